Source: an optimization exercise on an open RTL-to-GDS flow (aim: small area). Production flows keep margins and buffers that such runs may drop. The RTL was checked by simulation tests, not by an equivalence proof against the original design. The runs stand in the order in which they began. Some may have run side by side, so a run need not build on the results above it, and the first need not be the original design. The series may have gaps, and a smaller design here may also do less where the tests do not look. Power figures rest on the tool's default switching activity, not on a simulated workload.

## flow/design.v

```verilog
`timescale 1ns / 1ps
module fibonacci_lfsr_64(CLK, nRST, r);
parameter SEED = 64'hFEEDBABEDEADBEEF;
input CLK, nRST;
output reg [63:0] r;
reg [63:0] shift_reg, next_shift_reg;
reg [63:0] next_r;
wire shift_in;
assign shift_in = shift_reg[63] ^ shift_reg[62] ^ shift_reg[60] ^ shift_reg[59];
always @(posedge CLK) begin
    if (!nRST) begin
        shift_reg <= SEED;
        r <= 64'd0;
    end
    else begin
        shift_reg <= next_shift_reg;
        r <= next_r;
    end
end
always @(*) begin
    next_shift_reg <= {shift_reg[62:0], shift_in};
    next_r <= {r[62:0], shift_reg[63]};
end
endmodule
`timescale 1ns / 1ps
module stoch_decorr(CLK, nRST, a, y);
parameter COUNTER_SIZE = 8;
parameter NEW_COUNTER_SIZE = (COUNTER_SIZE != 8) ? 8 : COUNTER_SIZE;
parameter STEP_VAL = 16;
input CLK, nRST;
input a;
output y;
wire [NEW_COUNTER_SIZE-1:0] c;
reg [1:0] buffer, next_buffer;
reg [NEW_COUNTER_SIZE-1:0] counter, next_counter;
wire [63:0] r;
wire shift_in;
wire [NEW_COUNTER_SIZE-1:0] dec;
fibonacci_lfsr_64 lfsr(
    .CLK(CLK),
    .nRST(nRST),
    .r(r)
    );
assign c = (a == 1'b1) ? counter + STEP_VAL : counter;
assign shift_in = (r[NEW_COUNTER_SIZE-1:0] <= counter) ? 1'b1 : 1'b0;
assign y = buffer[1];
assign dec = (y == 1'b1) ? c - STEP_VAL : c;
always @(posedge CLK) begin
    if (!nRST) begin
        counter <= {NEW_COUNTER_SIZE{1'b0}};
        buffer <= 2'd0;
    end
    else begin
        counter <= next_counter;
        buffer <= next_buffer;
    end
end
always @(*) begin
    if ((c < STEP_VAL) & y) next_counter <= {NEW_COUNTER_SIZE{1'b0}};
    else next_counter <= dec;
end
always @(*) begin
    next_buffer <= {buffer[0], shift_in};
end
endmodule
`timescale 1ns / 1ps
module stoch_decorr_mat(CLK, nRST, A, Y);
parameter COUNTER_SIZE = 8;
parameter STEP_VAL = 16;
parameter NUM_ROWS = 2;
parameter NUM_COLS = 2;
input CLK, nRST;
input [(NUM_ROWS*NUM_COLS)-1:0] A;
output [(NUM_ROWS*NUM_COLS)-1:0] Y;
genvar i, j;
generate
    for (i = 0; i < NUM_ROWS; i = i + 1) begin : row
        for (j = 0; j < NUM_COLS; j = j + 1) begin: col
            stoch_decorr #(.COUNTER_SIZE(COUNTER_SIZE), .STEP_VAL(STEP_VAL)) decorr(
                .CLK(CLK),
                .nRST(nRST),
                .a(A[(i*NUM_COLS)+j]),
                .y(Y[(i*NUM_COLS)+j])
                );
        end
    end 
endgenerate
endmodule
`timescale 1ns / 1ps
module stoch_dot_prod(CLK, nRST, u, v, y);
parameter VEC_LEN = 2;
parameter COUNTER_SIZE = 8;
input CLK, nRST;
input [VEC_LEN-1:0] u, v;
output y;
wire [VEC_LEN-1:0] c;
reg signed [COUNTER_SIZE-1:0] sum [0:VEC_LEN-2];
wire signed [COUNTER_SIZE-1:0] new_counter;
reg signed [COUNTER_SIZE-1:0] counter, next_counter;
assign c = u & v;
integer i;
always @(*) begin
    for (i = 0; i < VEC_LEN - 1; i = i + 1) begin
        if (i == 0) sum[i] <= c[i] + c[i + 1];
        else sum[i] <= sum[i - 1] + c[i + 1];
    end
end
assign new_counter = counter + sum[VEC_LEN - 2];
assign y = (new_counter >= $signed({{(COUNTER_SIZE - 1){1'b0}}, 1'b1})) ? 1'b1 : 1'b0;
always @(posedge CLK) begin
    if (!nRST) counter <= {COUNTER_SIZE{1'b0}};
    else counter <= next_counter;
end
always @(*) begin
    next_counter <= new_counter - y;
end
endmodule
`timescale 1ns / 1ps
module stoch_matrix_mult(CLK, nRST, A, B, Y);
parameter NUM_ROWS = 2;
parameter NUM_MID = 2;
parameter NUM_COLS = 2;
input CLK, nRST;
input [(NUM_ROWS*NUM_MID)-1:0] A;
input [(NUM_MID*NUM_COLS)-1:0] B;
output [(NUM_ROWS*NUM_COLS)-1:0] Y;
reg [(NUM_MID*NUM_COLS)-1:0] B_transpose;
always @(*) begin : transpose
    integer m, n;
    for (m = 0; m < NUM_MID; m = m + 1) begin
        for (n = 0; n < NUM_COLS; n = n + 1) begin
            B_transpose[(n*NUM_MID) + m] <= B[(m*NUM_COLS) + n];
        end
    end
end
genvar i, j;
generate
    for (i = 0; i < NUM_ROWS; i = i + 1) begin : row
        for (j = 0; j < NUM_COLS; j = j + 1) begin : col
            stoch_dot_prod #(.VEC_LEN(NUM_MID)) dot_prod(
                .CLK(CLK),
                .nRST(nRST),
                .u(A[(i*NUM_MID) +: NUM_MID]),
                .v(B_transpose[(j*NUM_MID) +: NUM_MID]),
                .y(Y[(i*NUM_COLS)+j])
                );
        end
    end 
endgenerate
endmodule
`timescale 1ns / 1ps
module stoch_square_root(CLK, nRST, a, y);
parameter COUNTER_SIZE = 10;
input CLK, nRST;
input a;
output y;
reg signed [COUNTER_SIZE-1:0] counter, next_counter;
reg b_and;
wire next_b_and;
wire y_decorr;
wire [2:0] a_x4, b_and_x4;
wire signed [COUNTER_SIZE-1:0] new_counter;
wire [63:0] r;
fibonacci_lfsr_64 lfsr(
    .CLK(CLK),
    .nRST(nRST),
    .r(r)
    );
stoch_decorr decorr(
	.CLK(CLK),
	.nRST(nRST),
	.a(y),
	.y(y_decorr)
	);
assign a_x4 = a << 2;
assign b_and_x4 = b_and << 2;
assign new_counter = counter + a_x4 - b_and_x4;
assign y = (next_counter > $signed({{(COUNTER_SIZE-8){1'b0}}, r[8:0]})) ? 1'b1 : 1'b0;
assign next_b_and = y & y_decorr;
always @(posedge CLK) begin
    if (!nRST) begin
        counter <= {COUNTER_SIZE{1'b0}};
        b_and <= 1'b0;
    end
    else begin
        counter <= next_counter;
        b_and <= next_b_and;
    end
end
always @(*) begin
    if (new_counter < $signed({{(COUNTER_SIZE-8){1'b1}}, -8'sd100})) next_counter <= {{(COUNTER_SIZE-8){1'b1}}, -8'sd100};
    else next_counter <= new_counter;
end
endmodule
`timescale 1ns / 1ps
module stoch_l2_norm(CLK, nRST, up, un, y);
parameter COUNTER_SIZE = 8;
parameter SQ_RT_COUNTER_SIZE = (COUNTER_SIZE + 1 < 10) ? 10 : COUNTER_SIZE + 1;
parameter STEP_VAL = 16;
parameter VEC_LEN = 2;
input CLK, nRST;
input [VEC_LEN-1:0] up, un;
output y;
wire [VEC_LEN-1:0] u, u_decorr;
wire y_sq;
assign u = up | un;
stoch_decorr_mat #(.COUNTER_SIZE(COUNTER_SIZE), .STEP_VAL(STEP_VAL), .NUM_ROWS(VEC_LEN), .NUM_COLS(1)) decorr(
	.CLK(CLK),
	.nRST(nRST),
	.A(u),
	.Y(u_decorr)
	);
stoch_dot_prod #(.VEC_LEN(VEC_LEN)) dot_prod (
	.CLK(CLK),
	.nRST(nRST),
	.u(u),
	.v(u_decorr),
	.y(y_sq)
	);
stoch_square_root #(.COUNTER_SIZE(SQ_RT_COUNTER_SIZE)) sq_root(
	.CLK(CLK),
	.nRST(nRST),
	.a(y_sq),
	.y(y)
	);
endmodule
`timescale 1ns / 1ps
module stoch_div(CLK, nRST, a, b, y);
parameter COUNTER_SIZE = 10;
parameter NEW_COUNTER_SIZE = (COUNTER_SIZE < 10) ? 10 : COUNTER_SIZE;
input CLK, nRST;
input a, b;
output y;
reg signed [NEW_COUNTER_SIZE-1:0] counter, next_counter;
reg b_and;
wire next_b_and;
wire [1:0] a_x2, b_and_x2;
wire signed [NEW_COUNTER_SIZE-1:0] new_counter;
wire [63:0] r;
fibonacci_lfsr_64 lfsr(
    .CLK(CLK),
    .nRST(nRST),
    .r(r)
    );
assign a_x2 = a << 1;
assign b_and_x2 = b_and << 1;
assign new_counter = counter + a_x2 - b_and_x2;
assign y = (next_counter > $signed({{(NEW_COUNTER_SIZE-5){1'b0}}, r[5:0]})) ? 1'b1 : 1'b0;
assign next_b_and = y & b;
always @(posedge CLK) begin
    if (!nRST) begin
        counter <= {NEW_COUNTER_SIZE{1'b0}};
        b_and <= 1'b0;
    end
    else begin
        counter <= next_counter;
        b_and <= next_b_and;
    end
end
always @(*) begin
    if (new_counter < -8'sd100) next_counter <= -8'sd100;
    else next_counter <= new_counter;
end
endmodule
`timescale 1ns / 1ps
module stoch_div_mat(CLK, nRST, A, B, Y);
parameter COUNTER_SIZE = 10;
parameter DIV_COUNTER_SIZE = (COUNTER_SIZE + 1 < 10) ? 10 : COUNTER_SIZE + 1;
parameter NUM_ROWS = 2;
parameter NUM_COLS = 2;
input CLK, nRST;
input [(NUM_ROWS*NUM_COLS)-1:0] A, B;
output [(NUM_ROWS*NUM_COLS)-1:0] Y;
genvar i, j;
generate
    for (i = 0; i < NUM_ROWS; i = i + 1) begin : row
        for (j = 0; j < NUM_COLS; j = j + 1) begin: col
            stoch_div #(.COUNTER_SIZE(DIV_COUNTER_SIZE)) div(
                .CLK(CLK),
                .nRST(nRST),
                .a(A[(i*NUM_COLS)+j]),
                .b(B[(i*NUM_COLS)+j]),
                .y(Y[(i*NUM_COLS)+j])
                );
        end
    end 
endgenerate
endmodule
`timescale 1ns / 1ps
module stoch_power_iter(CLK, nRST, A, v, w, sigma, u);
parameter NUM_ROWS = 8;
parameter NUM_COLS = 8;
input CLK, nRST;
input [(NUM_ROWS*NUM_COLS)-1:0] A;
input [NUM_COLS-1:0] v;
output [NUM_ROWS-1:0] w;
output sigma;
output [NUM_ROWS-1:0] u;
stoch_matrix_mult #(.NUM_ROWS(NUM_ROWS), .NUM_MID(NUM_COLS), .NUM_COLS(1)) mv(
    .CLK(CLK),
    .nRST(nRST),
    .A(A),
    .B(v),
    .Y(w)
    );
stoch_l2_norm #(.VEC_LEN(NUM_ROWS)) norm(
    .CLK(CLK),
    .nRST(nRST),
    .up(w),
    .un({NUM_ROWS{1'b0}}),
    .y(sigma)
    );
stoch_div_mat #(.NUM_ROWS(NUM_ROWS), .NUM_COLS(1)) div(
    .CLK(CLK),
    .nRST(nRST),
    .A(w),
    .B({NUM_ROWS{sigma}}),
    .Y(u)
    );
endmodule
```

## flow/run.sh

```bash
#!/bin/bash
# synth_recipe.tcl (not shown) runs the flow's synth.tcl, then flattens the netlist and writes it again
# the make line also repeats each setting of config.mk as NAME=value (left out here)
make -C /OpenROAD-flow-scripts/flow DESIGN_CONFIG=/design/flow/config.mk WORK_HOME=/design/flow/orfs CLKGATE_MAP_FILE= SYNTH_SCRIPT=/design/flow/synth_recipe.tcl finish
```

## flow/config.mk

```make
export PLATFORM = sky130hd
export DESIGN_NAME = stoch_power_iter
export DESIGN_NICKNAME = stoch_power_iter
export VERILOG_FILES = /design/flow/design.v
export SDC_FILE = /design/flow/constraint.sdc
export NUM_CORES = 4
export LEC_CHECK = 0
export CAP_MARGIN = 20
export CORE_MARGIN = 2
export CORE_UTILIZATION = 40
export SLEW_MARGIN = 20
```

## flow/constraint.sdc

```tcl
create_clock -name core_clock -period 25.0 [get_ports {CLK}]
set_input_delay 5.0000 -clock core_clock [delete_from_list [all_inputs] [get_ports {CLK}]]
set_output_delay 5.0000 -clock core_clock [all_outputs]
set_load 0.01 [all_outputs]
```

==> results_dict.tcl, run 1 <==
set metrics [dict create \
    synth_flop_cell "dfxtp_1" \
    max_clock_freq_mhz 44.0 \
    fp.dieH_um 371 \
    endpoint_kind "primary output" \
    grt_max_degree 274 \
    clk_latency_ps 760 \
    rr_startpoint "mv.row[1].col[0].dot_prod.counter[0]" \
    h-tree-depth 4 \
    yosysWarnings 8 \
    antenna_found_initial 0 \
    nets 5579 \
    avgViaCountPerCell 4.41 \
    antenna_left 0 \
    cts_resized 0 \
    dpl.hpwl_mm 49.9 \
    cts-root-buf "clkbuf_16" \
    num_rows 134 \
    cp_max_fo 11 \
    hold_depth 1 \
    yosys-top-cells-area "dfxtp_1 56%, nand2b_1 10%, ha_1 6.1%" \
    synth_area_um2 53700 \
    post-cts-setup-buffers 0 \
    synth.ff_latch_count 1514 \
    max_stage_delay_ps 660 \
    cpMostUsedCell "fa_1" \
    yosys.cell_types.count 81 \
    synth.avg_cell_area_um2 10.5 \
    period_minus_slack_ps 22710 \
    drc 0 \
    slew_violations 0 \
    yosysSeqAreaShare 0.564 \
    numCtsBuffers 155 \
    startpoint "v[0]" \
    maxCapViolCount 0 \
    cts_tree "built" \
    reg2reg_depth 48 \
    synth_cells 5122 \
    start_kind "input pin" \
    grt_setup_unrepaired "no" \
    yosys.area.top_type "dfxtp_1" \
    timing.setup.tns_ps 0 \
    status "complete, no violations" \
    async_reset_ff_frac 0 \
    die_x_um 371 \
    cts_buffer_depth 3 \
    gr-total-overflow 0 \
    track_usage 0.124 \
    io_pins 91 \
    crit_type "in2out" \
    grt_pass1_vias 30500 \
    worst_pin_slew_ps 1180 \
    core_area_um2 133000 \
    vias 31200 \
    port_buffers 90 \
    setup_viol 0 \
    area_growth_pct 14.0 \
    crit_slowest_cell "clkdlybuf4s50_1" \
    cp.arrival_ps 17710 \
    post_drt_wl_per_cell_um 11.7 \
    start_util 0.403 \
    clock-sinks 1514 \
    cts_hold_buf 0 \
    die-area_um2 137000 \
    hp-class "reg2reg" \
    hold_viol 0 \
    cts.clk_slew.worst_paths_ps 60 \
    synth_edf_count 0 \
    drive_above_1_share 0.0595 \
    drtIter0Drc 1422 \
    grt_pass1_wl_mm 144 \
    whs_ps 387 \
    clock_skew_ps 20.9 \
    max_slew_margin 0.213 \
    routed_wl_mm 82.8 \
    synth_top_cell_area_share 0.564 \
    n_antenna_cell 0 \
    synth_nets 5522 \
    gp_congestion 0.810 \
    drtPass1Iterations 6 \
    fin_crit_sh 0.908 \
    cp.required_ps 20000 \
]
layout make-up:
class	count	area, um2
inverter	329	1240
clock buffer	227	4510
clock inverter	47	598
sequential	1514	30300
tap	1768	2210
fill	12500	72200
timing repair buffer	102	1050
multi-input combinational	3077	21400
metrics by stage:
step / cell area [um2] / setup WS (ps) / std cells / util
after floorplan: 53700 / 4140 / 5122 / -
final: 61300 / 2290 / 7064 / 0.459
after detailed placement: 56200 / 2290 / 6790 / 0.421
after CTS: 61300 / 2200 / 7064 / 0.459
after global routing: 61300 / 1350 / 7064 / 0.459
after global placement: 56200 / 2470 / 6790 / 0.421
worst paths after layout:
| kind | to | slack, ps |
|---|---|---|
| min reg2reg | register | 390 |
| max | sigma | 2290 |
| max reg2reg | norm.sq_root.decorr.counter[7] | 12360 |
| min | register | 390 |
placed cells by master (no fill, tap or decap), drive strengths merged, types with 11 or more instances in the layout:
cell,instances
a211oi,28
a21o,37
a21oi,143
a31oi,11
and2,430
and3,22
buf,13
clkbuf,227
clkdlybuf4s50,89
clkinv,29
dfxtp,1514
fa,62
ha,264
inv,337
mux2i,19
nand2,151
nand2b,887
nand3,76
nand4,13
nor2,316
nor2b,38
nor3,45
o21a,20
o21ai,75
o31ai,11
or2,42
or3,18
xnor2,129
xor2,111
worst max-delay path, delay by kind of cell:
family | cells | cell delay, ps
AND/OR/NAND/NOR | 10 | 1960
XOR/XNOR | 1 | 350
buffers and inverters | 6 | 1520
AO/OA/AOI/OAI | 16 | 3510
adder cells (fa/ha/maj) | 13 | 5350
synthesized netlist by cell type (all sizes together) (9+ instances only):
library cell,count
nor2b,38
o211ai,10
ha,264
clkbuf,178
and3,22
dfxtp,1514
xnor2,129
o21a,20
nor4b,10
nand4,13
o31ai,11
a21o,37
a31oi,11
o21ai,75
a211oi,28
and2,430
nor2,316
nor3,45
xor2,111
nand2b,887
inv,328
fa,62
or3,18
nand2,151
buf,24
nand3,76
a21oi,143
or2,42
and4b,9
mux2i,19
kinds of logic after synthesis:
family / count (synthesis) / share of synthesized area
fa+ha+maj: 326 / 0.0846
buf+inv: 531 / 0.0383
mux: 21 / 0.00403
flops: 1514 / 0.564
xor+xnor: 241 / 0.0397
simple gates: 2094 / 0.222
compound gates: 395 / 0.0472
per-layer routing:
layer | vias to the layer above | track usage | wire length (um)
met4 | 0 | 0.0466 | 1920
met1 | 14300 | 0.171 | 42700
met5 | - | 0 | 0
met3 | 130 | 0.0311 | 3870
li1 | 16300 | - | -
met2 | 365 | 0.185 | 34300
Power of run 1 is not shown: the default activity estimate is doubtful for this run.
==> run 2: changes to the inputs <==
==> flow/design.v (replaced) <==
`timescale 1ns / 1ps
module fibonacci_lfsr_64(CLK, nRST, r);
parameter SEED = 64'hFEEDBABEDEADBEEF;
input CLK, nRST;
output [8:0] r;
reg [72:0] e;
wire shift_in = e[63] ^ e[62] ^ e[60] ^ e[59];
always @(posedge CLK) begin
    if (!nRST) e <= {9'd0, SEED};
    else e <= {e[71:0], shift_in};
end
assign r = e[72:64];
endmodule
`timescale 1ns / 1ps
module stoch_decorr(CLK, nRST, a, rq, y);
input CLK, nRST;
input a;
input [4:0] rq;      
output y;
reg [3:0] k;
reg [1:0] buffer;
wire [3:0] c = k + {3'd0, a};
wire shift_in = (rq <= {k, 1'b0});
assign y = buffer[1];
always @(posedge CLK) begin
    if (!nRST) begin
        k <= 4'd0;
        buffer <= 2'd0;
    end
    else begin
        k <= (y & (c == 4'd0)) ? 4'd0 : c - {3'd0, y};
        buffer <= {buffer[0], shift_in};
    end
end
endmodule
`timescale 1ns / 1ps
module stoch_decorr_mat(CLK, nRST, A, rq, Y);
parameter N = 2;
input CLK, nRST;
input [N-1:0] A;
input [4:0] rq;
output [N-1:0] Y;
genvar i;
generate
    for (i = 0; i < N; i = i + 1) begin : el
        stoch_decorr decorr(
            .CLK(CLK),
            .nRST(nRST),
            .a(A[i]),
            .rq(rq),
            .y(Y[i])
            );
    end
endgenerate
endmodule
`timescale 1ns / 1ps
module stoch_dot_prod(CLK, nRST, u, v, y);
parameter VEC_LEN = 2;
parameter COUNTER_SIZE = 8;
input CLK, nRST;
input [VEC_LEN-1:0] u, v;
output y;
wire [VEC_LEN-1:0] c = u & v;
reg [COUNTER_SIZE-1:0] counter;
reg [COUNTER_SIZE-1:0] sum;
integer i;
always @(*) begin
    sum = {COUNTER_SIZE{1'b0}};
    for (i = 0; i < VEC_LEN; i = i + 1)
        sum = sum + c[i];
end
wire [COUNTER_SIZE-1:0] new_counter = counter + sum;
assign y = ~new_counter[COUNTER_SIZE-1] & (|new_counter[COUNTER_SIZE-2:0]);
always @(posedge CLK) begin
    if (!nRST) counter <= {COUNTER_SIZE{1'b0}};
    else counter <= new_counter - {{(COUNTER_SIZE-1){1'b0}}, y};
end
endmodule
`timescale 1ns / 1ps
module stoch_matrix_mult(CLK, nRST, A, B, Y);
parameter NUM_ROWS = 2;
parameter NUM_MID = 2;
input CLK, nRST;
input [(NUM_ROWS*NUM_MID)-1:0] A;
input [NUM_MID-1:0] B;
output [NUM_ROWS-1:0] Y;
genvar i;
generate
    for (i = 0; i < NUM_ROWS; i = i + 1) begin : row
        stoch_dot_prod #(.VEC_LEN(NUM_MID)) dot_prod(
            .CLK(CLK),
            .nRST(nRST),
            .u(A[(i*NUM_MID) +: NUM_MID]),
            .v(B),
            .y(Y[i])
            );
    end
endgenerate
endmodule
`timescale 1ns / 1ps
module stoch_square_root(CLK, nRST, a, r, rq, y);
input CLK, nRST;
input a;
input [8:0] r;
input [4:0] rq;
output y;
reg [7:0] m;
reg b_and;
wire y_decorr;
stoch_decorr decorr(
    .CLK(CLK),
    .nRST(nRST),
    .a(y),
    .rq(rq),
    .y(y_decorr)
    );
wire [7:0] new_m = m + {7'd0, a} - {7'd0, b_and};
wire [7:0] next_m = ($signed(new_m) < -8'sd25) ? -8'sd25 : new_m;
assign y = $signed(next_m) > $signed({2'b00, r[8:2]});
always @(posedge CLK) begin
    if (!nRST) begin
        m <= 8'd0;
        b_and <= 1'b0;
    end
    else begin
        m <= next_m;
        b_and <= y & y_decorr;
    end
end
endmodule
`timescale 1ns / 1ps
module stoch_l2_norm(CLK, nRST, u, r, rq, y);
parameter VEC_LEN = 2;
input CLK, nRST;
input [VEC_LEN-1:0] u;
input [8:0] r;
input [4:0] rq;
output y;
wire [VEC_LEN-1:0] u_decorr;
wire y_sq;
stoch_decorr_mat #(.N(VEC_LEN)) decorr(
    .CLK(CLK),
    .nRST(nRST),
    .A(u),
    .rq(rq),
    .Y(u_decorr)
    );
stoch_dot_prod #(.VEC_LEN(VEC_LEN)) dot_prod(
    .CLK(CLK),
    .nRST(nRST),
    .u(u),
    .v(u_decorr),
    .y(y_sq)
    );
stoch_square_root sq_root(
    .CLK(CLK),
    .nRST(nRST),
    .a(y_sq),
    .r(r),
    .rq(rq),
    .y(y)
    );
endmodule
`timescale 1ns / 1ps
module stoch_div(CLK, nRST, a, b, r, y);
input CLK, nRST;
input a, b;
input [4:0] r;       
output y;
reg [9:0] n;
reg b_and;
wire [9:0] new_n = n + {9'd0, a} - {9'd0, b_and};
wire [9:0] next_n = ($signed(new_n) < -10'sd50) ? -10'sd50 : new_n;
assign y = $signed(next_n) > $signed({1'b0, r});
always @(posedge CLK) begin
    if (!nRST) begin
        n <= 10'd0;
        b_and <= 1'b0;
    end
    else begin
        n <= next_n;
        b_and <= y & b;
    end
end
endmodule
`timescale 1ns / 1ps
module stoch_div_mat(CLK, nRST, A, B, r, Y);
parameter N = 2;
input CLK, nRST;
input [N-1:0] A, B;
input [4:0] r;
output [N-1:0] Y;
genvar i;
generate
    for (i = 0; i < N; i = i + 1) begin : el
        stoch_div div(
            .CLK(CLK),
            .nRST(nRST),
            .a(A[i]),
            .b(B[i]),
            .r(r),
            .y(Y[i])
            );
    end
endgenerate
endmodule
`timescale 1ns / 1ps
module stoch_power_iter(CLK, nRST, A, v, w, sigma, u);
parameter NUM_ROWS = 8;
parameter NUM_COLS = 8;
input CLK, nRST;
input [(NUM_ROWS*NUM_COLS)-1:0] A;
input [NUM_COLS-1:0] v;
output [NUM_ROWS-1:0] w;
output sigma;
output [NUM_ROWS-1:0] u;
wire [8:0] r;
wire [4:0] rq = {r[7:4], |r[3:0]};
fibonacci_lfsr_64 lfsr(
    .CLK(CLK),
    .nRST(nRST),
    .r(r)
    );
stoch_matrix_mult #(.NUM_ROWS(NUM_ROWS), .NUM_MID(NUM_COLS)) mv(
    .CLK(CLK),
    .nRST(nRST),
    .A(A),
    .B(v),
    .Y(w)
    );
stoch_l2_norm #(.VEC_LEN(NUM_ROWS)) norm(
    .CLK(CLK),
    .nRST(nRST),
    .u(w),
    .r(r),
    .rq(rq),
    .y(sigma)
    );
stoch_div_mat #(.N(NUM_ROWS)) div(
    .CLK(CLK),
    .nRST(nRST),
    .A(w),
    .B({NUM_ROWS{sigma}}),
    .r(r[5:1]),
    .Y(u)
    );
endmodule
==> results_dict.tcl, run 2 <==
set metrics [dict create \
    antenna_found_initial 1 \
    maxCapViolCount 0 \
    num_rows 82 \
    r2r_slack_ps 12940 \
    grt_max_degree 92 \
    die_x_um 229 \
    yosysSeqAreaShare 0.294 \
    yosys-top-cells-area "dfxtp_1 29%, ha_1 18%, fa_1 5.4%" \
    dpl.hpwl_mm 32.0 \
    clk_latency_ps 550 \
    cp_max_fo 10 \
    largest_reg_flops 80 \
    drive_above_1_share 0.0515 \
    synth.avg_cell_area_um2 8.68 \
    max_slew_margin 0.371 \
    post_drt_wl_per_cell_um 13.9 \
    area_growth_pct 13.5 \
    cpMostUsedCell "fa_1" \
    multiInputGateArea_um2 13000 \
    grt_pass1_wl_mm 73.8 \
    post-cts-setup-buffers 0 \
    core_area_um2 50000 \
    setup_viol 0 \
    routed_wl_mm 43.0 \
    cts-root-buf "clkbuf_16" \
    cts_resized 0 \
    grt_setup_unrepaired "no" \
    yosys.area.top_type "dfxtp_1" \
    synth_area_um2 20200 \
    port_buffers 90 \
    top_register "div.el.div.n" \
    timing.setup.tns_ps 0 \
    period_minus_slack_ps 22430 \
    io_pins 91 \
    hold_viol 0 \
    slew_violations 0 \
    track_usage 0.167 \
    worst_pin_slew_ps 944 \
    crit_type "in2out" \
    cts_buffer_depth 3 \
    regArea_um2 5930 \
    drtIter0Drc 778 \
    yosys-top-cells-count "296 x dfxtp_1, 288 x ha_1, 254 x nor2_1, 240 x inv_1, 125 x nand2_1" \
    gp_congestion 0.849 \
    n_antenna_cell 0 \
    synth_cells 2323 \
    synth_edf_count 0 \
    hp-class "reg2reg" \
    crit_slowest_cell "clkdlybuf4s50_1" \
    final_common_cell "dfxtp_1" \
    h-tree-depth 2 \
    synth.ff_latch_count 296 \
    avgViaCountPerCell 5.00 \
    yosys.cell_types.count 75 \
    nets 2818 \
    max_clock_freq_mhz 44.6 \
    nFillCells 4840 \
    async_reset_ff_frac 0 \
    synth_flop_cell "dfxtp_1" \
    fp.dieH_um 229 \
    dp_slack_ps 2530 \
    fin_crit_sh 0.897 \
    numCtsBuffers 37 \
    status "complete, no violations" \
    synth_nets 2739 \
    synth_top_cell_area_share 0.294 \
    vias 15500 \
    grt_pass1_vias 15600 \
    layout_common_cells "296 x dfxtp_1, 288 x ha_1, 254 x nor2_1, 240 x inv_1, 125 x nand2_1" \
    cts.clk_slew.worst_paths_ps 60 \
    max_stage_delay_ps 690 \
    antenna_left 0 \
    start_kind "input pin" \
    drc 0 \
    setup_ws_ps 2570 \
    cp.required_ps 20000 \
    clock_skew_ps 12.4 \
    cts_hold_buf 0 \
    gr-total-overflow 0 \
    cts_tree "built" \
    cp.arrival_ps 17430 \
    die-area_um2 52200 \
    clock-sinks 296 \
    start_util 0.404 \
    drtPass1Iterations 7 \
    yosysWarnings 5 \
    endpoint_kind "primary output" \
    synth_most_common_cell "dfxtp_1" \
]
==> run 2: cells by family (layout without fill, tap and decap cells) <==
group | Yosys count | after routing | synth area share
AOI/OAI and AO/OA | 383 | 383 | 0.126
xor gates and xnor gates | 184 | 184 | 0.0799
adders and majority gates | 342 | 342 | 0.232
buffers and inverters | 302 | 408 | 0.0596
DFF | 296 | 296 | 0.294
muxes | 21 | 21 | 0.0106
and+or+nand+nor | 795 | 795 | 0.198
==> run 2: path summary, 6_finish.rpt <==
check                                              startpoint                        to  depth (start not counted)
worst max-delay path                                     v[0]                     sigma                         46
worst min register to register                     lfsr.e[14]                lfsr.e[15]                          1
worst max register to register  mv.row[3].dot_prod.counter[0]  norm.sq_root.decorr.k[2]                         50
worst min-delay path                               lfsr.e[14]                lfsr.e[15]                          1
==> run 2: cell type report <==
| type | instances | area share |
|---|---|---|
| tap | 672 | 0.0367 |
| timing repair buffer | 101 | 0.0428 |
| multi-input combinational | 1725 | 0.570 |
| clock buffer | 52 | 0.0464 |
| inverter | 241 | 0.0396 |
| sequential | 296 | 0.259 |
| clock inverter | 14 | 0.00601 |
==> run 2: through the flow <==
stage	hold WS, ps	utilization	std cells	instance area (um2)
6_report	401	0.458	3101	22900
5_1_grt	412	0.458	3101	22900
4_1_cts	403	0.458	3101	22900
3_5_place_dp	391	0.434	3035	21700
3_3_place_gp	390	0.434	3035	21700
2_1_floorplan	386	-	2323	20200
==> run 2: worst max-delay path: cells and delay by family <==
family                   cells  cell delay, ps
adder cells (fa/ha/maj)     15            6190
AND/OR/NAND/NOR             10            1850
AO/OA/AOI/OAI               13            2640
buffers and inverters        8            1790
==> run 2: metal layers <==
| layer | wire length (um) | global-route usage |
|---|---|---|
| met5 | 0 | 0 |
| met1 | 20600 | 0.217 |
| met4 | 1050 | 0.0490 |
| met3 | 1810 | 0.0341 |
| met2 | 19500 | 0.281 |
Power of run 2 is left out: the tool's default activity adds up to more than one toggle a clock period on the data nets, which glitch-free logic cannot reach.
==> run 3: changes to the inputs <==
--- a/flow/design.v
+++ b/flow/design.v
@@ -2,13 +2,15 @@
 module fibonacci_lfsr_64(CLK, nRST, r);
 parameter SEED = 64'hFEEDBABEDEADBEEF;
+localparam [72:0] POL = 73'h0AAAAAAAAAAAAAAAAAA;
+localparam [72:0] INIT = {9'd0, SEED} ^ POL;
 input CLK, nRST;
 output [8:0] r;
-reg [72:0] e;
-wire shift_in = e[63] ^ e[62] ^ e[60] ^ e[59];
-always @(posedge CLK) begin
-    if (!nRST) e <= {9'd0, SEED};
-    else e <= {e[71:0], shift_in};
-end
-assign r = e[72:64];
+reg [72:0] s;
+wire shift_in = s[63] ^ s[62] ^ s[60] ^ s[59];
+always @(posedge CLK) begin
+    if (!nRST) s <= INIT;
+    else s <= {~s[71:0], shift_in};
+end
+assign r = s[72:64] ^ POL[72:64];
 endmodule
 `timescale 1ns / 1ps
@@ -16,19 +18,37 @@
 input CLK, nRST;
 input a;
-input [4:0] rq;      
+input [4:0] rq;
 output y;
 reg [3:0] k;
-reg [1:0] buffer;
-wire [3:0] c = k + {3'd0, a};
-wire shift_in = (rq <= {k, 1'b0});
-assign y = buffer[1];
+reg buf0_n, buf1;
+reg [3:0] nk;
+assign y = buf1;
+wire [5:0] g;
+assign g[1] = rq[0];
+genvar i;
+generate
+    for (i = 1; i < 5; i = i + 1) begin : cmp
+        assign g[i+1] = (rq[i] & ~k[i-1]) | (rq[i] & g[i]) | (~k[i-1] & g[i]);
+    end
+endgenerate
+wire shift_in = ~g[5];
+always @(*) begin
+    case ({a, y})
+        2'b10: nk = k ^ {k[2] & k[1] & k[0], k[1] & k[0], k[0], 1'b1};
+        2'b01: nk = (k == 4'd0) ? 4'd0 : k ^ {~k[2] & ~k[1] & ~k[0], ~k[1] & ~k[0], ~k[0], 1'b1};
+        2'b11: nk = (k == 4'd15) ? 4'd0 : k;
+        default: nk = k;
+    endcase
+end
 always @(posedge CLK) begin
     if (!nRST) begin
         k <= 4'd0;
-        buffer <= 2'd0;
+        buf0_n <= 1'b1;
+        buf1 <= 1'b0;
     end
     else begin
-        k <= (y & (c == 4'd0)) ? 4'd0 : c - {3'd0, y};
-        buffer <= {buffer[0], shift_in};
+        k <= nk;
+        buf0_n <= ~shift_in;
+        buf1 <= ~buf0_n;
     end
 end
@@ -55,24 +75,48 @@
 endmodule
 `timescale 1ns / 1ps
+module stoch_fa(a, b, c, s, co);
+input a, b, c;
+output s, co;
+assign s = a ^ b ^ c;
+assign co = (a & b) | (a & c) | (b & c);
+endmodule
 module stoch_dot_prod(CLK, nRST, u, v, y);
-parameter VEC_LEN = 2;
-parameter COUNTER_SIZE = 8;
-input CLK, nRST;
-input [VEC_LEN-1:0] u, v;
-output y;
-wire [VEC_LEN-1:0] c = u & v;
-reg [COUNTER_SIZE-1:0] counter;
-reg [COUNTER_SIZE-1:0] sum;
-integer i;
-always @(*) begin
-    sum = {COUNTER_SIZE{1'b0}};
-    for (i = 0; i < VEC_LEN; i = i + 1)
-        sum = sum + c[i];
-end
-wire [COUNTER_SIZE-1:0] new_counter = counter + sum;
-assign y = ~new_counter[COUNTER_SIZE-1] & (|new_counter[COUNTER_SIZE-2:0]);
-always @(posedge CLK) begin
-    if (!nRST) counter <= {COUNTER_SIZE{1'b0}};
-    else counter <= new_counter - {{(COUNTER_SIZE-1){1'b0}}, y};
+input CLK, nRST;
+input [7:0] u, v;
+output y;
+wire [7:0] c = u & v;
+reg [7:0] q;
+wire [7:0] nw;
+wire s1, s2, s3, s5, k1, k2, k3, k4, k5, k6, k7;
+wire [7:3] cy;
+stoch_fa fa1(c[0], c[1], c[2], s1, k1);
+stoch_fa fa2(c[3], c[4], c[5], s2, k2);
+stoch_fa fa3(c[6], c[7], q[0], s3, k3);
+stoch_fa fa4(s1, s2, s3, nw[0], k4);
+stoch_fa fa5(k1, k2, k3, s5, k5);
+stoch_fa fa6(s5, k4, q[1], nw[1], k6);
+stoch_fa fa7(k5, k6, q[2], nw[2], k7);
+assign cy[3] = k7;
+genvar i;
+generate
+    for (i = 3; i < 8; i = i + 1) begin : inc
+        assign nw[i] = q[i] ^ cy[i];
+        if (i < 7) assign cy[i+1] = q[i] & cy[i];
+    end
+endgenerate
+assign y = ~nw[7] & (|nw[6:0]);
+wire [7:0] bw;
+wire [7:0] nxt;
+assign bw[0] = y;
+generate
+    for (i = 0; i < 7; i = i + 1) begin : dec
+        assign nxt[i] = nw[i] ^ bw[i];
+        assign bw[i+1] = bw[i] & ~nw[i];
+    end
+endgenerate
+assign nxt[7] = nw[7];
+always @(posedge CLK) begin
+    if (!nRST) q <= 8'd0;
+    else q <= nxt;
 end
 endmodule
@@ -88,5 +132,5 @@
 generate
     for (i = 0; i < NUM_ROWS; i = i + 1) begin : row
-        stoch_dot_prod #(.VEC_LEN(NUM_MID)) dot_prod(
+        stoch_dot_prod dot_prod(
             .CLK(CLK),
             .nRST(nRST),
@@ -115,7 +159,28 @@
     .y(y_decorr)
     );
-wire [7:0] new_m = m + {7'd0, a} - {7'd0, b_and};
-wire [7:0] next_m = ($signed(new_m) < -8'sd25) ? -8'sd25 : new_m;
-assign y = $signed(next_m) > $signed({2'b00, r[8:2]});
+wire inc = a & ~b_and;
+wire dec = ~a & b_and;
+wire is_max = ~m[7] & (&m[6:0]);           
+wire is_min = m[7] & ~m[4] & ~m[3];        
+wire [8:0] all1, all0;
+assign all1[0] = 1'b1;
+assign all0[0] = 1'b1;
+genvar i;
+generate
+    for (i = 0; i < 8; i = i + 1) begin : chain
+        assign all1[i+1] = all1[i] & m[i];
+        assign all0[i+1] = all0[i] & ~m[i];
+    end
+endgenerate
+wire [7:0] t = ({8{inc}} & all1[7:0]) | ({8{dec & ~is_min}} & all0[7:0]);
+wire [7:0] next_m = (inc & is_max) ? 8'hE7 : (m ^ t);
+wire [7:0] g;
+assign g[0] = 1'b0;
+generate
+    for (i = 0; i < 7; i = i + 1) begin : cmp
+        assign g[i+1] = (next_m[i] & ~r[i+2]) | (next_m[i] & g[i]) | (~r[i+2] & g[i]);
+    end
+endgenerate
+assign y = ~next_m[7] & g[7];
 always @(posedge CLK) begin
     if (!nRST) begin
@@ -146,5 +211,5 @@
     .Y(u_decorr)
     );
-stoch_dot_prod #(.VEC_LEN(VEC_LEN)) dot_prod(
+stoch_dot_prod dot_prod(
     .CLK(CLK),
     .nRST(nRST),
@@ -170,7 +235,28 @@
 reg [9:0] n;
 reg b_and;
-wire [9:0] new_n = n + {9'd0, a} - {9'd0, b_and};
-wire [9:0] next_n = ($signed(new_n) < -10'sd50) ? -10'sd50 : new_n;
-assign y = $signed(next_n) > $signed({1'b0, r});
+wire inc = a & ~b_and;
+wire dec = ~a & b_and;
+wire is_max = ~n[9] & (&n[8:0]);                   
+wire is_min = n[9] & ~n[5] & ~n[4] & ~n[0];        
+wire [10:0] all1, all0;
+assign all1[0] = 1'b1;
+assign all0[0] = 1'b1;
+genvar i;
+generate
+    for (i = 0; i < 10; i = i + 1) begin : chain
+        assign all1[i+1] = all1[i] & n[i];
+        assign all0[i+1] = all0[i] & ~n[i];
+    end
+endgenerate
+wire [9:0] t = ({10{inc}} & all1[9:0]) | ({10{dec & ~is_min}} & all0[9:0]);
+wire [9:0] next_n = (inc & is_max) ? 10'h3CE : (n ^ t);
+wire [5:0] g;
+assign g[0] = 1'b0;
+generate
+    for (i = 0; i < 5; i = i + 1) begin : cmp
+        assign g[i+1] = (next_n[i] & ~r[i]) | (next_n[i] & g[i]) | (~r[i] & g[i]);
+    end
+endgenerate
+assign y = ~next_n[9] & ((|next_n[8:5]) | g[5]);
 always @(posedge CLK) begin
     if (!nRST) begin
==> results_dict.tcl, run 3 <==
set metrics [dict create \
    grt_pass1_wl_mm 73.8 \
    drc 0 \
    cts_resized 0 \
    yosysSeqAreaShare 0.328 \
    p_leak_nw 8.36 \
    avgViaCountPerCell 5.39 \
    rr_startpoint "mv.row[7].dot_prod.q[0]" \
    cts_buffer_depth 3 \
    cp.arrival_ps 15550 \
    hold_viol 0 \
    antenna_left 0 \
    clockPowerShare 0.211 \
    dpl.hpwl_mm 31.4 \
    yosys-top-cells-count "296 x dfxtp_1, 279 x nor2_1, 174 x inv_1, 130 x ha_1, 126 x nand2_1" \
    wl_met2_mm 20.4 \
    antenna_found_initial 0 \
    largest_reg_flops 80 \
    highest_layer "met4" \
    crit_type "in2out" \
    async_reset_ff_frac 0 \
    yosys.area.top_type "dfxtp_1" \
    grt_max_degree 129 \
    endpoint_kind "primary output" \
    n_antenna_cell 0 \
    yosys-top-cells-area "dfxtp_1 33%, ha_1 9.0%, fa_1 6.7%" \
    cp.required_ps 20000 \
    p_switching_mw 1.04 \
    r2r_slack_ps 14580 \
    start_util 0.407 \
    drive_above_1_share 0.0556 \
    nets 2396 \
    synth.ff_latch_count 296 \
    timing.setup.tns_ps 0 \
    numCtsBuffers 35 \
    synth_cells 2112 \
    clk_latency_ps 530 \
    track_usage 0.191 \
    power.internal_mw 1.48 \
    routed_wl_mm 44.5 \
    p_comb_frac 0.517 \
    grt_setup_unrepaired "no" \
    post-cts-setup-buffers 0 \
    fp.dieH_um 216 \
    area_growth_pct 13.1 \
    start_kind "input pin" \
    cts_tree "built" \
    r2r-end "norm.sq_root.decorr.k[2]" \
    wl_met1_mm 21.2 \
    cp_max_fo 12 \
    final_common_cell "dfxtp_1" \
    vdd_ir_drop_max_uv 68.2 \
    num_rows 77 \
    synth_flop_cell "dfxtp_1" \
    die-area_um2 46900 \
    cts_hold_buf 0 \
    yosys.cell_types.count 99 \
    synth_most_common_cell "dfxtp_1" \
    met3RoutedLength_mm 1.83 \
    crit_slowest_cell "clkdlybuf4s50_1" \
    holdPathEnd "lfsr.s[6]" \
    total_power_mw 2.53 \
    h-tree-depth 2 \
    seqPwrFrac 0.272 \
    yosysWarnings 5 \
    max_clock_freq_mhz 48.7 \
    hold_depth 1 \
    synth_edf_count 0 \
    gr-total-overflow 0 \
    clock_skew_ps 21.4 \
    cts-root-buf "clkbuf_16" \
    cts.clk_slew.worst_paths_ps 60 \
    hp-class "reg2reg" \
    die_x_um 216 \
    reg2reg_depth 40 \
    period_minus_slack_ps 20550 \
    cpMostUsedCell "ha_1" \
    hold_start "lfsr.s[5]" \
    top_register "div.el.div.n" \
    setup_viol 0 \
    maxCapViolCount 0 \
    grt_pass1_vias 14500 \
    vias 14800 \
    drtIter0Drc 1050 \
    slew_violations 0 \
    sw_frac_of_total 0.413 \
    max_slew_margin 0.331 \
    gp_congestion 0.877 \
    worst_pin_slew_ps 1000 \
    whs_ps 363 \
    io_pins 91 \
    post_drt_wl_per_cell_um 16.2 \
    clock-sinks 296 \
    fin_crit_sh 0.822 \
    port_buffers 90 \
    drtPass1Iterations 7 \
    synth.avg_cell_area_um2 8.55 \
    synth_top_cell_area_share 0.328 \
    max_stage_delay_ps 690 \
    layout_common_cells "296 x dfxtp_1, 279 x nor2_1, 173 x inv_1, 130 x ha_1, 126 x nand2_1" \
    synth_area_um2 18100 \
    status "complete, no violations" \
    synth_nets 2376 \
    core_area_um2 44400 \
    power_density_nw_per_um2 124 \
]
## run 3: cell types whose count changed in the layout (fill, tap and decap cells not counted), moves of 20 or more
cell      before  now
ha_1         288  130
nand2b_1      82   21
o21a_1        32   11
maj3_1         0   22
xnor2_1      106   56
o21ai_0       65   85
or2_2         40    4
nor2_1       254  279
xor2_1        78   26
inv_1        240  173
a21o_1        42   13
a21oi_1      110   85
## run 3: layout make-up
cell class	instances	area, um2
clock buffer	50	1010
clock inverter	12	185
fill	4299	24000
inverter	179	677
multi-input combinational	1523	10900
sequential	296	5930
tap	592	741
timing repair buffer	97	948
## run 3: worst max path at each step
stage | startpoint | endpoint | slack (ps) | cells after the start
detailed placement | v[3] | sigma | 4480 | 39
floorplan | v[3] | sigma | 6550 | 39
finish | v[3] | sigma | 4450 | 38
CTS | v[3] | sigma | 4430 | 38
global route | v[3] | sigma | 3830 | 39
global placement | v[3] | sigma | 4710 | 39
## run 3: layer usage
layer / track usage / vias up
met1: 0.259 / 7057
li1: - / 7407
met5: 0 / -
met2: 0.317 / 298
met3: 0.0247 / 59
met4: 0.0587 / 0
## run 3: worst max-delay path: cells and delay by family
| kind | cells | cell delay, ps |
|---|---|---|
| fa+ha+maj | 16 | 4710 |
| buf+inv | 10 | 2200 |
| compound gates | 7 | 1900 |
| simple gates | 4 | 1470 |
| xor+xnor | 1 | 260 |
## run 3: cells by family (layout without fill, tap and decap cells)
| family | count (synthesis) | count (layout) | synth area share |
|---|---|---|---|
| flip-flops | 296 | 296 | 0.328 |
| adder cells (fa/ha/maj) | 213 | 213 | 0.169 |
| buffers and inverters | 293 | 338 | 0.0660 |
| AO/OA/AOI/OAI | 438 | 438 | 0.172 |
| multiplexers | 20 | 20 | 0.0114 |
| AND/OR/NAND/NOR | 770 | 770 | 0.214 |
| XOR/XNOR | 82 | 82 | 0.0398 |
## run 3: power groups by stage
stage | Sequential (mW) | Combinational [mW] | Clock, mW
2_1_floorplan | 0.656 | 1.00 | 0
3_3_place_gp | 0.692 | 1.29 | 0
3_5_place_dp | 0.695 | 1.31 | 0
4_1_cts | 0.686 | 1.32 | 0.548
5_1_grt | 0.704 | 1.48 | 0.568
6_report | 0.688 | 1.31 | 0.532
## run 3: metrics by stage
| step | area [um2] | util | cells | setup WS, ps |
|---|---|---|---|---|
| 2_1_floorplan | 18100 | - | 2112 | 6550 |
| 3_3_place_gp | 19200 | 0.433 | 2687 | 4710 |
| 3_5_place_dp | 19200 | 0.433 | 2687 | 4480 |
| 4_1_cts | 20400 | 0.460 | 2749 | 4430 |
| 5_1_grt | 20400 | 0.460 | 2749 | 3830 |
| 6_report | 20400 | 0.460 | 2749 | 4450 |
==> run 4: changes to the inputs <==
==> flow/flow/run.sh (new file) <==
#!/bin/bash
# Own layout flow: the standard synthesis, then the combinational logic
# (everything but the flip-flops, which keep their names and cells) is mapped
# again by ABC for area; then the standard layout with smaller port
# buffers and a lighter clock tree.
set -euo pipefail
W=$(pwd)
R=$W/orfs/results/$FLOW_PLATFORM/stoch_power_iter/base

bash standard.sh synth > $W/log_synth.txt 2>&1

cp $R/1_2_yosys.v $W/std_synth.v
STD_NETLIST=$W/std_synth.v OUT_NETLIST=$W/remap.v ABC_SCRIPT=$W/flow/remap.abc \
    LIB=$FLOW_HOME/platforms/$FLOW_PLATFORM/lib/sky130_fd_sc_hd__tt_025C_1v80.lib \
    yosys -c $W/flow/remap.tcl > $W/log_remap.txt 2>&1
cp $W/remap.v $R/1_2_yosys.v
rm -f $R/1_synth.odb $R/1_synth.sdc

bash standard.sh \
    "BUFFER_PORTS_ARGS=-buffer_cell sky130_fd_sc_hd__buf_1" \
    finish > $W/log_layout.txt 2>&1
==> flow/flow/remap.abc (new file) <==
&get -n
&st
&syn2
&dch -f
&nf -R 1000
&put
==> flow/flow/remap.tcl (new file) <==
# Re-map the combinational cells of the standard synthesis with ABC.
# Flip-flops stay as they are (same instances, names and cell types).
yosys read_liberty -ignore_miss_func $::env(LIB)
yosys read_verilog $::env(STD_NETLIST)
yosys hierarchy -top $::env(FLOW_TOP)
yosys setattr -mod -set keep_hierarchy 1 sky130_fd_sc_hd__dfxtp_1 sky130_fd_sc_hd__fa_1
yosys flatten
yosys opt_clean
yosys stat
yosys abc -liberty $::env(LIB) -dont_use *probe* -dont_use *lpflow* -script $::env(ABC_SCRIPT)
yosys opt_clean -purge
yosys hilomap -singleton -hicell sky130_fd_sc_hd__conb_1 HI -locell sky130_fd_sc_hd__conb_1 LO
yosys stat -liberty $::env(LIB)
yosys select $::env(FLOW_TOP)
yosys write_verilog -noattr -nohex -nodec -selected $::env(OUT_NETLIST)
==> flow/standard.sh (new file) <==
#!/bin/bash
# synth_recipe.tcl (not shown) runs the flow's synth.tcl, then flattens the netlist and writes it again
# the make line also repeats each setting of config.mk as NAME=value (left out here)
make -C /OpenROAD-flow-scripts/flow DESIGN_CONFIG=/design/flow/config.mk WORK_HOME=/design/flow/orfs CLKGATE_MAP_FILE= SYNTH_SCRIPT=/design/flow/synth_recipe.tcl "${@:-finish}"
removed: flow/run.sh
==> results_dict.tcl, run 4 <==
set metrics [dict create \
    max_clock_freq_mhz 51.5 \
    hp-class "reg2reg" \
    p_leak_nw 6.83 \
    cts_hold_buf 0 \
    area_growth_pct 15.4 \
    routed_wl_mm 38.4 \
    endpoint_kind "primary output" \
    cts_buffer_depth 3 \
    grt_busiest_layer "met2" \
    cts_resized 0 \
    avgViaCountPerCell 5.33 \
    power_density_nw_per_um2 126 \
    period_minus_slack_ps 19430 \
    drc 0 \
    track_usage 0.188 \
    grt_setup_unrepaired "no" \
    yosysWarnings 5 \
    drive_above_1_share 0.0369 \
    numCtsBuffers 36 \
    start_kind "input pin" \
    cp.arrival_ps 14430 \
    nets 2220 \
    cts-root-buf "clkbuf_16" \
    antenna_left 0 \
    max_slew_margin 0.381 \
    die_x_um 202 \
    cp.required_ps 20000 \
    clk_latency_ps 530 \
    use_met1 0.255 \
    slew_violations 0 \
    io_pins 91 \
    maxCapViolCount 0 \
    synth_area_um2 15700 \
    final_common_cell "nor2_1" \
    gr-usage-met2 0.310 \
    clock_skew_ps 21.4 \
    dpl.hpwl_mm 26.5 \
    whs_ps 365 \
    antenna_found_initial 0 \
    synth_cells 1944 \
    h-tree-depth 2 \
    top_register "div.el.div.n" \
    grt_max_degree 88 \
    max_stage_delay_ps 650 \
    num_rows 72 \
    grt_pass1_vias 13300 \
    timing.setup.tns_ps 0 \
    layout_common_cells "317 x nor2_1, 296 x dfxtp_1, 212 x nand2_1, 132 x a21oi_1, 127 x o21ai_0" \
    dp_slack_ps 5330 \
    worst_pin_slew_ps 929 \
    vias 14000 \
    grt_pass1_wl_mm 64.5 \
    cts.clk_slew.worst_paths_ps 60 \
    gp_congestion 0.894 \
    hold_viol 0 \
    synth_nets 2078 \
    cp_max_fo 11 \
    fp.dieH_um 202 \
    vdd_ir_drop_max_uv 54.1 \
    start_util 0.406 \
    drtPass1Iterations 5 \
    largest_reg_flops 80 \
    synth.avg_cell_area_um2 8.09 \
    crit_slowest_cell "o221ai_1" \
    status "complete, no violations" \
    port_buffers 90 \
    crit_type "in2out" \
    die-area_um2 40900 \
    gr-total-overflow 0 \
    n_antenna_cell 0 \
    fin_crit_sh 0.777 \
    clock-sinks 296 \
    setup_viol 0 \
    setup_ws_ps 5570 \
    core_area_um2 38700 \
    cpMostUsedCell "fa_1" \
    drtIter0Drc 831 \
    cts_tree "built" \
    gr-usage-met3 0.0287 \
    post-cts-setup-buffers 0 \
    post_drt_wl_per_cell_um 14.6 \
]
[run 4: through the flow]
| stage | power [mW] | util | cell area (um2) | cells |
|---|---|---|---|---|
| floorplan | 1.46 | - | 15700 | 1944 |
| global placement | 1.70 | 0.434 | 16800 | 2566 |
| detailed placement | 1.72 | 0.434 | 16800 | 2566 |
| CTS | 2.31 | 0.468 | 18100 | 2631 |
| global route | 2.49 | 0.468 | 18100 | 2631 |
| finish | 2.29 | 0.468 | 18100 | 2631 |
[run 4: where the power goes]
group / internal [mW] / switching, mW / total [mW]
Clock: 0.362 / 0.210 / 0.573
Combinational: 0.418 / 0.599 / 1.02
Sequential: 0.584 / 0.119 / 0.703
Total: 1.36 / 0.929 / 2.29
[run 4: layer usage]
| layer | vias to the layer above | wire, um |
|---|---|---|
| met2 | 263 | 17700 |
| met5 | - | 0 |
| met3 | 56 | 1710 |
| li1 | 7087 | - |
| met1 | 6627 | 18200 |
| met4 | 0 | 788 |
[run 4: critical path, delay by kind of cell]
kind / cells / cell delay (ps)
AO/OA/AOI/OAI: 8 / 1940
XOR/XNOR: 1 / 160
adder cells (fa/ha/maj): 7 / 3010
buffers and inverters: 9 / 1310
AND/OR/NAND/NOR: 11 / 2990
[run 4: worst paths after layout]
| check | start | end | slack (ps) | cells past startpoint |
|---|---|---|---|---|
| worst min register to register | lfsr.s[61] | lfsr.s[62] | 360 | 1 |
| worst max register to register | mv.row[6].dot_prod.q[0] | norm.sq_root.decorr.k[1] | 15170 | 34 |
| worst min-delay path | lfsr.s[61] | lfsr.s[62] | 360 | 1 |
| worst max-delay path | v[3] | sigma | 5570 | 36 |
[run 4: layout make-up]
class / count / area [um2]
Fill cell: 3842 / 20600
Sequential cell: 296 / 5930
Tap cell: 518 / 648
Clock inverter: 17 / 287
Multi-Input combinational cell: 1536 / 9380
Timing Repair Buffer: 104 / 447
Inverter: 112 / 423
Clock buffer: 48 / 1030
==> run 5: changes to the inputs <==
--- a/flow/flow/run.sh
+++ b/flow/flow/run.sh
@@ -19,3 +19,4 @@
 bash standard.sh \
     "BUFFER_PORTS_ARGS=-buffer_cell sky130_fd_sc_hd__buf_1" \
+    "CTS_ARGS=-sink_clustering_enable -repair_clock_nets -dont_use_dummy_load -buf_list sky130_fd_sc_hd__clkbuf_2" \
     finish > $W/log_layout.txt 2>&1
--- a/flow/config.mk
+++ b/flow/config.mk
@@ -8,4 +8,5 @@
 export CAP_MARGIN = 20
 export CORE_MARGIN = 2
-export CORE_UTILIZATION = 40
+export CORE_UTILIZATION = 65
+export PLACE_DENSITY = 0.75
 export SLEW_MARGIN = 20
==> results_dict.tcl, run 5 <==
set metrics [dict create \
    status "complete, no violations" \
    max_slew_margin 0.306 \
    die-area_um2 25400 \
    worst_pin_slew_ps 1030 \
    dp_slack_ps 5690 \
    dpl.hpwl_mm 25.0 \
    io_pins 91 \
    fp.dieH_um 160 \
    cts_resized 0 \
    antenna_left 0 \
    post-cts-setup-buffers 0 \
    die_x_um 160 \
    cts_tree "built" \
    hold_viol 0 \
    area_growth_pct 7.69 \
    drtPass1Iterations 6 \
    cts-root-buf "clkbuf_2" \
    power_density_nw_per_um2 116 \
    cp.required_ps 20000 \
    multiInputGateArea_um2 9380 \
    fin_util 0.717 \
    period_minus_slack_ps 19510 \
    clk_latency_ps 850 \
    num_rows 56 \
    drtIter0Drc 1176 \
    vdd_ir_drop_max_uv 70.2 \
    nets 2256 \
    cp_max_fo 11 \
    top_register "div.el.div.n" \
    synth_nets 2078 \
    setup_ws_ps 5490 \
    cp.arrival_ps 14510 \
    p_leak_nw 6.49 \
    h-tree-depth 3 \
    endpoint_kind "primary output" \
    synth.avg_cell_area_um2 8.09 \
    clock-sinks 296 \
    layout_common_cells "317 x nor2_1, 296 x dfxtp_1, 212 x nand2_1, 132 x a21oi_1, 128 x o21ai_0" \
    fin_crit_sh 0.780 \
    grt_pass1_vias 13900 \
    largest_reg_flops 80 \
    setup_viol 0 \
    critPathBufInv 7 \
    crit_type "in2out" \
    grt_max_degree 97 \
    cts.clk_slew.worst_paths_ps 100 \
    final_common_cell "nor2_1" \
    dp.cells 2363 \
    cpMostUsedCell "fa_1" \
    yosysWarnings 5 \
    cts_buffer_depth 3 \
    track_usage 0.283 \
    start_kind "input pin" \
    r2r_slack_ps 14780 \
    final_cells 2440 \
    vias 14400 \
    gr-total-overflow 0 \
    slew_violations 0 \
    post_drt_wl_per_cell_um 14.7 \
    max_stage_delay_ps 820 \
    start_util 0.666 \
    max_clock_freq_mhz 51.3 \
    core_area_um2 23600 \
    grt_setup_unrepaired "no" \
    cp_top_family "adder cells" \
    port_buffers 90 \
    antenna_found_initial 1 \
    clock_skew_ps 171 \
    routed_wl_mm 36.0 \
    timing.setup.tns_ps 0 \
    synth_area_um2 15700 \
    synth_cells 1944 \
    cts_hold_buf 0 \
    crit_slowest_cell "o21ai_0" \
    gp_congestion 0.881 \
    drc 0 \
    avgViaCountPerCell 5.88 \
    maxCapViolCount 0 \
    drive_above_1_share 0.0420 \
    grt_pass1_wl_mm 61.7 \
    nFillCells 2047 \
    numCtsBuffers 76 \
    regArea_um2 5930 \
    hp-class "reg2reg" \
]
==> run 5: routing by layer <==
metal / GRT usage / up-vias / part of all wire
li1: - / 7147 / -
met1: 0.360 / 6733 / 0.46
met2: 0.482 / 395 / 0.47
met3: 0.0539 / 84 / 0.050
met4: 0.0988 / 0 / 0.023
met5: 0 / - / 0
==> run 5: through the flow <==
stage                     hold slack [ps]  total power [mW]  area, um2
after detailed placement              355              1.71      16500
final                                 317              1.96      16900
after CTS                             308              1.96      16900
after global routing                  315              2.14      16900
after global placement                354              1.67      16500
after floorplan                       350              1.46      15700
==> run 5: final cells by class <==
type	instances	share of cell area
multi-input cells	1536	0.554
flip-flops and latches	296	0.350
inverters	112	0.0250
repair buffers	100	0.0246
well taps	319	0.0236
clock buffers	76	0.0225
diodes	1	0.000148
==> run 5: path summary, 6_finish.rpt <==
check	from	end	depth (start not counted)
worst max register to register	mv.row[0].dot_prod.q[0]	norm.sq_root.decorr.k[2]	37
worst max-delay path	v[0]	sigma	35
worst min-delay path	lfsr.s[11]	lfsr.s[12]	1
worst min register to register	lfsr.s[11]	lfsr.s[12]	1
==> run 5: where the power goes <==
group / switching (mW) / internal, mW / leakage [nW] / total (mW)
clock network: 0.168 / 0.0789 / 0.316 / 0.247
logic: 0.591 / 0.419 / 3.74 / 1.01
registers: 0.119 / 0.583 / 2.43 / 0.703
total: 0.878 / 1.08 / 6.49 / 1.96
==> run 6: changes to the inputs <==
--- a/flow/config.mk
+++ b/flow/config.mk
@@ -8,5 +8,4 @@
 export CAP_MARGIN = 20
 export CORE_MARGIN = 2
-export CORE_UTILIZATION = 65
-export PLACE_DENSITY = 0.75
+export CORE_UTILIZATION = 40
 export SLEW_MARGIN = 20
==> results_dict.tcl, run 6 <==
set metrics [dict create \
    layout_common_cells "317 x nor2_1, 296 x dfxtp_1, 212 x nand2_1, 132 x a21oi_1, 127 x o21ai_0" \
    post_drt_wl_per_cell_um 14.5 \
    gr-total-overflow 0 \
    max_slew_margin 0.386 \
    largest_reg_flops 80 \
    yosysWarnings 5 \
    grt_pass1_wl_mm 64.8 \
    r2r_slack_ps 15160 \
    worst_pin_slew_ps 920 \
    drtPass1Iterations 5 \
    avgViaCountPerCell 5.35 \
    cts_hold_buf 0 \
    rr_startpoint "mv.row[7].dot_prod.q[0]" \
    p_switching_mw 0.898 \
    period_minus_slack_ps 19410 \
    seqPwrFrac 0.354 \
    die_x_um 202 \
    antenna_found_initial 2 \
    grt_setup_unrepaired "no" \
    p_comb_frac 0.512 \
    cp_max_fo 11 \
    final_cells 2651 \
    port_buffers 90 \
    fin_crit_sh 0.777 \
    hold_depth 1 \
    die-area_um2 40900 \
    cp.arrival_ps 14410 \
    clock_skew_ps 93.1 \
    max_stage_delay_ps 660 \
    drtIter0Drc 807 \
    p_leak_nw 6.54 \
    power.internal_mw 1.09 \
    routed_wl_mm 38.5 \
    power_density_nw_per_um2 115 \
    nets 2267 \
    sw_frac_of_total 0.453 \
    clockPowerShare 0.134 \
    setup_viol 0 \
    hold_viol 0 \
    synth_area_um2 15700 \
    vdd_ir_drop_max_uv 38.0 \
    h-tree-depth 3 \
    cts_tree "built" \
    final_common_cell "nor2_1" \
    cts_resized 0 \
    endpoint_kind "primary output" \
    num_rows 72 \
    io_pins 91 \
    timing.setup.tns_ps 0 \
    track_usage 0.190 \
    synth_cells 1944 \
    area_growth_pct 9.70 \
    slew_violations 0 \
    top_register "div.el.div.n" \
    holdPathEnd "norm.decorr.el[5].decorr.buf1" \
    reg2reg_depth 35 \
    grt_max_degree 88 \
    cpMostUsedCell "fa_1" \
    cts.clk_slew.worst_paths_ps 90 \
    antenna_left 0 \
    status "complete, no violations" \
    max_clock_freq_mhz 51.5 \
    dpl.hpwl_mm 26.5 \
    start_util 0.406 \
    fin_util 0.445 \
    synth_nets 2078 \
    clk_latency_ps 930 \
    fp.dieH_um 202 \
    clock-sinks 296 \
    hp-class "reg2reg" \
    drc 0 \
    cts-root-buf "clkbuf_2" \
    core_area_um2 38700 \
    dp.cells 2566 \
    gp_congestion 0.894 \
    synth.avg_cell_area_um2 8.09 \
    nFillCells 3993 \
    hold_start "norm.decorr.el[5].decorr.buf0_n" \
    multiInputGateArea_um2 9380 \
    crit_slowest_cell "o221ai_1" \
    vias 14200 \
    drive_above_1_share 0.0469 \
    regArea_um2 5930 \
    post-cts-setup-buffers 0 \
    cts_buffer_depth 3 \
    start_kind "input pin" \
    maxCapViolCount 0 \
    cp.required_ps 20000 \
    grt_pass1_vias 13700 \
    r2r-end "norm.sq_root.decorr.k[1]" \
    numCtsBuffers 83 \
    crit_type "in2out" \
]
[run 6: metrics by stage]
step	hold slack, ps	worst slack (ps)	instance area [um2]	power (mW)
after floorplan	350	5870	15700	1.46
after global placement	354	5620	16800	1.70
after detailed placement	355	5330	16800	1.72
after CTS	351	5280	17200	2.01
after global routing	368	4730	17200	2.18
final	351	5590	17200	1.98
[run 6: layout make-up]
type,count,area share
diodes,2,0.000290
clock buffers,83,0.0241
inverters,112,0.0245
multi-input cells,1536,0.544
flip-flops and latches,296,0.344
well taps,518,0.0376
repair buffers,104,0.0259
[run 6: worst max-delay path, delay by kind of cell]
kind	cells	cell delay [ps]
mux	1	160
simple gates	10	2740
fa+ha+maj	7	3010
buf+inv	9	1310
xor+xnor	2	400
compound gates	6	1790
[run 6: routing by layer]
metal / part of all wire / vias up / track usage
met2: 0.46 / 248 / 0.309
met4: 0.026 / 0 / 0.0746
met1: 0.47 / 6687 / 0.249
li1: - / 7158 / -
met5: 0 / - / 0
met3: 0.042 / 85 / 0.0389
[run 6: power by group through the flow]
stage / logic, mW / registers (mW) / clock network, mW
floorplan: 0.777 / 0.682 / 0
global placement: 0.997 / 0.707 / 0
detailed placement: 1.01 / 0.711 / 0
CTS: 1.02 / 0.701 / 0.284
global route: 1.16 / 0.722 / 0.305
finish: 1.02 / 0.702 / 0.267
[run 6: how the worst max path moves through the flow]
stage,from,cells past startpoint,endpoint
4_1_cts,v[3],35,sigma
6_report,v[3],35,sigma
5_1_grt,v[3],35,sigma
3_3_place_gp,v[0],32,sigma
2_1_floorplan,A[40],30,sigma
3_5_place_dp,v[3],35,sigma
==> run 7: changes to the inputs <==
--- a/flow/design.v
+++ b/flow/design.v
@@ -18,9 +18,8 @@
 input CLK, nRST;
 input a;
-input [4:0] rq;
+input [4:0] rq;      
 output y;
 reg [3:0] k;
 reg buf0_n, buf1;
-reg [3:0] nk;
 assign y = buf1;
 wire [5:0] g;
@@ -33,12 +32,12 @@
 endgenerate
 wire shift_in = ~g[5];
-always @(*) begin
-    case ({a, y})
-        2'b10: nk = k ^ {k[2] & k[1] & k[0], k[1] & k[0], k[0], 1'b1};
-        2'b01: nk = (k == 4'd0) ? 4'd0 : k ^ {~k[2] & ~k[1] & ~k[0], ~k[1] & ~k[0], ~k[0], 1'b1};
-        2'b11: nk = (k == 4'd15) ? 4'd0 : k;
-        default: nk = k;
-    endcase
-end
+wire en = a ? (~y | (&k)) : (y & (|k));
+wire [4:0] t;
+assign t[0] = en;
+generate
+    for (i = 0; i < 4; i = i + 1) begin : cnt
+        assign t[i+1] = t[i] & ~(k[i] ^ a);
+    end
+endgenerate
 always @(posedge CLK) begin
     if (!nRST) begin
@@ -48,5 +47,5 @@
     end
     else begin
-        k <= nk;
+        k <= k ^ t[3:0];
         buf0_n <= ~shift_in;
         buf1 <= ~buf0_n;
==> flow/flow/remap.abc (replaced) <==
strash
&get -n
&st
&syn2
&deepsyn -T 60
&dch -f
&put
amap
topo
==> results_dict.tcl, run 7 <==
set metrics [dict create \
    largest_reg_flops 80 \
    critPathBufInv 7 \
    period_minus_slack_ps 19050 \
    cp.required_ps 20000 \
    track_usage 0.183 \
    routed_wl_mm 33.9 \
    cpMostUsedCell "fa_1" \
    vdd_ir_drop_max_uv 47.6 \
    die-area_um2 37900 \
    io_pins 91 \
    status "complete, no violations" \
    drtIter0Drc 688 \
    max_clock_freq_mhz 52.5 \
    cts-root-buf "clkbuf_2" \
    drive_above_1_share 0.0475 \
    p_leak_nw 5.94 \
    h-tree-depth 3 \
    layout_common_cells "436 x nor2_1, 296 x dfxtp_1, 237 x clkinv_1, 194 x nand2_1, 119 x a21oi_1" \
    avgViaCountPerCell 5.18 \
    die_x_um 195 \
    worst_pin_slew_ps 1230 \
    post-cts-setup-buffers 0 \
    hold_start "norm.decorr.el[1].decorr.buf0_n" \
    drtPass1Iterations 5 \
    crit_type "in2out" \
    clock-sinks 296 \
    nFillCells 3609 \
    drc 0 \
    power_density_nw_per_um2 115 \
    yosysWarnings 5 \
    met3RoutedLength_mm 1.73 \
    cts_hold_buf 0 \
    fin_crit_sh 0.762 \
    fp.dieH_um 195 \
    cts_buffer_depth 3 \
    clock_skew_ps 72.2 \
    nets 2202 \
    max_slew_margin 0.181 \
    grt_pass1_vias 12600 \
    cts_resized 0 \
    endpoint_kind "primary output" \
    post_drt_wl_per_cell_um 13.4 \
    sw_frac_of_total 0.449 \
    hp-class "reg2reg" \
    rr_startpoint "mv.row[6].dot_prod.q[0]" \
    start_kind "input pin" \
    timing.setup.tns_ps 0 \
    synth_nets 2016 \
    hold_depth 1 \
    setup_ws_ps 5950 \
    fin_util 0.448 \
    maxCapViolCount 0 \
    r2r-end "norm.sq_root.decorr.k[3]" \
    synth_cells 1879 \
    cts.clk_slew.worst_paths_ps 100 \
    wl_met1_mm 16.1 \
    reg2reg_depth 39 \
    port_buffers 90 \
    start_util 0.408 \
    dp.cells 2443 \
    grt_max_degree 98 \
    top_register "div.el.div.n" \
    holdPathEnd "norm.decorr.el[1].decorr.buf1" \
    final_cells 2529 \
    numCtsBuffers 81 \
    p_switching_mw 0.823 \
    gp_congestion 0.897 \
    wl_met2_mm 15.2 \
    cts_tree "built" \
    grt_pass1_wl_mm 57.8 \
    power.internal_mw 1.01 \
    cp.arrival_ps 14050 \
    final_common_cell "nor2_1" \
    r2r_slack_ps 15190 \
    hold_viol 0 \
    grt_setup_unrepaired "no" \
    synth_area_um2 14500 \
    area_growth_pct 9.99 \
    clockPowerShare 0.144 \
    dpl.hpwl_mm 23.6 \
    core_area_um2 35700 \
    p_comb_frac 0.500 \
    crit_slowest_cell "o21ai_0" \
    synth.avg_cell_area_um2 7.74 \
    max_stage_delay_ps 750 \
    highest_layer "met4" \
    vias 13100 \
    setup_viol 0 \
    num_rows 69 \
    clk_latency_ps 910 \
    cp_top_family "adder cells" \
    gr-total-overflow 0 \
    seqPwrFrac 0.355 \
    antenna_left 0 \
    dp_slack_ps 6080 \
    slew_violations 0 \
    antenna_found_initial 2 \
    cp_max_fo 9 \
    whs_ps 341 \
]
## run 7: power by group through the flow
stage / sequential (mW) / combinational [mW] / clock (mW)
6_report: 0.651 / 0.916 / 0.265
3_5_place_dp: 0.660 / 0.916 / 0
3_3_place_gp: 0.659 / 0.903 / 0
4_1_cts: 0.650 / 0.922 / 0.281
5_1_grt: 0.666 / 1.06 / 0.303
2_1_floorplan: 0.645 / 0.703 / 0
## run 7: layout make-up
type / count / area (um2) / share of cell area
timing repair buffer: 103 / 437 / 0.0273
inverter: 238 / 898 / 0.0562
clock buffer: 81 / 405 / 0.0254
multi-input combinational: 1345 / 7730 / 0.484
antenna: 5 / 12.5 / 0.000783
tap: 461 / 577 / 0.0361
sequential: 296 / 5930 / 0.371
## run 7: worst max path at each step
| stage | start | endpoint | cells after the start |
|---|---|---|---|
| 6_report | v[3] | sigma | 35 |
| 5_1_grt | v[0] | sigma | 35 |
| 4_1_cts | v[3] | sigma | 35 |
| 3_5_place_dp | v[3] | sigma | 35 |
| 3_3_place_gp | v[3] | sigma | 35 |
| 2_1_floorplan | v[1] | sigma | 33 |
## run 7: stage by stage
stage,area [um2],total power [mW]
after global placement,15600,1.56
after global routing,16000,2.03
after detailed placement,15600,1.58
after CTS,16000,1.85
after floorplan,14500,1.35
final,16000,1.83
## run 7: metal layers
layer,track usage,vias to the layer above
li1,-,6803
met1,0.242,5945
met2,0.291,268
met3,0.0429,82
met4,0.0718,0
met5,0,-
==> run 8: changes to the inputs <==
==> flow/flow/run.sh (replaced) <==
#!/bin/bash
# Own layout flow: the standard synthesis, then the combinational logic
# (everything but the flip-flops and full adders; the flip-flops keep their
# names and cells) is mapped again by ABC for area, with four random seeds in
# parallel, keeping the smallest result; then the standard layout with
# small port buffers and a clock tree of small buffers without dummy loads.
set -euo pipefail
W=$(pwd)
R=$W/orfs/results/$FLOW_PLATFORM/stoch_power_iter/base
LIB=$FLOW_HOME/platforms/$FLOW_PLATFORM/lib/sky130_fd_sc_hd__tt_025C_1v80.lib

bash standard.sh synth > $W/log_synth.txt 2>&1

cp $R/1_2_yosys.v $W/std_synth.v
for s in 1 2 3 4; do
    sed "s/@SEED@/$s/" $W/flow/remap.abc > $W/remap_$s.abc
    STD_NETLIST=$W/std_synth.v OUT_NETLIST=$W/remap_$s.v ABC_SCRIPT=$W/remap_$s.abc LIB=$LIB \
        yosys -c $W/flow/remap.tcl > $W/log_remap_$s.txt 2>&1 &
done
wait
best=""
best_area=""
for s in 1 2 3 4; do
    a=$(grep "Chip area for top module" $W/log_remap_$s.txt | tail -1 | awk '{print $NF}')
    [[ -n "$a" && -s $W/remap_$s.v ]] || continue
    if [[ -z "$best" ]] || awk -v a="$a" -v b="$best_area" 'BEGIN { exit !(a < b) }'; then
        best=$s
        best_area=$a
    fi
done
[[ -n "$best" ]]
echo "remap: seed $best, area $best_area" > $W/log_remap_choice.txt
cp $W/remap_$best.v $R/1_2_yosys.v
rm -f $R/1_synth.odb $R/1_synth.sdc

bash standard.sh \
    "BUFFER_PORTS_ARGS=-buffer_cell sky130_fd_sc_hd__buf_1" \
    "CTS_ARGS=-sink_clustering_enable -repair_clock_nets -dont_use_dummy_load -buf_list sky130_fd_sc_hd__clkbuf_2" \
    finish > $W/log_layout.txt 2>&1
==> flow/flow/remap.abc (replaced) <==
strash
&get -n
&st
&syn2
&deepsyn -T 60 -S @SEED@
&dch -f
&put
amap
topo
==> results_dict.tcl, run 8 <==
set metrics [dict create \
    status "complete, no violations" \
    cp.arrival_ps 14890 \
    drtIter0Drc 572 \
    grt_pass1_vias 12700 \
    synth_area_um2 14500 \
    port_buffers 90 \
    cts-root-buf "clkbuf_2" \
    top_register "div.el.div.n" \
    grt_pass1_wl_mm 57.9 \
    hold_viol 0 \
    drtPass1Iterations 17 \
    nets 2189 \
    numCtsBuffers 82 \
    cts.clk_slew.worst_paths_ps 90 \
    cts_resized 0 \
    antenna_left 0 \
    crit_slowest_cell "fa_1" \
    fp.dieH_um 194 \
    crit_type "in2out" \
    largest_reg_flops 80 \
    hp-class "reg2reg" \
    die-area_um2 37800 \
    vias 13000 \
    vdd_ir_drop_max_uv 51.6 \
    layout_common_cells "412 x nor2_1, 296 x dfxtp_1, 229 x clkinv_1, 201 x nand2_1, 118 x a21oi_1" \
    post_drt_wl_per_cell_um 13.3 \
    timing.setup.tns_ps 0 \
    clock-sinks 296 \
    start_util 0.406 \
    cts_hold_buf 0 \
    post-cts-setup-buffers 0 \
    clock_skew_ps 138 \
    setup_ws_ps 5110 \
    maxCapViolCount 0 \
    track_usage 0.184 \
    cpMostUsedCell "clkinv_1" \
    worst_pin_slew_ps 1020 \
    cts_buffer_depth 3 \
    clk_latency_ps 900 \
    yosysWarnings 5 \
    drc 0 \
    io_pins 91 \
    power_density_nw_per_um2 113 \
    max_slew_margin 0.319 \
    gp_congestion 0.886 \
    core_area_um2 35700 \
    h-tree-depth 3 \
    gr-total-overflow 0 \
    die_x_um 194 \
    num_rows 69 \
    synth_nets 2001 \
    drive_above_1_share 0.0483 \
    slew_violations 0 \
    synth_cells 1864 \
    final_common_cell "nor2_1" \
    setup_viol 0 \
    synth.avg_cell_area_um2 7.77 \
    avgViaCountPerCell 5.17 \
    p_leak_nw 6.00 \
    grt_max_degree 74 \
    dpl.hpwl_mm 23.6 \
    grt_setup_unrepaired "no" \
    max_clock_freq_mhz 50.3 \
    fin_crit_sh 0.796 \
    max_stage_delay_ps 560 \
    start_kind "input pin" \
    cts_tree "built" \
    cp.required_ps 20000 \
    endpoint_kind "primary output" \
    cp_max_fo 8 \
    area_growth_pct 10.0 \
    dp_slack_ps 5170 \
    r2r_slack_ps 14150 \
    routed_wl_mm 33.5 \
    period_minus_slack_ps 19890 \
    antenna_found_initial 2 \
]
run 8: worst max-delay path: cells and delay by family:
kind | cells | cell delay [ps]
fa+ha+maj | 8 | 3310
compound gates | 12 | 2430
simple gates | 15 | 2380
buf+inv | 13 | 1740
run 8: cell type report:
| class | count | area [um2] |
|---|---|---|
| fill | 3625 | 19700 |
| tap | 461 | 577 |
| timing repair buffer | 104 | 444 |
| multi-input combinational | 1338 | 7710 |
| clock buffer | 82 | 410 |
| antenna | 2 | 5.00 |
| sequential | 296 | 5930 |
| inverter | 230 | 868 |
run 8: stage by stage:
step | power (mW) | utilization | cell area (um2) | hold WS, ps | instances
4_1_cts | 1.82 | 0.447 | 15900 | 354 | 2511
5_1_grt | 1.99 | 0.447 | 15900 | 355 | 2513
3_3_place_gp | 1.53 | 0.435 | 15500 | 356 | 2429
6_report | 1.80 | 0.447 | 15900 | 346 | 2513
3_5_place_dp | 1.54 | 0.435 | 15500 | 357 | 2429
2_1_floorplan | 1.33 | - | 14500 | 350 | 1864
run 8: routing by layer:
| metal | part of all wire | GRT usage | vias to the layer above |
|---|---|---|---|
| li1 | - | - | 6784 |
| met1 | 0.48 | 0.235 | 5913 |
| met2 | 0.46 | 0.305 | 208 |
| met3 | 0.038 | 0.0370 | 79 |
| met4 | 0.026 | 0.0732 | 0 |
| met5 | 0 | 0 | - |
run 8: final timing paths:
| kind | startpoint | endpoint | cells after the start |
|---|---|---|---|
| min | norm.decorr.el[6].decorr.buf0_n | norm.decorr.el[6].decorr.buf1 | 1 |
| max | v[3] | sigma | 48 |
| max reg2reg | mv.row[5].dot_prod.q[0] | norm.sq_root.decorr.k[3] | 47 |
| min reg2reg | norm.decorr.el[6].decorr.buf0_n | norm.decorr.el[6].decorr.buf1 | 1 |
run 8: power breakdown:
group	internal, mW	switching (mW)
Combinational	0.345	0.544
Clock	0.0848	0.178
Sequential	0.577	0.0674
==> run 9: changes to the inputs <==
==> flow/flow/run.sh (replaced) <==
#!/bin/bash
# Own layout flow.
# 1. the standard synthesis (its registers and names are kept).
# 2. Area-oriented re-synthesis: every module of the design is synthesised on
#    its own with ABC's deep resynthesis, with eight random seeds; for each
#    module the smallest result is kept; the design is then flattened. Its
#    flip-flops get the standard synthesis's names (same Yosys naming), which
#    is checked, and a Yosys equivalence proof against the standard netlist
#    must pass. If either check fails, the standard netlist's combinational
#    logic is re-mapped by ABC instead (remap.tcl), or, failing that, the
#    standard netlist is used as it is.
# 3. the standard layout, with small port buffers and a clock tree of
#    small buffers without dummy loads.
set -uo pipefail
W=$(pwd)
R=$W/orfs/results/$FLOW_PLATFORM/stoch_power_iter/base
LIB=$FLOW_HOME/platforms/$FLOW_PLATFORM/lib/sky130_fd_sc_hd__tt_025C_1v80.lib
export LIB

bash standard.sh synth > $W/log_synth.txt 2>&1 || exit 1
cp $R/1_2_yosys.v $W/std_synth.v

use_netlist() {
    cp "$1" $R/1_2_yosys.v
    rm -f $R/1_synth.odb $R/1_synth.sdc
    echo "netlist: $1" >> $W/log_choice.txt
}

ff_names() {
    grep -o 'sky130_fd_sc_hd__dfxtp_1 [^ ]*' "$1" | sort
}

check_netlist() {
    # same flip-flops (names and cells) as the standard synthesis, and equivalent
    ff_names $W/std_synth.v > $W/ff_std.txt
    ff_names "$1" > $W/ff_new.txt
    cmp -s $W/ff_std.txt $W/ff_new.txt || { echo "$1: flip-flops differ" >> $W/log_choice.txt; return 1; }
    STD_NETLIST=$W/std_synth.v NETLIST="$1" OUT_EQ="$1.eq.txt" \
        timeout 1200 yosys -c $W/flow/eq.tcl > "$1.eq.log" 2>&1 \
        || { echo "$1: equivalence not proven" >> $W/log_choice.txt; return 1; }
    return 0
}

# 2. per-module synthesis, eight seeds, four at a time
for wave in "1 2 3 4" "5 6 7 8"; do
    for s in $wave; do
        sed "s/@SEED@/$s/" $W/flow/pm.abc > $W/pm_$s.abc
        DESIGN=$W/design.v FAMAP=$W/flow/fa_map.v ABC_SCRIPT=$W/pm_$s.abc \
            OUT_STAT=$W/pm_stat_$s.txt OUT_NETLIST=$W/pm_net_$s.v \
            timeout 1200 yosys -c $W/flow/pm.tcl > $W/log_pm_$s.txt 2>&1 &
    done
    wait
done
args=()
for s in 1 2 3 4 5 6 7 8; do
    [[ -s $W/pm_stat_$s.txt && -s $W/pm_net_$s.v ]] && args+=($W/pm_stat_$s.txt $W/pm_net_$s.v)
done
done_ok=0
if (( ${#args[@]} > 0 )) && python3 $W/flow/assemble.py $W/pm_asm.v "${args[@]}" > $W/log_assemble.txt 2>&1; then
    IN_NETLIST=$W/pm_asm.v OUT_STAT=$W/pm_flat_stat.txt OUT_NETLIST=$W/pm_flat.v \
        yosys -c $W/flow/flat.tcl > $W/log_flat.txt 2>&1 \
        && check_netlist $W/pm_flat.v && use_netlist $W/pm_flat.v && done_ok=1
fi

# fallback: re-map the standard netlist's combinational logic
if (( ! done_ok )); then
    for s in 1 2 3 4; do
        sed "s/@SEED@/$s/" $W/flow/remap.abc > $W/remap_$s.abc
        STD_NETLIST=$W/std_synth.v OUT_NETLIST=$W/remap_$s.v ABC_SCRIPT=$W/remap_$s.abc \
            timeout 1200 yosys -c $W/flow/remap.tcl > $W/log_remap_$s.txt 2>&1 &
    done
    wait
    best=""
    best_area=""
    for s in 1 2 3 4; do
        a=$(grep "Chip area for top module" $W/log_remap_$s.txt | tail -1 | awk '{print $NF}')
        [[ -n "$a" && -s $W/remap_$s.v ]] || continue
        if [[ -z "$best" ]] || awk -v a="$a" -v b="$best_area" 'BEGIN { exit !(a < b) }'; then
            best=$s
            best_area=$a
        fi
    done
    if [[ -n "$best" ]] && check_netlist $W/remap_$best.v; then
        use_netlist $W/remap_$best.v
        done_ok=1
    fi
fi
(( done_ok )) || echo "netlist: standard synthesis" >> $W/log_choice.txt

bash standard.sh \
    "BUFFER_PORTS_ARGS=-buffer_cell sky130_fd_sc_hd__buf_1" \
    "CTS_ARGS=-sink_clustering_enable -repair_clock_nets -dont_use_dummy_load -buf_list sky130_fd_sc_hd__clkbuf_2" \
    finish > $W/log_layout.txt 2>&1
==> flow/flow/assemble.py (new file) <==
#!/usr/bin/env python3
"""Build one hierarchical netlist from several per-module syntheses of the same
design, taking for each module the smallest implementation.
usage: assemble.py OUT.v STAT1 NET1 [STAT2 NET2 ...]"""
import re
import sys

out = sys.argv[1]
pairs = list(zip(sys.argv[2::2], sys.argv[3::2]))


def stat_areas(path):
    areas = {}
    for line in open(path):
        m = re.match(r"\s*Chip area for module '(.*)': ([0-9.]+)", line)
        if m:
            name = m.group(1)
            if name.startswith("\\"):
                name = name[1:]
            areas[name] = float(m.group(2))
    return areas


def modules(path):
    text = open(path).read()
    mods = {}
    for m in re.finditer(r"^module\s+(\S+)\s*\(.*?^endmodule\s*$", text, re.M | re.S):
        name = m.group(1)
        if name.startswith("\\"):
            name = name[1:]
        mods[name] = m.group(0)
    return mods


runs = [(stat_areas(s), modules(n)) for s, n in pairs]
names = set(runs[0][1])
for _, mods in runs:
    if set(mods) != names:
        sys.exit("runs differ in their modules")
total = 0.0
with open(out, "w") as f:
    for name in sorted(names):
        best = min(range(len(runs)), key=lambda i: runs[i][0].get(name, 0.0))
        area = runs[best][0].get(name, 0.0)
        total += area
        print(f"{name}: run {best + 1}, area {area:.1f}")
        f.write(runs[best][1][name] + "\n")
==> flow/flow/eq.tcl (new file) <==
# Prove that NETLIST does what the standard synthesis STD_NETLIST does.
yosys read_liberty -ignore_miss_func $::env(LIB)
yosys read_verilog $::env(STD_NETLIST)
yosys rename $::env(FLOW_TOP) gold
yosys read_verilog $::env(NETLIST)
yosys rename $::env(FLOW_TOP) gate
yosys flatten gold gate
yosys opt_clean
yosys equiv_make gold gate eq
yosys hierarchy -top eq
yosys equiv_simple -seq 2
yosys equiv_induct
yosys tee -o $::env(OUT_EQ) equiv_status -assert
==> flow/flow/fa_map.v (new file) <==
module stoch_fa(a, b, c, s, co);
input a, b, c;
output s, co;
sky130_fd_sc_hd__fa_1 fa(.A(a), .B(b), .CIN(c), .SUM(s), .COUT(co));
endmodule
==> flow/flow/flat.tcl (new file) <==
yosys read_liberty -lib $::env(LIB)
yosys read_verilog $::env(IN_NETLIST)
yosys hierarchy -check -top $::env(FLOW_TOP)
yosys flatten
yosys splitnets
yosys opt_clean -purge
yosys hilomap -singleton -hicell sky130_fd_sc_hd__conb_1 HI -locell sky130_fd_sc_hd__conb_1 LO
yosys tee -o $::env(OUT_STAT) stat -liberty $::env(LIB)
yosys write_verilog -noattr -nohex -nodec $::env(OUT_NETLIST)
==> flow/flow/pm.abc (new file) <==
strash
&get -n
&st
&syn2
&deepsyn -T 30 -S @SEED@
&dch -f
&put
amap
topo
==> flow/flow/pm.tcl (new file) <==
# Per-module synthesis of the design for area: each module is mapped on its
# own by ABC (with the seed in ABC_SCRIPT); full adders are the library cell.
set LIB $::env(LIB)
yosys read_liberty -lib $LIB
yosys read_verilog $::env(DESIGN)
yosys delete stoch_fa
yosys read_verilog $::env(FAMAP)
yosys hierarchy -check -top $::env(FLOW_TOP)
yosys synth -top $::env(FLOW_TOP) -nofsm -noshare -noabc
yosys rename -wire
yosys dfflibmap -liberty $LIB -dont_use *lpflow*
yosys opt
yosys abc -liberty $LIB -dont_use *probe* -dont_use *lpflow* -script $::env(ABC_SCRIPT)
yosys opt_clean -purge
yosys tee -o $::env(OUT_STAT) stat -liberty $LIB
yosys write_verilog -noattr -nohex -nodec $::env(OUT_NETLIST)
==> results_dict.tcl, run 9 <==
set metrics [dict create \
    status "complete, no violations" \
    grt_pass1_vias 11500 \
    holdPathEnd "lfsr.s[33]" \
    final_common_cell "dfxtp_1" \
    cts_tree "built" \
    grt_setup_unrepaired "no" \
    numCtsBuffers 79 \
    drive_above_1_share 0.0440 \
    grt_pass1_wl_mm 52.2 \
    max_stage_delay_ps 550 \
    dp_slack_ps 6230 \
    cts.clk_slew.worst_paths_ps 90 \
    crit_slowest_cell "o211a_1" \
    die-area_um2 37000 \
    vias 12400 \
    power_density_nw_per_um2 110 \
    cts_resized 0 \
    r2r-end "norm.sq_root.decorr.k[2]" \
    dpl.hpwl_mm 22.1 \
    gr-total-overflow 0 \
    antenna_left 0 \
    yosysWarnings 5 \
    routed_wl_mm 31.3 \
    cp.required_ps 20000 \
    top_register "div.el.div.n" \
    clock-sinks 296 \
    cts_hold_buf 0 \
    hold_viol 0 \
    slew_violations 0 \
    start_kind "input pin" \
    area_growth_pct 9.44 \
    clock_skew_ps 147 \
    largest_reg_flops 80 \
    cpMostUsedCell "fa_1" \
    hp-class "reg2reg" \
    drtIter0Drc 831 \
    nets 2046 \
    drc 0 \
    cts-root-buf "clkbuf_2" \
    layout_common_cells "296 x dfxtp_1, 277 x nor2_1, 197 x nand2_1, 150 x clkinv_1, 146 x a21oi_1" \
    cts_buffer_depth 3 \
    setup_ws_ps 6260 \
    clk_latency_ps 930 \
    p_leak_nw 5.66 \
    avgViaCountPerCell 5.25 \
    antenna_found_initial 1 \
    hold_depth 1 \
    endpoint_kind "primary output" \
    core_area_um2 34700 \
    post_drt_wl_per_cell_um 13.2 \
    r2r_slack_ps 15740 \
    rr_startpoint "mv.row[0].dot_prod.q[0]" \
    drtPass1Iterations 6 \
    hold_start "lfsr.s[32]" \
    worst_pin_slew_ps 926 \
    period_minus_slack_ps 18740 \
    cp_max_fo 13 \
    synth_nets 1871 \
    post-cts-setup-buffers 0 \
    h-tree-depth 3 \
    synth.avg_cell_area_um2 8.18 \
    timing.setup.tns_ps 0 \
    grt_max_degree 63 \
    track_usage 0.172 \
    cp.arrival_ps 13740 \
    die_x_um 192 \
    io_pins 91 \
    fp.dieH_um 192 \
    fin_util 0.447 \
    synth_area_um2 14200 \
    setup_viol 0 \
    synth_cells 1734 \
    reg2reg_depth 36 \
    port_buffers 90 \
    crit_type "in2out" \
    vdd_ir_drop_max_uv 47.2 \
    max_slew_margin 0.382 \
    max_clock_freq_mhz 53.4 \
    fin_crit_sh 0.750 \
    start_util 0.409 \
    maxCapViolCount 0 \
    gp_congestion 0.834 \
    num_rows 68 \
]
[run 9: changes by cell type in the layout (fill, tap and decap cells not counted), sizes merged, moves of 14 or more]
cell,before,now
o211ai,5,26
a311oi,7,26
a21boi,0,17
nand3,24,10
a221oi,18,0
nor2b,48,17
and2,2,72
o21ai,90,117
nor2,412,277
clkinv,229,150
nand2b,0,17
a21oi,118,146
a211oi,42,19
[run 9: worst max path at each step]
stage	slack [ps]	startpoint	cells after the start	to
floorplan	7550	v[0]	31	sigma
global placement	6420	v[0]	34	sigma
detailed placement	6230	v[0]	33	sigma
CTS	6210	v[1]	33	sigma
global route	5440	v[1]	34	sigma
finish	6260	v[0]	33	sigma
[run 9: worst max-delay path, delay by kind of cell]
family / cells / cell delay, ps
and+or+nand+nor: 13 / 2500
buffers and inverters: 3 / 490
adders and majority gates: 8 / 3700
AOI/OAI and AO/OA: 9 / 2020
[run 9: per-layer routing]
metal	up-vias	GRT usage	share of wire
li1	6442	-	-
met1	5593	0.223	0.48
met2	309	0.274	0.43
met3	56	0.0418	0.065
met4	0	0.0731	0.024
met5	-	0	0
[run 9: report_power, final]
part	leakage, nW	total [mW]	internal, mW	switching (mW)
logic	2.91	0.803	0.327	0.476
registers	2.43	0.646	0.574	0.0718
clock network	0.328	0.256	0.0819	0.174
[run 9: stage by stage]
step	total power [mW]	hold WS, ps	instances	area [um2]
3_3_place_gp	1.45	344	2283	15100
2_1_floorplan	1.26	343	1734	14200
4_1_cts	1.73	241	2362	15500
6_report	1.71	282	2363	15500
5_1_grt	1.88	285	2363	15500
3_5_place_dp	1.46	348	2283	15100
[run 9: layout make-up]
cell class	instances	area, um2
flip-flops and latches	296	5930
multi-input cells	1288	7700
clock buffers	79	395
well taps	455	569
repair buffers	94	372
fillers	3454	19200
inverters	150	563
diodes	1	2.50
==> run 10: changes to the inputs <==
--- a/flow/flow/flat.tcl
+++ b/flow/flow/flat.tcl
@@ -3,4 +3,6 @@
 yosys hierarchy -check -top $::env(FLOW_TOP)
 yosys flatten
+# share identical gates of different module instances (not flip-flops)
+yosys opt_merge -share_all t:sky130_fd_sc_hd__dfxtp_1 %n
 yosys splitnets
 yosys opt_clean -purge
==> results_dict.tcl, run 10 <==
set metrics [dict create \
    status "complete, no violations" \
    synth_cells 1716 \
    h-tree-depth 3 \
    grt_max_degree 129 \
    fp.dieH_um 192 \
    port_buffers 90 \
    post-cts-setup-buffers 0 \
    seqPwrFrac 0.379 \
    largest_reg_flops 80 \
    die-area_um2 36800 \
    top_register "div.el.div.n" \
    clock_skew_ps 110 \
    nets 2030 \
    avgViaCountPerCell 5.29 \
    drtIter0Drc 621 \
    cts.clk_slew.worst_paths_ps 100 \
    power.internal_mw 0.983 \
    worst_pin_slew_ps 1020 \
    max_clock_freq_mhz 53.1 \
    cts_resized 0 \
    slew_violations 0 \
    vias 12400 \
    regArea_um2 5930 \
    dp_slack_ps 6210 \
    dpl.hpwl_mm 22.2 \
    post_drt_wl_per_cell_um 13.5 \
    crit_slowest_cell "o211a_1" \
    holdPathEnd "norm.decorr.el[5].decorr.buf1" \
    drtPass1Iterations 5 \
    antenna_found_initial 2 \
    crit_type "in2out" \
    cpMostUsedCell "fa_1" \
    dp.cells 2266 \
    clockPowerShare 0.149 \
    synth.avg_cell_area_um2 8.23 \
    drive_above_1_share 0.0460 \
    cp.arrival_ps 13830 \
    timing.setup.tns_ps 0 \
    reg2reg_depth 36 \
    cts_buffer_depth 3 \
    clk_latency_ps 870 \
    hold_depth 1 \
    core_area_um2 34600 \
    routed_wl_mm 31.7 \
    drc 0 \
    hold_start "norm.decorr.el[5].decorr.buf0_n" \
    sw_frac_of_total 0.423 \
    period_minus_slack_ps 18830 \
    final_common_cell "dfxtp_1" \
    gr-total-overflow 0 \
    final_cells 2348 \
    synth_area_um2 14100 \
    numCtsBuffers 80 \
    antenna_left 0 \
    max_slew_margin 0.323 \
    cp.required_ps 20000 \
    clock-sinks 296 \
    p_switching_mw 0.721 \
    cts_hold_buf 0 \
    start_kind "input pin" \
    cts-root-buf "clkbuf_2" \
    io_pins 91 \
    endpoint_kind "primary output" \
    yosysWarnings 5 \
    area_growth_pct 9.61 \
    grt_pass1_wl_mm 53.7 \
    r2r_slack_ps 15570 \
    layout_common_cells "296 x dfxtp_1, 277 x nor2_1, 197 x nand2_1, 146 x a21oi_1, 131 x clkinv_1" \
    num_rows 68 \
    grt_setup_unrepaired "no" \
    maxCapViolCount 0 \
    grt_pass1_vias 11900 \
    hp-class "reg2reg" \
    p_comb_frac 0.471 \
    synth_nets 1853 \
    setup_ws_ps 6170 \
    setup_viol 0 \
    track_usage 0.177 \
    fin_crit_sh 0.753 \
    r2r-end "norm.sq_root.decorr.k[2]" \
    gp_congestion 0.856 \
    nFillCells 3414 \
    vdd_ir_drop_max_uv 62.9 \
    start_util 0.408 \
    rr_startpoint "mv.row[4].dot_prod.q[0]" \
    p_leak_nw 5.65 \
    max_stage_delay_ps 600 \
    die_x_um 192 \
    cts_tree "built" \
    hold_viol 0 \
    cp_max_fo 13 \
    power_density_nw_per_um2 110 \
    multiInputGateArea_um2 7700 \
]
[run 10: stage by stage]
stage / hold slack, ps / total power, mW / utilization / cell area (um2)
CTS: 312 / 1.73 / 0.447 / 15500
detailed placement: 348 / 1.46 / 0.435 / 15100
global placement: 345 / 1.45 / 0.435 / 15100
floorplan: 343 / 1.27 / - / 14100
global route: 363 / 1.87 / 0.447 / 15500
finish: 343 / 1.70 / 0.447 / 15500
[run 10: per-layer routing]
metal	routed length (um)	GRT usage
met2	14500	0.292
met4	797	0.0725
met5	0	0
met3	1760	0.0393
met1	14700	0.225
[run 10: worst max-delay path by stage]
| stage | from | endpoint | slack, ps | cells after the start |
|---|---|---|---|---|
| 2_1_floorplan | v[0] | sigma | 7550 | 31 |
| 3_3_place_gp | v[0] | sigma | 6430 | 33 |
| 3_5_place_dp | v[0] | sigma | 6210 | 33 |
| 4_1_cts | v[0] | sigma | 6190 | 33 |
| 5_1_grt | v[0] | sigma | 5420 | 34 |
| 6_report | v[7] | sigma | 6170 | 34 |
[run 10: power by group through the flow]
stage	clock, mW	combinational [mW]	sequential (mW)
finish	0.254	0.803	0.647
global route	0.293	0.918	0.661
CTS	0.273	0.807	0.646
detailed placement	0	0.803	0.656
global placement	0	0.792	0.656
floorplan	0	0.627	0.639
[run 10: cell type report]
type,instances,area share
antenna,2,0.000323
clock buffer,80,0.0259
inverter,132,0.0323
multi-input combinational,1288,0.497
sequential,296,0.383
tap,455,0.0368
timing repair buffer,95,0.0243
[run 10: critical path: cells and delay by family]
family	cells	cell delay, ps
buf+inv	4	720
compound gates	9	2230
fa+ha+maj	8	3580
simple gates	13	2290
==> run 11: changes to the inputs <==
--- a/flow/flow/run.sh
+++ b/flow/flow/run.sh
@@ -3,5 +3,6 @@
 # 1. the standard synthesis (its registers and names are kept).
 # 2. Area-oriented re-synthesis: every module of the design is synthesised on
-#    its own with ABC's deep resynthesis, with eight random seeds; for each
+#    its own with ABC's deep resynthesis (eight random seeds, two mappers:
+#    sixteen runs); for each
 #    module the smallest result is kept; the design is then flattened. Its
 #    flip-flops get the standard synthesis's names (same Yosys naming), which
@@ -42,17 +43,18 @@
 }
 
-# 2. per-module synthesis, eight seeds, four at a time
-for wave in "1 2 3 4" "5 6 7 8"; do
-    for s in $wave; do
-        sed "s/@SEED@/$s/" $W/flow/pm.abc > $W/pm_$s.abc
-        DESIGN=$W/design.v FAMAP=$W/flow/fa_map.v ABC_SCRIPT=$W/pm_$s.abc \
-            OUT_STAT=$W/pm_stat_$s.txt OUT_NETLIST=$W/pm_net_$s.v \
-            timeout 1200 yosys -c $W/flow/pm.tcl > $W/log_pm_$s.txt 2>&1 &
+# 2. per-module synthesis: sixteen runs (eight seeds, two mappers), four at a time
+for wave in "1 2 3 4" "5 6 7 8" "9 10 11 12" "13 14 15 16"; do
+    for c in $wave; do
+        if (( c <= 8 )); then m=amap; else m=nf; fi
+        sed "s/@SEED@/$(( (c - 1) % 8 + 1 ))/" $W/flow/pm_$m.abc > $W/pm_$c.abc
+        DESIGN=$W/design.v FAMAP=$W/flow/fa_map.v ABC_SCRIPT=$W/pm_$c.abc \
+            OUT_STAT=$W/pm_stat_$c.txt OUT_NETLIST=$W/pm_net_$c.v \
+            timeout 1200 yosys -c $W/flow/pm.tcl > $W/log_pm_$c.txt 2>&1 &
     done
     wait
 done
 args=()
-for s in 1 2 3 4 5 6 7 8; do
-    [[ -s $W/pm_stat_$s.txt && -s $W/pm_net_$s.v ]] && args+=($W/pm_stat_$s.txt $W/pm_net_$s.v)
+for c in $(seq 1 16); do
+    [[ -s $W/pm_stat_$c.txt && -s $W/pm_net_$c.v ]] && args+=($W/pm_stat_$c.txt $W/pm_net_$c.v)
 done
 done_ok=0
==> flow/flow/pm_amap.abc (new file) <==
strash
&get -n
&st
&syn2
&deepsyn -T 30 -S @SEED@
&dch -f
&put
amap
topo
==> flow/flow/pm_nf.abc (new file) <==
strash
&get -n
&st
&syn2
&deepsyn -T 30 -S @SEED@
&dch -f
&nf -R 1000
&put
topo
removed: flow/flow/pm.abc
==> results_dict.tcl, run 11 <==
set metrics [dict create \
    h-tree-depth 3 \
    power_density_nw_per_um2 110 \
    post_drt_wl_per_cell_um 13.5 \
    hold_start "norm.decorr.el[5].decorr.buf0_n" \
    grt_setup_unrepaired "no" \
    cts_resized 0 \
    hp-class "reg2reg" \
    max_clock_freq_mhz 53.1 \
    grt_max_degree 129 \
    io_pins 91 \
    avgViaCountPerCell 5.29 \
    area_growth_pct 9.61 \
    drtIter0Drc 621 \
    rr_startpoint "mv.row[4].dot_prod.q[0]" \
    slew_violations 0 \
    post-cts-setup-buffers 0 \
    cts-root-buf "clkbuf_2" \
    die-area_um2 36800 \
    synth_nets 1853 \
    largest_reg_flops 80 \
    antenna_found_initial 2 \
    antenna_left 0 \
    cts.clk_slew.worst_paths_ps 100 \
    period_minus_slack_ps 18830 \
    clock_skew_ps 110 \
    die_x_um 192 \
    num_rows 68 \
    synth.avg_cell_area_um2 8.23 \
    cts_buffer_depth 3 \
    hold_viol 0 \
    grt_pass1_wl_mm 53.7 \
    timing.setup.tns_ps 0 \
    holdPathEnd "norm.decorr.el[5].decorr.buf1" \
    layout_common_cells "296 x dfxtp_1, 277 x nor2_1, 197 x nand2_1, 146 x a21oi_1, 131 x clkinv_1" \
    final_common_cell "dfxtp_1" \
    nets 2030 \
    routed_wl_mm 31.7 \
    crit_slowest_cell "o211a_1" \
    cp.arrival_ps 13830 \
    gr-total-overflow 0 \
    core_area_um2 34600 \
    yosysWarnings 5 \
    status "complete, no violations" \
    port_buffers 90 \
    fp.dieH_um 192 \
    nFillCells 3414 \
    synth_area_um2 14100 \
    track_usage 0.177 \
    r2r_slack_ps 15570 \
    numCtsBuffers 80 \
    gp_congestion 0.856 \
    start_util 0.408 \
    reg2reg_depth 36 \
    start_kind "input pin" \
    cts_hold_buf 0 \
    cp_top_family "adder cells" \
    top_register "div.el.div.n" \
    synth_cells 1716 \
    maxCapViolCount 0 \
    max_slew_margin 0.323 \
    worst_pin_slew_ps 1020 \
    hold_depth 1 \
    p_leak_nw 5.65 \
    vias 12400 \
    cp.required_ps 20000 \
    drtPass1Iterations 5 \
    cts_tree "built" \
    whs_ps 343 \
    r2r-end "norm.sq_root.decorr.k[2]" \
    clk_latency_ps 870 \
    endpoint_kind "primary output" \
    grt_pass1_vias 11900 \
    clock-sinks 296 \
    critPathBufInv 4 \
    setup_viol 0 \
    max_stage_delay_ps 600 \
    vdd_ir_drop_max_uv 62.9 \
    cpMostUsedCell "fa_1" \
    cp_max_fo 13 \
    dpl.hpwl_mm 22.2 \
    drc 0 \
    crit_type "in2out" \
    fin_crit_sh 0.753 \
    drive_above_1_share 0.0460 \
]
[run 11: metrics by stage]
| step | power [mW] | setup slack (ps) | utilization | instances | area [um2] |
|---|---|---|---|---|---|
| floorplan | 1.27 | 7550 | - | 1716 | 14100 |
| global placement | 1.45 | 6430 | 0.435 | 2266 | 15100 |
| detailed placement | 1.46 | 6210 | 0.435 | 2266 | 15100 |
| CTS | 1.73 | 6190 | 0.447 | 2346 | 15500 |
| global route | 1.87 | 5420 | 0.447 | 2348 | 15500 |
| finish | 1.70 | 6170 | 0.447 | 2348 | 15500 |
[run 11: per-layer routing]
layer / global-route usage / wire, um
met1: 0.225 / 14700
met2: 0.292 / 14500
met5: 0 / 0
met3: 0.0393 / 1760
met4: 0.0725 / 797
[run 11: worst max-delay path by stage]
stage,start,end,cells after the start
6_report,v[7],sigma,34
5_1_grt,v[0],sigma,34
4_1_cts,v[0],sigma,33
3_5_place_dp,v[0],sigma,33
3_3_place_gp,v[0],sigma,33
2_1_floorplan,v[0],sigma,31
[run 11: cell type report]
cell class	count	area [um2]	share of cell area
repair buffers	95	377	0.0243
diodes	2	5.00	0.000323
inverters	132	500	0.0323
clock buffers	80	400	0.0259
multi-input cells	1288	7700	0.497
well taps	455	569	0.0368
flip-flops and latches	296	5930	0.383
[run 11: worst reg2reg max path, delay by kind of cell (launching register included)]
family                     cells  cell delay [ps]
DFF                            1              330
buffers and inverters          2              210
AOI/OAI and AO/OA             11             2540
and+or+nand+nor               15             2670
adders and majority gates      8             3550
[run 11: report_power, final]
group | switching (mW) | internal (mW) | total (mW)
Clock | 0.171 | 0.0828 | 0.254
Sequential | 0.0720 | 0.575 | 0.647
Combinational | 0.478 | 0.325 | 0.803
==> run 12: changes to the inputs <==
--- a/flow/config.mk
+++ b/flow/config.mk
@@ -8,4 +8,5 @@
 export CAP_MARGIN = 20
 export CORE_MARGIN = 2
-export CORE_UTILIZATION = 40
+export CORE_UTILIZATION = 60
+export PLACE_DENSITY = 0.7
 export SLEW_MARGIN = 20
==> results_dict.tcl, run 12 <==
set metrics [dict create \
    cpMostUsedCell "fa_1" \
    power.internal_mw 0.980 \
    cts_resized 0 \
    post_drt_wl_per_cell_um 13.7 \
    routed_wl_mm 30.3 \
    timing.setup.tns_ps 0 \
    final_cells 2208 \
    cts.clk_slew.worst_paths_ps 90 \
    core_area_um2 23300 \
    seqPwrFrac 0.382 \
    p_comb_frac 0.471 \
    crit_type "in2out" \
    io_pins 91 \
    start_util 0.607 \
    power_density_nw_per_um2 111 \
    h-tree-depth 3 \
    cp.arrival_ps 13630 \
    cp.required_ps 20000 \
    antenna_found_initial 1 \
    final_common_cell "dfxtp_1" \
    antenna_left 0 \
    avgViaCountPerCell 5.66 \
    maxCapViolCount 0 \
    cts_tree "built" \
    drc 0 \
    cts_hold_buf 0 \
    clk_latency_ps 840 \
    drtPass1Iterations 6 \
    die_x_um 157 \
    layout_common_cells "295 x dfxtp_1, 277 x nor2_1, 197 x nand2_1, 146 x a21oi_1, 131 x clkinv_1" \
    hold_viol 0 \
    post-cts-setup-buffers 0 \
    endpoint_kind "primary output" \
    drive_above_1_share 0.0450 \
    period_minus_slack_ps 18630 \
    hp-class "reg2reg" \
    numCtsBuffers 78 \
    setup_viol 0 \
    grt_pass1_wl_mm 51.1 \
    clockPowerShare 0.147 \
    max_slew_margin 0.376 \
    dp.cells 2129 \
    top_register "div.el.div.n" \
    cts_buffer_depth 3 \
    track_usage 0.250 \
    sw_frac_of_total 0.421 \
    crit_slowest_cell "fa_1" \
    grt_max_degree 99 \
    worst_pin_slew_ps 936 \
    num_rows 56 \
    start_kind "input pin" \
    vias 12500 \
    grt_pass1_vias 11500 \
    yosysWarnings 5 \
    synth_nets 1853 \
    area_growth_pct 8.27 \
    vdd_ir_drop_max_uv 69.3 \
    cp_max_fo 13 \
    max_stage_delay_ps 500 \
    cp_top_family "adder cells" \
    synth_cells 1716 \
    max_clock_freq_mhz 53.7 \
    status "complete, no violations" \
    port_buffers 90 \
    die-area_um2 24800 \
    largest_reg_flops 80 \
    critPathBufInv 3 \
    gp_congestion 0.854 \
    clock_skew_ps 146 \
    synth_area_um2 14100 \
    grt_setup_unrepaired "no" \
    slew_violations 0 \
    gr-total-overflow 0 \
    nets 2027 \
    drtIter0Drc 844 \
    clock-sinks 296 \
    cts-root-buf "clkbuf_2" \
    p_switching_mw 0.713 \
    fin_crit_sh 0.745 \
    p_leak_nw 5.63 \
    dpl.hpwl_mm 21.2 \
    synth.avg_cell_area_um2 8.23 \
    nFillCells 2104 \
    fp.dieH_um 157 \
]
run 12: cell types whose count changed in the layout (fill, tap and decap cells not counted), sizes merged:
cell,previous run,this run
clkbuf,80,78
buf,95,94
diode,2,1
run 12: metrics by stage:
| stage | utilization | power [mW] | instance area, um2 | setup WS (ps) | hold slack, ps |
|---|---|---|---|---|---|
| 2_1_floorplan | - | 1.27 | 14100 | 7550 | 343 |
| 3_3_place_gp | 0.640 | 1.43 | 14900 | 6560 | 345 |
| 3_5_place_dp | 0.640 | 1.45 | 14900 | 6370 | 348 |
| 4_1_cts | 0.657 | 1.70 | 15300 | 6350 | 270 |
| 5_1_grt | 0.657 | 1.85 | 15300 | 5770 | 272 |
| 6_report | 0.657 | 1.69 | 15300 | 6370 | 272 |
run 12: final timing paths:
| path | slack, ps | end | start | cells past startpoint |
|---|---|---|---|---|
| min reg2reg | 270 | lfsr.s[49] | lfsr.s[48] | 1 |
| max reg2reg | 15800 | norm.sq_root.decorr.k[2] | mv.row[5].dot_prod.q[0] | 38 |
| min | 270 | lfsr.s[49] | lfsr.s[48] | 1 |
| max | 6370 | sigma | v[2] | 33 |
run 12: power by group through the flow:
stage	sequential (mW)	combinational [mW]	clock [mW]
final	0.647	0.798	0.249
after global routing	0.660	0.909	0.282
after CTS	0.645	0.794	0.262
after detailed placement	0.655	0.791	0
after global placement	0.655	0.778	0
after floorplan	0.639	0.627	0
run 12: per-layer routing:
metal | up-vias | wire [um] | GRT usage
met5 | - | 0 | 0
met4 | 0 | 577 | 0.0779
met3 | 51 | 1660 | 0.0493
met2 | 337 | 13800 | 0.418
met1 | 5715 | 14300 | 0.328
li1 | 6395 | - | -
run 12: area by class of cell:
class / count / area, um2 / share of cell area
well taps: 319 / 399 / 0.0261
inverters: 132 / 500 / 0.0327
flip-flops and latches: 296 / 5930 / 0.388
diodes: 1 / 2.50 / 0.000164
repair buffers: 94 / 369 / 0.0241
clock buffers: 78 / 390 / 0.0255
multi-input cells: 1288 / 7700 / 0.504
==> run 13: changes to the inputs <==
--- a/flow/design.v
+++ b/flow/design.v
@@ -2,15 +2,16 @@
 module fibonacci_lfsr_64(CLK, nRST, r);
 parameter SEED = 64'hFEEDBABEDEADBEEF;
-localparam [72:0] POL = 73'h0AAAAAAAAAAAAAAAAAA;
-localparam [72:0] INIT = {9'd0, SEED} ^ POL;
+localparam [63:0] PRE_SEED = {SEED[0] ^ SEED[63] ^ SEED[61] ^ SEED[60], SEED[63:1]};
+localparam [71:0] POL = 72'hAAAAAAAAAAAAAAAAAA;
+localparam [71:0] INIT = {8'd0, PRE_SEED} ^ POL;
 input CLK, nRST;
 output [8:0] r;
-reg [72:0] s;
-wire shift_in = s[63] ^ s[62] ^ s[60] ^ s[59];
+reg [71:0] q;
+wire shift_in = q[63] ^ q[62] ^ q[60] ^ q[59];
 always @(posedge CLK) begin
-    if (!nRST) s <= INIT;
-    else s <= {~s[71:0], shift_in};
+    if (!nRST) q <= INIT;
+    else q <= {~q[70:0], shift_in};
 end
-assign r = s[72:64] ^ POL[72:64];
+assign r = q[71:63] ^ POL[71:63];
 endmodule
 `timescale 1ns / 1ps
==> results_dict.tcl, run 13 <==
set metrics [dict create \
    dpl.hpwl_mm 21.4 \
    synth_nets 1852 \
    top_register "div.el.div.n" \
    slew_violations 0 \
    maxCapViolCount 0 \
    drtPass1Iterations 8 \
    p_comb_frac 0.471 \
    crit_type "in2out" \
    reg2reg_depth 36 \
    grt_max_degree 70 \
    hold_start "lfsr.q[51]" \
    fp.dieH_um 157 \
    routed_wl_mm 30.5 \
    p_leak_nw 5.64 \
    port_buffers 90 \
    worst_pin_slew_ps 901 \
    nFillCells 2022 \
    whs_ps 278 \
    clock-sinks 295 \
    die_x_um 157 \
    placed_area_um2 14900 \
    fin_util 0.656 \
    post_drt_wl_per_cell_um 13.8 \
    setup_viol 0 \
    num_rows 56 \
    antenna_left 0 \
    vdd_ir_drop_max_uv 59.6 \
    drive_above_1_share 0.0450 \
    final_area_um2 15300 \
    h-tree-depth 3 \
    drtIter0Drc 869 \
    holdPathEnd "lfsr.q[52]" \
    period_minus_slack_ps 18730 \
    final_cells 2208 \
    power.internal_mw 0.980 \
    synth.avg_cell_area_um2 8.22 \
    drc 0 \
    cts-root-buf "clkbuf_2" \
    cpMostUsedCell "fa_1" \
    max_slew_margin 0.398 \
    cts.clk_slew.worst_paths_ps 90 \
    grt_pass1_wl_mm 51.6 \
    cts_hold_buf 0 \
    synth_cells 1715 \
    crit_slowest_cell "fa_1" \
    critPathBufInv 3 \
    endpoint_kind "primary output" \
    clock_skew_ps 157 \
    nets 2027 \
    antenna_found_initial 1 \
    core_area_um2 23300 \
    post-cts-setup-buffers 0 \
    cp_top_family "adder cells" \
    cp_max_fo 13 \
    gr-total-overflow 0 \
    die-area_um2 24700 \
    sw_frac_of_total 0.420 \
    final_common_cell "dfxtp_1" \
    cp.required_ps 20000 \
    cts_buffer_depth 3 \
    start_util 0.606 \
    avgViaCountPerCell 5.65 \
    grt_setup_unrepaired "no" \
    max_stage_delay_ps 530 \
    numCtsBuffers 78 \
    hold_depth 1 \
    hp-class "reg2reg" \
    r2r-end "norm.sq_root.decorr.k[2]" \
    clk_latency_ps 860 \
    grt_pass1_vias 11700 \
    fin_crit_sh 0.749 \
    clockPowerShare 0.147 \
    cts_resized 0 \
    layout_common_cells "295 x dfxtp_1, 255 x nor2_1, 218 x nand2_1, 146 x a21oi_1, 132 x clkinv_1" \
    total_power_mw 1.69 \
    status "complete, no violations" \
    dp_slack_ps 6340 \
    p_switching_mw 0.710 \
    timing.setup.tns_ps 0 \
    setup_ws_ps 6270 \
    cp.arrival_ps 13730 \
    hold_viol 0 \
    vias 12500 \
    dp.cells 2129 \
    largest_reg_flops 80 \
    power_density_nw_per_um2 111 \
    io_pins 91 \
    cts_tree "built" \
    area_growth_pct 8.33 \
    yosysWarnings 5 \
    seqPwrFrac 0.382 \
    rr_startpoint "mv.row[2].dot_prod.q[0]" \
    r2r_slack_ps 15580 \
    gp_congestion 0.854 \
    synth_area_um2 14100 \
    start_kind "input pin" \
    track_usage 0.253 \
    max_clock_freq_mhz 53.4 \
]
run 13: changes by cell type in the layout (fill, tap and decap cells not counted):
cell | before | now
buf_2 | 1 | 0
buf_4 | 4 | 5
clkbuf_4 | 0 | 1
clkinv_1 | 131 | 132
dfxtp_2 | 1 | 0
inv_4 | 0 | 1
inv_6 | 1 | 0
nand2_1 | 197 | 218
nor2_1 | 277 | 255
run 13: cell type report:
class	instances	area, um2	share of cell area
sequential	295	5910	0.387
clock buffer	78	390	0.0256
multi-input combinational	1287	7690	0.504
inverter	133	502	0.0329
tap	319	399	0.0261
antenna	1	2.50	0.000164
timing repair buffer	95	379	0.0248
run 13: how the worst max path moves through the flow:
stage / startpoint / end / cells past startpoint
3_5_place_dp: v[1] / sigma / 33
4_1_cts: v[0] / sigma / 33
6_report: v[1] / sigma / 33
3_3_place_gp: v[0] / sigma / 33
2_1_floorplan: v[0] / sigma / 31
5_1_grt: v[1] / sigma / 35
run 13: metal layers:
layer / vias to the layer above / GRT usage / part of all wire / wire length (um)
met5: - / 0 / 0 / 0
met4: 0 / 0.0896 / 0.019 / 568
met3: 58 / 0.0485 / 0.052 / 1590
met2: 270 / 0.427 / 0.47 / 14200
met1: 5758 / 0.324 / 0.46 / 14100
li1: 6398 / - / - / -
run 13: power by group through the flow:
stage / Clock [mW] / Sequential, mW / Combinational (mW)
2_1_floorplan: 0 / 0.637 / 0.625
3_3_place_gp: 0 / 0.653 / 0.775
3_5_place_dp: 0 / 0.654 / 0.791
4_1_cts: 0.263 / 0.644 / 0.796
5_1_grt: 0.284 / 0.658 / 0.911
6_report: 0.248 / 0.645 / 0.796
==> run 14: changes to the inputs <==
--- a/flow/design.v
+++ b/flow/design.v
@@ -149,6 +149,8 @@
 input [4:0] rq;
 output y;
-reg [7:0] m;
-reg b_and;
+reg [7:0] ms;
+reg b_and_n;
+wire [7:0] m = ms ^ 8'h80;
+wire b_and = ~b_and_n;
 wire y_decorr;
 stoch_decorr decorr(
@@ -185,10 +187,10 @@
 always @(posedge CLK) begin
     if (!nRST) begin
-        m <= 8'd0;
-        b_and <= 1'b0;
+        ms <= 8'h80;
+        b_and_n <= 1'b1;
     end
     else begin
-        m <= next_m;
-        b_and <= y & y_decorr;
+        ms <= next_m ^ 8'h80;
+        b_and_n <= ~(y & y_decorr);
     end
 end
@@ -233,6 +235,8 @@
 input [4:0] r;       
 output y;
-reg [9:0] n;
-reg b_and;
+reg [9:0] ns;
+reg b_and_n;
+wire [9:0] n = ns ^ 10'h200;
+wire b_and = ~b_and_n;
 wire inc = a & ~b_and;
 wire dec = ~a & b_and;
@@ -261,10 +265,10 @@
 always @(posedge CLK) begin
     if (!nRST) begin
-        n <= 10'd0;
-        b_and <= 1'b0;
+        ns <= 10'h200;
+        b_and_n <= 1'b1;
     end
     else begin
-        n <= next_n;
-        b_and <= y & b;
+        ns <= next_n ^ 10'h200;
+        b_and_n <= ~(y & b);
     end
 end
==> results_dict.tcl, run 14 <==
set metrics [dict create \
    port_buffers 90 \
    area_growth_pct 8.41 \
    grt_max_degree 76 \
    dp_slack_ps 6390 \
    p_leak_nw 5.73 \
    max_clock_freq_mhz 53.7 \
    max_slew_margin 0.428 \
    endpoint_kind "primary output" \
    synth_cells 1684 \
    nFillCells 1999 \
    gr-total-overflow 0 \
    antenna_found_initial 1 \
    die_x_um 157 \
    antenna_left 0 \
    numCtsBuffers 76 \
    largest_reg_flops 80 \
    clock_skew_ps 153 \
    setup_viol 0 \
    post_drt_wl_per_cell_um 13.7 \
    layout_common_cells "295 x dfxtp_1, 254 x nor2_1, 188 x nand2_1, 163 x a21oi_1" \
    yosysWarnings 5 \
    fin_crit_sh 0.745 \
    cts_resized 0 \
    grt_pass1_wl_mm 50.4 \
    avgViaCountPerCell 5.62 \
    vias 12200 \
    io_pins 91 \
    drtIter0Drc 676 \
    hold_viol 0 \
    cp_max_fo 10 \
    period_minus_slack_ps 18640 \
    cp.required_ps 20000 \
    crit_type "in2out" \
    h-tree-depth 3 \
    synth_nets 1821 \
    synth_area_um2 14000 \
    cts_tree "built" \
    status "complete, no violations" \
    num_rows 55 \
    cts.clk_slew.worst_paths_ps 100 \
    crit_slowest_cell "fa_1" \
    synth.avg_cell_area_um2 8.32 \
    grt_pass1_vias 11500 \
    multiInputGateArea_um2 7750 \
    start_util 0.615 \
    drc 0 \
    start_kind "input pin" \
    cts_hold_buf 0 \
    clock-sinks 295 \
    timing.setup.tns_ps 0 \
    grt_setup_unrepaired "no" \
    worst_pin_slew_ps 857 \
    track_usage 0.247 \
    core_area_um2 22800 \
    power_density_nw_per_um2 111 \
    cts-root-buf "clkbuf_2" \
    top_register "div.el.div.ns" \
    drive_above_1_share 0.0463 \
    fp.dieH_um 157 \
    maxCapViolCount 0 \
    setup_ws_ps 6360 \
    max_stage_delay_ps 510 \
    clk_latency_ps 850 \
    dpl.hpwl_mm 20.8 \
    cp.arrival_ps 13640 \
    die-area_um2 24600 \
    vdd_ir_drop_max_uv 55.4 \
    post-cts-setup-buffers 0 \
    regArea_um2 5910 \
    cpMostUsedCell "fa_1" \
    cts_buffer_depth 3 \
    nets 1996 \
    final_common_cell "dfxtp_1" \
    gp_congestion 0.846 \
    hp-class "reg2reg" \
    drtPass1Iterations 5 \
    slew_violations 0 \
    routed_wl_mm 29.7 \
]
## run 14: power by group
group / switching [mW] / internal, mW / total [mW]
registers: 0.0686 / 0.572 / 0.641
clock network: 0.166 / 0.0789 / 0.245
logic: 0.471 / 0.323 / 0.794
total: 0.705 / 0.974 / 1.68
## run 14: stage by stage
step / hold WS (ps) / std cells / power [mW] / cell area [um2] / util
6_report: 347 / 2171 / 1.68 / 15200 / 0.666
5_1_grt: 342 / 2171 / 1.84 / 15200 / 0.666
4_1_cts: 342 / 2170 / 1.69 / 15200 / 0.666
3_5_place_dp: 348 / 2094 / 1.44 / 14800 / 0.650
3_3_place_gp: 345 / 2094 / 1.42 / 14800 / 0.650
2_1_floorplan: 343 / 1684 / 1.26 / 14000 / -
## run 14: area by class of cell
| cell class | count | area share |
|---|---|---|
| repair buffers | 97 | 0.0260 |
| flip-flops and latches | 295 | 0.389 |
| diodes | 1 | 0.000165 |
| clock buffers | 76 | 0.0251 |
| multi-input cells | 1294 | 0.510 |
| inverters | 95 | 0.0237 |
| well taps | 313 | 0.0258 |
## run 14: path summary, 6_finish.rpt
kind                                               from                  endpoint  slack, ps  cells after the start
worst min register to register                lfsr.q[6]                 lfsr.q[7]        350                      1
worst max-delay path                               v[3]                     sigma       6360                     30
worst max register to register  mv.row[6].dot_prod.q[0]  norm.sq_root.decorr.k[2]      15960                     33
worst min-delay path                          lfsr.q[6]                 lfsr.q[7]        350                      1
## run 14: critical path, delay by kind of cell
family                     cells  cell delay, ps
buffers and inverters          4             790
and+or+nand+nor               10            2310
adders and majority gates      8            3660
AOI/OAI and AO/OA              8            1870
## run 14: layer usage
| metal | track usage | part of all wire | wire length [um] |
|---|---|---|---|
| met5 | 0 | 0 | 0 |
| met4 | 0.0939 | 0.023 | 671 |
| met3 | 0.0443 | 0.052 | 1530 |
| met2 | 0.419 | 0.46 | 13700 |
| met1 | 0.313 | 0.46 | 13800 |

[afterwards: timing with drivers on the ports]
The flow's constraints put no driver on any port. The routed layouts listed below were extracted and timed again, unchanged, in two steps.
Step 1: set_driving_cell puts a clkbuf_16 on CLK and a buf_2 on each other input, an assumption about the parent block.
Step 2 adds t to the input delays and takes it off the output delays; t is the mean of the earliest and latest rising clock arrival at the registers after step 1. Input paths then give back, and output paths get back, about the clock's delay inside the block.
Three values: ideal, step 1, step 2; two values: the first two.
run	t, ns	setup WS [ns]	clock arrival spread, ns	worst register clock-pin slew, ns	pins driven straight from the clock port
run 1	0.817	2.288 / 2.262 / 2.262	0.029 / 0.029	0.06 / 0.06	1
run 2	0.603	2.568 / 2.534 / 2.534	0.013 / 0.012	0.06 / 0.06	1
run 3	0.570	4.447 / 4.424 / 4.424	0.021 / 0.022	0.06 / 0.06	1
run 4	0.579	5.566 / 5.543 / 5.543	0.024 / 0.023	0.06 / 0.06	1
run 5	0.828	5.492 / 5.472 / 5.472	0.210 / 0.210	0.11 / 0.11	1
run 6	0.934	5.587 / 5.565 / 5.565	0.093 / 0.093	0.10 / 0.10	1
run 7	0.923	5.953 / 5.925 / 5.925	0.072 / 0.073	0.11 / 0.11	1
run 8	0.883	5.111 / 5.089 / 5.089	0.150 / 0.149	0.10 / 0.10	1
run 9	0.894	6.261 / 6.240 / 6.240	0.156 / 0.156	0.10 / 0.10	1
run 10	0.865	6.170 / 6.149 / 6.149	0.111 / 0.112	0.11 / 0.11	1
run 11	0.865	6.170 / 6.149 / 6.149	0.111 / 0.112	0.11 / 0.11	1
run 12	0.814	6.373 / 6.350 / 6.350	0.152 / 0.152	0.10 / 0.10	1
run 13	0.829	6.271 / 6.247 / 6.247	0.157 / 0.157	0.10 / 0.10	1
run 14	0.824	6.364 / 6.342 / 6.342	0.171 / 0.171	0.11 / 0.11	1
After both steps every run listed still meets setup and hold. The setup slack of run 2, which loses most, moves by -0.034 ns with the drivers and by -0.034 ns with both steps.
